Context: an optimization exercise on an open-source flow, tuned for small area. The choices shown serve that exercise and are no tape-out recipe. At most, simulation tests tie the RTL to the original design; equivalence was not proved. The runs stand in the order in which they began. Some may have run side by side, so a run need not build on the results above it, and the first need not be the original design. The series may have gaps, and a smaller design here may also do less where the tests do not look. For runs 13 and 14, only the layout was checked, not whether the RTL still works. In runs 13 to 16 the design's own scripts or RTL, not TritonCTS, make the clock network. No driver is modelled on the clock port, so clock power and skew are understated where the tree is cut down; a real chip needs a root buffer or a tree. Power figures rest on the tool's default switching activity, not on a simulated workload.

[config.mk]
export PLATFORM = sky130hd
export DESIGN_NAME = project
export DESIGN_NICKNAME = project
export VERILOG_FILES = /design/flow/design.v
export SDC_FILE = /design/flow/constraint.sdc
export NUM_CORES = 4
export LEC_CHECK = 0
export CAP_MARGIN = 20
export CORE_MARGIN = 2
export CORE_UTILIZATION = 40
export SLEW_MARGIN = 20
[run.sh]
#!/bin/bash
# synth_recipe.tcl (not shown) runs the flow's synth.tcl, then flattens the netlist and writes it again
# the make line also repeats each setting of config.mk as NAME=value (left out here)
make -C /OpenROAD-flow-scripts/flow DESIGN_CONFIG=/design/flow/config.mk WORK_HOME=/design/flow/orfs CLKGATE_MAP_FILE= SYNTH_SCRIPT=/design/flow/synth_recipe.tcl finish
[design.v]
module project(clk,rst,echo,trigger,seg1,seg,seg2,seg3);
input clk,rst,echo;
output reg trigger;
output reg [6:0]seg;
output reg [6:0]seg1;
output reg [6:0]seg2;
output reg [6:0]seg3;
reg[31:0]distance;
reg [31:0]a;
reg [31:0]b;
reg [31:0]c;
reg [31:0]d;
reg [31:0]temp2;
reg [31:0]temp3;
reg [31:0]temp1;
reg [31:0]count8;
reg nclk;
reg [31:0]w1;
reg [31:0]w2;
reg [31:0]w3;
reg [31:0]w4;
reg [31:0]w5;
reg nclk_rise;
parameter oncount=500;
parameter offcount=30000;
parameter halfrefresh=500;
reg [31:0]count;
reg [31:0]timeofecho,finaltime,timeofecho2;
always@(posedge clk)
 begin
 if(rst)
   begin
	count<=0;
	trigger<=0;
	end
 else if(trigger==1)
   begin
	if(count+1==oncount)
	begin
	count<=0;
	trigger<=0;
	end
	else
	count<=count+1;
	end
 else
   begin
	if(count+1==offcount)
	begin
	count<=0;
	trigger<=1;
	end
	else
	count<=count+1;
	end
end
always@(*)
begin
 temp1=(timeofecho2)*(171);
 temp2=temp1/10;
 temp3=temp2/5;
 w5=temp3/10;
end
always@(posedge clk)
begin
 if(rst)
	distance<=0;
 else
	distance<=w5;
end
 always@(posedge clk)
 begin
    if(rst)
	 begin
	timeofecho<=0;
	finaltime<=0;
	timeofecho2<=0;
	 end
    else if(echo==1)
	 begin
	timeofecho<=timeofecho+1;
	finaltime<=timeofecho+1;
	 end
	 else
	 begin
	 timeofecho2<=finaltime+1;
	 timeofecho<=0;
	 end
end
always@(*)
begin
	nclk_rise=(count8+1==halfrefresh)&&(nclk==0);
end
always @(posedge clk) begin
	if(rst)
	begin
		count8<=0;
		nclk<=0;
	end
	else if(count8+1==halfrefresh)
	begin
		nclk<=~nclk;
		count8<=0;
	end
	else
		count8<=count8+1;
end
 always@(*)
	begin
	w1=distance/100;
   a=w1/10;
	w2=distance%100;
	w3=w2%10;
   w4=distance/100;
   b=w4%10;
	c=w2/10;
	d=(distance%10);
	end
	always @(posedge clk)
	begin
	if(nclk_rise)
	begin
		case(d)
		      0: seg<=7'b0000001;
			  	1: seg<=7'b1001111;
				2: seg<=7'b0010010;
				3: seg<=7'b0000110;
				4: seg<=7'b1001100;
				5: seg<=7'b0100100;
				6: seg<=7'b0100000;
				7: seg<=7'b0001111;
				8: seg<=7'b0000000;
				9: seg<=7'b0000100;
		endcase
		case(c)
		      0: seg1<=7'b0000001;
			  	1: seg1<=7'b1001111;
				2: seg1<=7'b0010010;
				3: seg1<=7'b0000110;
				4: seg1<=7'b1001100;
				5: seg1<=7'b0100100;
				6: seg1<=7'b0100000;
				7: seg1<=7'b0001111;
				8: seg1<=7'b0000000;
				9: seg1<=7'b0000100;
		endcase
		case(b)
		      0: seg2<=7'b0000001;
			  	1: seg2<=7'b1001111;
				2: seg2<=7'b0010010;
				3: seg2<=7'b0000110;
				4: seg2<=7'b1001100;
				5: seg2<=7'b0100100;
				6: seg2<=7'b0100000;
				7: seg2<=7'b0001111;
				8: seg2<=7'b0000000;
				9: seg2<=7'b0000100;
		endcase
		case(a)
		      0: seg3<=7'b0000001;
			  	1: seg3<=7'b1001111;
				2: seg3<=7'b0010010;
				3: seg3<=7'b0000110;
				4: seg3<=7'b1001100;
				5: seg3<=7'b0100100;
				6: seg3<=7'b0100000;
				7: seg3<=7'b0001111;
				8: seg3<=7'b0000000;
				9: seg3<=7'b0000100;
		endcase
	end
 end
endmodule
[constraint.sdc]
create_clock -name core_clock -period 20.0 [get_ports {clk}]
set_input_delay 4.0000 -clock core_clock [delete_from_list [all_inputs] [get_ports {clk}]]
set_output_delay 4.0000 -clock core_clock [all_outputs]
set_load 0.01 [all_outputs]
==> metrics.csv, run 1 <==
stage,metric,value,unit
global_route,M2 GR Usage,32.56,%
synthesis,Main synth FF type,dfxtp_1,
synthesis,Mean Syn Cell Area,7.127,um^2
critical_path,Worst path max stage delay,0.57,ns
clock_tree,CTS Sinks,214,
drt,drt pass-1 iters,9,
place,Port Buffers,31,
synthesis,Post-synth EDFFs,28,
final_layout,n_diodes,0,
critical_path,"Req. time, crit path",20.46,ns
sta,hold slack,0.4442,ns
critical_path,Worst setup EP type,flip-flop,
global_route,first-pass GRT wire length,158.3,mm
sta,Tmin final,18.87,ns
synthesis,sequential area share after synthesis,13.19,%
critical_path,Crit Reg-Reg Endpoint,distance[0],
global_route,largest net degree at the start of global routing,49,
critical_path,CP dominant cell by count,buf_4,
drt,DR WL/cell,15.80,um
floorplanning,Rows,107,
clock_tree,CTS buffer count,27,
critical_path,Crit path max-delay family,compound AO/OA/AOI/OAI gates,
final_layout,"commonest non-fill, non-tap cell in the layout",nor2_1,
global_route,Tot GR Track Use,19.80,%
synthesis,"Distinct cells, synth",144,
synthesis,syn_nets,5040,
sta,final setup violation count,0,
critical_path,Critical Path AT,19.33,ns
run_status,status,finished clean,
clock_tree,Longest Clk Path Bufs,3,
place,Final HPWL DP,67.69,mm
job,max-cap violations,0,
critical_path,slowest CP cell,or4_1,
drt,number of nets with antenna violations after detailed routing,0,
global_route,routing usage on met1,28.41,%
synthesis,"FFs w/ async S/R, synth",0,%
global_route,global route total overflow,0,
final_layout,Final Instance Area,0.03720,mm^2
sta,Rel. slew slack,30.40,%
drt,vias per cell,6.143,
floorplanning,Die X,298.2,um
sta,f_max,0.05299,GHz
drt,DRC Markers,0,
final_layout,most frequent cells in the layout,"nor2_1 (537), nand2_1 (411), a21oi_1 (321), o21ai_0 (251), nand3_1 (210)",
global_route,GRT busiest layer,met2,
critical_path,crit path max fanout,17,
synthesis,Syn Inst Count,4856,
clock_tree,CTS tree,yes,
critical_path,worst reg2reg setup slack,1.13,ns
sta,worst slew pin tran,1.037,ns
floorplanning,IO Pins,32,
synthesis,#FFs+latches synth,214,
global_route,M3 GR Usage,1.779,%
drt,1st-iter DRT viols,2897,
critical_path,WP depth,67,
min_path,hold path cells,1,
floorplanning,Die Ht,298.2,um
floorplanning,core area,0.08541,mm^2
global_route,antenna violations before repair,0,
sta,Tcrit/Tclk final,94.37,%
floorplanning,Initial Util,40.52,%
drt,total wire length,93.10,mm
clock_tree,Clock Pin Slew Worst Setup and Hold Paths,0.06,ns
final_layout,nets,4914,
global_route,vias in the first global route,32569,
final_layout,share of cells above drive strength 1,9.118,%
clock_tree,CTS Hold Buffers Added,0,
sta,Final Max Slew Viols,0,
synthesis,Syn Std Cell Area,0.03461,mm^2
place,Place WS,0.1318,ns
place,RD Place Congestion,0.8725,
clock_tree,CTS Root Cell,clkbuf_16,
floorplanning,total die area,0.08890,mm^2
critical_path,startpoint types,flip-flop,
critical_path,reg2reg path depth,67,
clock_tree,"Clk Latency, worst-skew pair",0.60,ns
sta,final hold viol count,0,
sta,"Worst Setup Slack, final",1.127,ns
min_path,Hold Crit Class,flip-flop to flip-flop,
sta,Worst Skew,0.05351,ns
critical_path,WP buf/inv,9,
drt,Vias,36200,
min_path,min-delay src,count[0],
critical_path,crit path kind,flip-flop to flip-flop,
synthesis,Yosys warning count,1,
final_layout,Area Overhead vs Synth,7.483,%
place,Area after DPL,0.03587,mm^2
min_path,Hold Path End,count[0],
critical_path,R2R Path Start,timeofecho2[6],
clock_tree,htree depth,1,
[state kept, by name, summed over array words and instances, names as in the netlist]
signal and cells:
timeofecho 32, seg 7, seg2 7, finaltime 32
distance 24, trigger 1, count 32, timeofecho2 32
count8 32, seg1 7, nclk 1, seg3 7
[logic make-up (layout without fill, tap and decap cells)]
group,after synthesis,in the layout,share of synthesized area (%)
adder cells (fa/ha/maj),207,207,8.922
AO/OA/AOI/OAI,1660,1660,35.18
multiplexers,86,86,2.686
XOR/XNOR,320,320,8.423
buffers and inverters,541,434,6.279
AND/OR/NAND/NOR,1828,1828,25.32
flip-flops,214,214,13.19
[worst max-delay path by stage]
stage	slack [ns]	to	start
after floorplan	3.33	distance[0]	timeofecho2[8]
after global placement	0.42	distance[0]	timeofecho2[12]
after detailed placement	0.13	distance[0]	timeofecho2[12]
after CTS	0.16	distance[0]	timeofecho2[12]
after global routing	-0.01	distance[0]	timeofecho2[5]
final	1.13	distance[0]	timeofecho2[6]
[layout make-up]
type	count	area (um^2)
Clock buffer	37	785.8
Clock inverter	11	118.9
Fill cell	8839	48210
Inverter	220	825.8
Multi-Input combinational cell	4101	28160
Sequential cell	214	4567
Tap cell	1144	1431
Timing Repair Buffer	166	1314
[through the flow]
| stage | util, % | setup TNS, ns | cells |
|---|---|---|---|
| 2_1_floorplan | - | 0 | 4856 |
| 3_3_place_gp | 42.00 | 0 | 5824 |
| 3_5_place_dp | 42.00 | 0 | 5824 |
| 4_1_cts | 43.06 | 0 | 5872 |
| 5_1_grt | 43.55 | -0.01197 | 5893 |
| 6_report | 43.55 | 0 | 5893 |
[repair_timing]
| item | CTS | global route |
|---|---|---|
| setup buffers | 0 | 21 |
| hold endpoints to repair | 0 | 0 |
| gates resized for setup | 0 | 50 |
| endpoints found under the setup margin | 0 | 24 |
[metal layers]
layer	routed length (um)	vias up	share of wire, %
li1	-	18003	-
met1	45360	17033	49
met2	42050	1054	45
met3	4514	110	4.8
met4	1180	0	1.3
met5	0	-	0
[cell usage after synthesis (51+ instances only)]
| cell | n | area, um^2 |
|---|---|---|
| o31ai_1 | 51 | 382.9 |
| nand2_1 | 414 | 1554 |
| buf_2 | 61 | 305.3 |
| fa_1 | 74 | 1481 |
| o21ai_1 | 57 | 285.3 |
| and2_1 | 60 | 375.4 |
| nor3_1 | 176 | 880.8 |
| ha_1 | 107 | 1339 |
| clkbuf_1 | 222 | 833.3 |
| a211oi_1 | 72 | 540.5 |
| xor2_1 | 102 | 893.4 |
| o21ai_0 | 253 | 1266 |
| a31oi_1 | 70 | 437.9 |
| dfxtp_1 | 186 | 3724 |
| nand4_1 | 73 | 456.7 |
| o211ai_1 | 71 | 533.0 |
| nor2_1 | 540 | 2027 |
| xnor2_1 | 207 | 1813 |
| and3_1 | 75 | 469.2 |
| nand3_1 | 211 | 1056 |
| a21o_1 | 89 | 668.1 |
| a21oi_1 | 323 | 1617 |
| inv_1 | 204 | 765.7 |
| mux2i_1 | 58 | 580.6 |
Power of run 1 is left out: the tool's default activity adds up to more than one toggle a clock period on the data nets, which glitch-free logic cannot reach.
==> inputs of run 2 (changes only) <==
==> design.v (replaced) <==
module project(clk,rst,echo,trigger,seg1,seg,seg2,seg3);
input clk,rst,echo;
output trigger;
output [6:0]seg;
output [6:0]seg1;
output [6:0]seg2;
output [6:0]seg3;
reg [8:0] c;
reg [6:0] h;
wire cwrap = (c == 9'd499);
wire hwrap = cwrap & (h == 7'd121);
always @(posedge clk) begin
  c <= (rst | cwrap) ? 9'd0 : c + 9'd1;
  h <= (rst | hwrap) ? 7'd0 : h + {6'd0, cwrap};
end
assign trigger = (h == 7'd60) | (h == 7'd121);
wire upd = cwrap & ~h[0];
reg inp;
reg [8:0] acc;
reg [15:0] r;
wire [9:0] sum = acc + 10'd171;
wire cy = (sum >= 10'd500) & echo & inp;
wire [8:0] accn = (sum >= 10'd500) ? (acc - 9'd329) : sum[8:0];
wire [3:0] r0 = r[3:0], r1 = r[7:4], r2 = r[11:8], r3 = r[15:12];
wire c0 = cy & (r0 == 4'd9);
wire c1 = c0 & (r1 == 4'd9);
wire c2 = c1 & (r2 == 4'd9);
wire clr = rst | (echo & ~inp);
always @(posedge clk) begin
  inp <= ~rst & echo;
  acc <= inp ? accn : 9'd342;
  if (clr) r <= 16'd0;
  else begin
    if (cy) r[3:0] <= c0 ? 4'd0 : r0 + 4'd1;
    if (c0) r[7:4] <= c1 ? 4'd0 : r1 + 4'd1;
    if (c1) r[11:8] <= c2 ? 4'd0 : r2 + 4'd1;
    if (c2) r[15:12] <= r3 + 4'd1;
  end
end
reg [15:0] l, s;
always @(posedge clk) begin
  if (~inp) l <= r;
  if (upd) s <= l;
end
function [6:0] dec(input [3:0] v);
  begin
    dec[0] = (v == 4'd0) | (v == 4'd1) | (v == 4'd7);
    dec[1] = (v == 4'd1) | (v == 4'd2) | (v == 4'd3) | (v == 4'd7);
    dec[2] = (v == 4'd1) | (v == 4'd3) | (v == 4'd4) | (v == 4'd5) | (v == 4'd7) | (v == 4'd9);
    dec[3] = (v == 4'd1) | (v == 4'd4) | (v == 4'd7);
    dec[4] = (v == 4'd2);
    dec[5] = (v == 4'd5) | (v == 4'd6);
    dec[6] = (v == 4'd1) | (v == 4'd4);
  end
endfunction
assign seg  = dec(s[3:0]);
assign seg1 = dec(s[7:4]);
assign seg2 = dec(s[11:8]);
assign seg3 = dec(s[15:12]);
endmodule
--- a/config.mk
+++ b/config.mk
@@ -6,6 +6,7 @@
 export NUM_CORES = 4
 export LEC_CHECK = 0
+export ABC_AREA = 1
 export CAP_MARGIN = 20
 export CORE_MARGIN = 2
-export CORE_UTILIZATION = 40
+export CORE_UTILIZATION = 60
 export SLEW_MARGIN = 20
==> metrics.csv, run 2 <==
stage,metric,value,unit
run_status,status,finished clean,
floorplanning,total die area,0.006565,mm^2
critical_path,Worst setup EP type,output port,
global_route,antenna violations before repair,0,
floorplanning,Rows,28,
global_route,first-pass GRT wire length,10.53,mm
synthesis,leading area contributor after synthesis,edfxtp_1,
global_route,global route total overflow,0,
clock_tree,postcts setup bufs,0,
synthesis,"FFs w/ async S/R, synth",0,%
clock_tree,htree depth,3,
global_route,M2 GR Usage,36.28,%
drt,total wire length,6.037,mm
place,Port Buffers,31,
global_route,largest net degree at the start of global routing,22,
global_route,M3 GR Usage,5.000,%
pwr,Worst VDD drop,0.09664,mV
global_route,Tot GR Track Use,20.85,%
drt,DR WL/cell,11.18,um
critical_path,"Req. time, crit path",16.00,ns
floorplanning,core area,0.005816,mm^2
final_layout,n_diodes,0,
floorplanning,IO Pins,32,
floorplanning,Die X,81.03,um
final_layout,"commonest non-fill, non-tap cell in the layout",nand2_1,
place,Final HPWL DP,4.356,mm
clock_tree,CTS tree,yes,
final_layout,biggest regs,"l x16, r x16, s x16",
clock_tree,CTS buffer count,9,
final_layout,share of cells above drive strength 1,7.312,%
sta,worst slew pin tran,0.8090,ns
pwr,total power,386.4,uW
sta,final setup violation count,0,
synthesis,most instantiated library cell after synthesis,nand2_1,
global_route,routing usage on met1,25.58,%
clock_tree,CTS Root Cell,clkbuf_8,
synthesis,Mean Syn Cell Area,8.455,um^2
clock_tree,Clock Pin Slew Worst Setup and Hold Paths,0.07,ns
sta,hold slack,0.4165,ns
synthesis,Syn Std Cell Area,0.003560,mm^2
drt,vias per cell,5.087,
clock_tree,CTS Hold Buffers Added,0,
critical_path,crit path kind,flip-flop to output port,
synthesis,top-area cell type share of the netlist area,26.99,%
sta,Rel. slew slack,46.01,%
drt,drt pass-1 iters,4,
synthesis,"Distinct cells, synth",36,
global_route,GRT busiest layer,met2,
pwr,P_leak,1.773,nW
critical_path,startpoint types,flip-flop,
sta,Setup TNS Final,0,ns
floorplanning,Die Ht,81.03,um
sta,Final Max Slew Viols,0,
final_layout,nets,475,
drt,DRC Markers,0,
synthesis,ranking of synthesized cells by area,"edfxtp_1 (27%), dfxtp_1 (24%), nand2_1 (8.1%), inv_1 (6.1%), nor2_1 (5.7%)",
clock_tree,"Clk Latency, worst-skew pair",0.33,ns
drt,Vias,2747,
clock_tree,CTS Sinks,74,
synthesis,#FFs+latches synth,74,
synthesis,syn_nets,436,
sta,f_max,0.1726,GHz
sta,Tcrit/Tclk final,28.97,%
critical_path,Critical Path AT,1.79,ns
synthesis,most frequent cells after synthesis,"nand2_1 (77), inv_1 (58), nor2_1 (54), dfxtp_1 (42), edfxtp_1 (32)",
final_layout,most frequent cells in the layout,"nand2_1 (77), inv_1 (58), nor2_1 (54), dfxtp_1 (42), edfxtp_1 (32)",
sta,RSZ-0062 raised after global routing,no,
clock_tree,PostCTS Resize Cnt,0,
min_path,Hold Crit Class,flip-flop to flip-flop,
synthesis,sequential area share after synthesis,50.62,%
floorplanning,Initial Util,61.21,%
sta,Worst Skew,0.008720,ns
drt,1st-iter DRT viols,190,
sta,final hold viol count,0,
clock_tree,Longest Clk Path Bufs,2,
synthesis,Post-synth EDFFs,32,
critical_path,crit path max fanout,3,
pwr,PwrDens,93.58,mW/mm^2
global_route,vias in the first global route,2490,
place,RD Place Congestion,0.7987,
synthesis,Main synth FF type,dfxtp_1,
drt,number of nets with antenna violations after detailed routing,0,
synthesis,Syn Inst Count,421,
synthesis,Yosys warning count,1,
sta,Tmin final,5.794,ns
final_layout,Area Overhead vs Synth,15.99,%
job,max-cap violations,0,
==> run 2: cell types whose count changed after synthesis, sizes merged, moves of 88 or more <==
cell,previous run,this run
a21o,89,1
buf,97,3
nor2,548,58
inv,213,63
ha,107,12
nor3,183,7
xnor2,213,3
clkbuf,224,0
nand2,415,84
a21oi,337,26
dfxtp,186,42
o21ai,315,26
xor2,104,11
nand3,213,33
==> run 2: final timing paths <==
path	startpoint	to	slack, ns	cells after the start
worst min-delay path	l[7]	s[7]	0.42	0
worst max register to register	acc[0]	r[9]	17.83	16
worst min register to register	l[7]	s[7]	0.42	0
worst max-delay path	h[4]	trigger	14.21	5
==> run 2: area by class of cell <==
cell class                 instances  area (um^2)
clock buffer                      10        127.6
clock inverter                     6        58.81
fill                             468         1687
inverter                          63        236.5
multi-input combinational        281         1500
sequential                        74         1802
tap                               75        93.84
timing repair buffer              31        310.3
==> run 2: report_power, final <==
| group | switching (mW) | internal (mW) |
|---|---|---|
| Clock | 0.0515 | 0.0568 |
| Sequential | 0.0113 | 0.167 |
| Combinational | 0.0668 | 0.0333 |
==> run 2: kinds of logic after synthesis <==
| family | share of synthesized area (%) |
|---|---|
| compound gates | 8.788 |
| simple gates | 25.69 |
| flops | 50.62 |
| xor+xnor | 3.445 |
| buf+inv | 7.241 |
| fa+ha+maj | 4.218 |
==> run 2: critical path: stages (launching register included) <==
cell	delay, ns
dfxtp_1	0.36
nand2_1	0.09
nor3b_1	0.27
nand3_1	0.14
nand2_1	0.09
clkdlybuf4s50_1	0.52
==> run 2: layer usage <==
layer  vias to the layer above  part of all wire, %
met3                         2                  3.2
li1                       1453                    -
met1                      1246                   46
met5                         -                    0
met2                        46                   50
met4                         0                 0.40
==> run 2: through the flow <==
| step | setup WS (ns) | util, % | instances | instance area, um^2 |
|---|---|---|---|---|
| after floorplan | 15.11 | - | 421 | 3560 |
| after global placement | 14.58 | 67.79 | 524 | 3943 |
| after detailed placement | 14.52 | 67.79 | 524 | 3943 |
| after CTS | 14.18 | 71.00 | 540 | 4129 |
| after global routing | 14.05 | 71.00 | 540 | 4129 |
| final | 14.21 | 71.00 | 540 | 4129 |
==> inputs of run 3 (changes only) <==
==> design.v (replaced) <==
module project(clk,rst,echo,trigger,seg1,seg,seg2,seg3);
input clk,rst,echo;
output trigger;
output [6:0]seg;
output [6:0]seg1;
output [6:0]seg2;
output [6:0]seg3;
reg [8:0] q;
wire cwrap = q[7] & q[6] & q[5] & q[3] & q[2] & q[1] & q[0];
wire qload = rst | cwrap;
always @(posedge clk)
  q <= qload ? 9'b111111011 : {q[7:0], ~(q[8] ^ q[3])};
reg [5:0] h;
reg p;
wire hlast = h[5] & h[4] & ~h[2] & ~h[1] & ~h[0];
always @(posedge clk) begin
  if (rst | (cwrap & hlast)) h <= 6'd0;
  else if (cwrap) h <= {h[4:0], ~(h[5] ^ h[0])};
  p <= ~rst & (p ^ cwrap);
end
assign trigger = hlast;
wire upd = cwrap & ~p;
reg inp;
reg [1:0] a;
reg [3:0] b;
reg [2:0] c;
reg e;
wire az = ~a[1] & ~a[0];
wire bz = (b == 4'd0);
wire cz = (c == 3'd0);
always @(posedge clk) begin
  inp <= ~rst & echo;
  if (~inp) begin
    a <= 2'b00; b <= 4'd12; c <= 3'd5; e <= 1'b0;
  end else begin
    a <= {az & ~bz, a[1] | (az & bz)};
    if (az) b <= bz ? {3'b110, cz} : b - 4'd1;
    if (az & bz) c <= cz ? {1'b1, ~e, e} : c - 3'd1;
    if (az & bz & cz) e <= ~e;
  end
end
reg [15:0] r;
wire clr = rst | (echo & ~inp);
wire t0 = az & echo & inp;
wire t1 = t0 & r[0] & r[3];
wire t2 = t1 & r[4] & r[7];
wire t3 = t2 & r[8] & r[11];
function [3:0] bcdinc(input [3:0] d, input t);
  begin
    bcdinc[0] = d[0] ^ t;
    bcdinc[1] = d[1] ^ (t & d[0] & ~d[3]);
    bcdinc[2] = d[2] ^ (t & d[0] & d[1]);
    bcdinc[3] = t & d[0] ? (d[1] & d[2]) : d[3];
  end
endfunction
always @(posedge clk)
  r <= clr ? 16'd0 : {bcdinc(r[15:12], t3), bcdinc(r[11:8], t2), bcdinc(r[7:4], t1), bcdinc(r[3:0], t0)};
reg [15:0] l, s;
always @(posedge clk) begin
  if (~inp) l <= r;
  if (upd) s <= l;
end
function [6:0] dec(input [3:0] v);
  begin
    dec[6] = ~v[1] & ((v[0] & ~v[2] & ~v[3]) | (v[2] & ~v[0]));
    dec[0] = (~v[1] & ~v[2] & ~v[3]) | (v[0] & v[1] & v[2]);
    dec[1] = (v[1] & ~v[2]) | (v[0] & v[1]) | (v[0] & ~v[2] & ~v[3]);
    dec[2] = v[0] | (v[2] & ~v[1]);
    dec[3] = dec[6] | (v[0] & v[1] & v[2]);
    dec[4] = v[1] & ~v[0] & ~v[2];
    dec[5] = v[2] & (v[0] ^ v[1]);
  end
endfunction
assign seg  = dec(s[3:0]);
assign seg1 = dec(s[7:4]);
assign seg2 = dec(s[11:8]);
assign seg3 = dec(s[15:12]);
endmodule
==> metrics.csv, run 3 <==
stage,metric,value,unit
synthesis,#FFs+latches synth,75,
sta,hold slack,0.4166,ns
critical_path,startpoint types,input pin,
sta,worst slew pin tran,0.7926,ns
floorplanning,Rows,26,
drt,DR WL/cell,11.63,um
pwr,P_leak,1.695,nW
global_route,Tot GR Track Use,19.93,%
floorplanning,Initial Util,62.42,%
drt,total wire length,5.246,mm
clock_tree,CTS tree,yes,
clock_tree,"Clk Latency, worst-skew pair",0.32,ns
floorplanning,IO Pins,32,
drt,met3 routed WL,113,um
place,RD Place Congestion,0.7898,
global_route,first-pass GRT wire length,9.384,mm
sta,Worst Skew,0.006048,ns
final_layout,nets,394,
final_layout,share of cells above drive strength 1,7.612,%
min_path,hold path cells,1,
place,Port Buffers,31,
sta,Tmin final,6.231,ns
synthesis,ranking of synthesized cells by area,"edfxtp_1 (30%), dfxtp_1 (27%), inv_1 (7.8%), ha_1 (5.9%), nand2_1 (5.8%)",
sta,Final Max Slew Viols,0,
clock_tree,postcts setup bufs,0,
synthesis,sequential area share after synthesis,57.14,%
final_layout,biggest regs,"l x16, r x16, s x16",
global_route,antenna violations before repair,0,
clock_tree,CTS buffer count,9,
floorplanning,Die Ht,76.90,um
sta,final setup violation count,0,
sta,final hold viol count,0,
synthesis,"Distinct cells, synth",30,
synthesis,Post-synth EDFFs,32,
clock_tree,CTS Hold Buffers Added,0,
synthesis,most instantiated library cell after synthesis,inv_1,
drt,1st-iter DRT viols,95,
floorplanning,total die area,0.005913,mm^2
synthesis,Mean Syn Cell Area,9.517,um^2
floorplanning,core area,0.005107,mm^2
sta,Tcrit/Tclk final,31.16,%
synthesis,leading area contributor after synthesis,edfxtp_1,
sta,Rel. slew slack,47.10,%
clock_tree,PostCTS Resize Cnt,0,
critical_path,Worst setup EP type,flip-flop,
critical_path,crit path max fanout,6,
final_layout,FILL cells,396,
synthesis,most frequent cells after synthesis,"inv_1 (66), nand2_1 (49), dfxtp_1 (43), edfxtp_1 (32), nor2_1 (32)",
global_route,vias in the first global route,2180,
synthesis,Syn Std Cell Area,0.003188,mm^2
clock_tree,CTS Sinks,75,
clock_tree,Longest Clk Path Bufs,2,
drt,Top Layer Used,met4,
run_status,status,finished clean,
pwr,PwrDens,96.48,mW/mm^2
synthesis,syn_nets,353,
critical_path,reg2reg path depth,16,
synthesis,top-area cell type share of the netlist area,30.14,%
drt,Vias,2219,
drt,met2 WL,2.608,mm
drt,number of nets with antenna violations after detailed routing,0,
global_route,global route total overflow,0,
final_layout,n_diodes,0,
clock_tree,Clock Pin Slew Worst Setup and Hold Paths,0.07,ns
clock_tree,htree depth,3,
final_layout,most frequent cells in the layout,"inv_1 (66), nand2_1 (49), dfxtp_1 (43), nor2_1 (32), edfxtp_1 (32)",
drt,DRC Markers,0,
synthesis,"FFs w/ async S/R, synth",0,%
final_layout,"commonest non-fill, non-tap cell in the layout",inv_1,
sta,Setup TNS Final,0,ns
critical_path,Critical Path AT,6.45,ns
synthesis,Main synth FF type,dfxtp_1,
pwr,Worst VDD drop,0.06470,mV
final_layout,Area Overhead vs Synth,19.78,%
synthesis,Syn Inst Count,335,
sta,f_max,0.1605,GHz
place,Final HPWL DP,3.686,mm
drt,vias per cell,4.920,
drt,WL met1,2.500,mm
drt,drt pass-1 iters,4,
global_route,largest net degree at the start of global routing,23,
job,max-cap violations,0,
floorplanning,Die X,76.90,um
sta,RSZ-0062 raised after global routing,no,
clock_tree,CTS Root Cell,clkbuf_8,
critical_path,crit path kind,input pin to flip-flop,
synthesis,Yosys warning count,1,
min_path,Hold Crit Class,flip-flop to flip-flop,
critical_path,"Req. time, crit path",20.22,ns
-- run 3: through the flow --
| step | instance area [um^2] | cells | total power, mW | worst slack [ns] | utilization, % |
|---|---|---|---|---|---|
| floorplan | 3188 | 335 | 0.2115 | 14.26 | - |
| global placement | 3578 | 435 | 0.2347 | 13.61 | 70.06 |
| detailed placement | 3578 | 435 | 0.2365 | 13.52 | 70.06 |
| CTS | 3819 | 451 | 0.3733 | 13.78 | 74.77 |
| global route | 3819 | 451 | 0.3855 | 13.45 | 74.77 |
| finish | 3819 | 451 | 0.3684 | 13.77 | 74.77 |
-- run 3: power breakdown --
part	internal (mW)	total, mW	switching, mW
registers	0.170	0.177	0.00662
clock network	0.0853	0.136	0.0502
logic	0.0256	0.0562	0.0306
-- run 3: kinds of logic after synthesis --
kind of cell / after synthesis / share of synthesized area (%)
flops: 75 / 57.14
compound gates: 41 / 7.653
buf+inv: 68 / 8.124
fa+ha+maj: 15 / 5.887
simple gates: 135 / 20.92
xor+xnor: 1 / 0.2748
-- run 3: final timing paths --
path | from | to | slack, ns
setup / recovery | echo | r[13] | 13.77
hold / removal | q[4] | q[5] | 0.42
setup reg to reg | inp | r[13] | 16.94
hold reg to reg | q[4] | q[5] | 0.42
-- run 3: area by class of cell --
cell class	count	area [um^2]	share of cell area, %
clock buffers	10	137.6	3.604
well taps	70	87.58	2.294
inverters	67	251.5	6.586
clock inverters	6	102.6	2.687
flip-flops and latches	75	1822	47.71
repair buffers	31	310.3	8.126
multi-input cells	192	1107	29.00
-- run 3: routing by layer --
layer / vias up / track usage [%]
met5: - / 0
met1: 1019 / 24.24
li1: 1176 / -
met3: 2 / 5.294
met4: 0 / 4.909
met2: 22 / 35.18
-- run 3: worst max-delay path, stage by stage --
cell	delay [ns]
clkdlybuf4s50_1	0.45
inv_1	0.06
nor3_1	0.19
ha_1	0.29
nand2_1	0.09
inv_1	0.06
ha_1	0.23
nand2_1	0.07
inv_1	0.05
ha_1	0.23
nand2_1	0.09
inv_1	0.06
ha_1	0.17
inv_1	0.07
nor2_1	0.10
nor2_1	0.05
nor3_1	0.19
==> inputs of run 4 (changes only) <==
--- a/design.v
+++ b/design.v
@@ -40,20 +40,42 @@
   end
 end
+function [6:0] dec(input [3:0] v);
+  begin
+    dec[0] = ((v[0] & ~v[3]));
+    dec[1] = ((~v[0] & ~v[2]) | (v[0] & v[1] & ~v[3]));
+    dec[2] = ((v[0] & v[1]) | (~v[0] & ~v[3]));
+    dec[3] = ((v[1] & ~v[3]));
+    dec[4] = ((~v[0] & v[3]));
+    dec[5] = ((v[0] & ~v[2] & v[3]));
+    dec[6] = ((v[1] & v[2]));
+  end
+endfunction
+function [3:0] inc(input [3:0] v, input t);
+  begin
+    inc[0] = v[0] ^ (t & ((v[2])));
+    inc[1] = v[1] ^ (t & ((~v[2])));
+    inc[2] = v[2] ^ (t & ((~v[3])));
+    inc[3] = v[3] ^ (t & ~((~v[1] & ~v[3]) | (v[0] & v[1] & v[3])));
+  end
+endfunction
+function [3:0] last(input [3:0] v, input t);
+  begin
+    last[0] = v[0] ^ (t & ((v[2])));
+    last[1] = v[1] ^ (t & ((~v[2])));
+    last[2] = v[2] ^ (t & ((~v[3])));
+    last[3] = v[3] ^ (t & ~((~v[1] & ~v[3]) | (v[0] & v[1] & v[3])));
+  end
+endfunction
+function nine(input [3:0] v);
+  nine = ((~v[0] & ~v[1] & v[2]));
+endfunction
 reg [15:0] r;
 wire clr = rst | (echo & ~inp);
 wire t0 = az & echo & inp;
-wire t1 = t0 & r[0] & r[3];
-wire t2 = t1 & r[4] & r[7];
-wire t3 = t2 & r[8] & r[11];
-function [3:0] bcdinc(input [3:0] d, input t);
-  begin
-    bcdinc[0] = d[0] ^ t;
-    bcdinc[1] = d[1] ^ (t & d[0] & ~d[3]);
-    bcdinc[2] = d[2] ^ (t & d[0] & d[1]);
-    bcdinc[3] = t & d[0] ? (d[1] & d[2]) : d[3];
-  end
-endfunction
+wire t1 = t0 & nine(r[3:0]);
+wire t2 = t1 & nine(r[7:4]);
+wire t3 = t2 & nine(r[11:8]);
 always @(posedge clk)
-  r <= clr ? 16'd0 : {bcdinc(r[15:12], t3), bcdinc(r[11:8], t2), bcdinc(r[7:4], t1), bcdinc(r[3:0], t0)};
+  r <= clr ? 16'h1111 : {last(r[15:12], t3), inc(r[11:8], t2), inc(r[7:4], t1), inc(r[3:0], t0)};
 reg [15:0] l, s;
 always @(posedge clk) begin
@@ -61,15 +83,4 @@
   if (upd) s <= l;
 end
-function [6:0] dec(input [3:0] v);
-  begin
-    dec[6] = ~v[1] & ((v[0] & ~v[2] & ~v[3]) | (v[2] & ~v[0]));
-    dec[0] = (~v[1] & ~v[2] & ~v[3]) | (v[0] & v[1] & v[2]);
-    dec[1] = (v[1] & ~v[2]) | (v[0] & v[1]) | (v[0] & ~v[2] & ~v[3]);
-    dec[2] = v[0] | (v[2] & ~v[1]);
-    dec[3] = dec[6] | (v[0] & v[1] & v[2]);
-    dec[4] = v[1] & ~v[0] & ~v[2];
-    dec[5] = v[2] & (v[0] ^ v[1]);
-  end
-endfunction
 assign seg  = dec(s[3:0]);
 assign seg1 = dec(s[7:4]);
==> flow/run.sh (new file) <==
#!/bin/bash
# Standard ORFS flow with two changes to how the layout is made:
#  - synthesis maps logic with an area-oriented ABC script (flow/abc_area.script)
#  - port buffers use the smallest buffer cell
set -euo pipefail
rm -rf scripts_mod
cp -r "$FLOW_HOME/scripts" scripts_mod
cp flow/abc_area.script scripts_mod/abc_area.script
bash standard.sh SCRIPTS_DIR="$PWD/scripts_mod" BUFFER_PORTS_ARGS="-buffer_cell sky130_fd_sc_hd__buf_1" finish > standard.log 2>&1
==> flow/abc_area.script (new file) <==
strash
dch
amap
topo
==> standard.sh (new file) <==
#!/bin/bash
# synth_recipe.tcl (not shown) runs the flow's synth.tcl, then flattens the netlist and writes it again
# the make line also repeats each setting of config.mk as NAME=value (left out here)
make -C /OpenROAD-flow-scripts/flow DESIGN_CONFIG=/design/flow/config.mk WORK_HOME=/design/flow/orfs CLKGATE_MAP_FILE= SYNTH_SCRIPT=/design/flow/synth_recipe.tcl "${@:-finish}"
removed: run.sh
==> metrics.csv, run 4 <==
stage,metric,value,unit
final_layout,Area Overhead vs Synth,14.11,%
min_path,Hold Crit Class,flip-flop to flip-flop,
final_layout,most frequent cells in the layout,"nor2_1 (52), dfxtp_1 (43), clkinv_1 (37), edfxtp_1 (32), buf_1 (31)",
place,RD Place Congestion,0.8400,
synthesis,sequential area share after synthesis,66.27,%
clock_tree,CTS Sinks,75,
place,Place WS,12.46,ns
final_layout,FILL cells,327,
final_layout,Multi-input gate area,792.0,um^2
critical_path,R2R Path Start,inp,
final_layout,register area,0.001822,mm^2
place,Port Buffers,31,
drt,drt pass-1 iters,4,
synthesis,syn_nets,264,
drt,number of nets with antenna violations after detailed routing,0,
floorplanning,Rows,24,
synthesis,Synth Area in Adders,1.365,%
drt,Vias,1889,
min_path,hold path cells,1,
critical_path,worst reg2reg setup slack,15.37,ns
floorplanning,core area,0.004384,mm^2
global_route,largest net degree at the start of global routing,26,
clock_tree,postcts setup bufs,0,
global_route,GRT busiest layer,met2,
synthesis,post-synthesis mux area share,0,%
synthesis,Syn Std Cell Area,0.002749,mm^2
pwr,Worst VDD drop,0.08698,mV
clock_tree,"Clk Latency, worst-skew pair",0.33,ns
synthesis,"FFs w/ async S/R, synth",0,%
synthesis,simple-gate share of the synthesized area,14.70,%
synthesis,top-area cell type share of the netlist area,34.96,%
clock_tree,CTS buffer count,9,
drt,DR WL/cell,11.32,um
clock_tree,CTS Hold Buffers Added,0,
critical_path,startpoint types,input pin,
critical_path,CP dominant cell by count,clkinv_1,
drt,DRC Markers,0,
floorplanning,Die Ht,71.69,um
drt,vias per cell,5.277,
sta,Setup TNS Final,0,ns
clock_tree,Clock Pin Slew Worst Setup and Hold Paths,0.07,ns
global_route,first-pass GRT wire length,6.755,mm
synthesis,most instantiated library cell after synthesis,nor2_1,
clock_tree,PostCTS Resize Cnt,0,
sta,Worst Skew,0.005142,ns
final_layout,"commonest non-fill, non-tap cell in the layout",nor2_1,
critical_path,Crit Reg-Reg Endpoint,r[14],
sta,worst slew pin tran,0.7935,ns
critical_path,slowest CP cell,nor4_1,
synthesis,#FFs+latches synth,75,
pwr,PwrDens,98.43,mW/mm^2
job,max-cap violations,0,
critical_path,Worst path max stage delay,0.54,ns
sta,Final Max Slew Viols,0,
final_layout,fin util,71.55,%
critical_path,crit path cell chain,"buf_1, clkinv_1, nor3_1, clkinv_1, nor4_1, clkinv_1, nor4_1, clkinv_1, nor4_1, clkinv_1, nor2_1, nor2_1, a211oi_1",
global_route,Tot GR Track Use,17.39,%
synthesis,Post-synth EDFFs,32,
sta,Tmin final,7.216,ns
floorplanning,IO Pins,32,
synthesis,largest family of logic cells by synthesized area,simple AND/OR/NAND/NOR gates,
synthesis,ranking of synthesized cells by area,"edfxtp_1 (35%), dfxtp_1 (31%), nor2_1 (7.1%), clkinv_1 (5.1%), a21oi_1 (2.5%)",
floorplanning,total die area,0.005139,mm^2
min_path,min-delay src,q[4],
critical_path,Critical Path AT,7.47,ns
synthesis,Syn Inst Count,258,
clock_tree,CTS Root Cell,clkbuf_8,
global_route,M2 GR Usage,26.75,%
final_layout,biggest regs,"l x16, r x16, s x16",
synthesis,leading area contributor after synthesis,edfxtp_1,
critical_path,crit path max fanout,4,
synthesis,Mean Syn Cell Area,10.65,um^2
clock_tree,Longest Clk Path Bufs,2,
sta,final setup violation count,0,
synthesis,Main synth FF type,dfxtp_1,
sta,"Worst Setup Slack, final",12.78,ns
critical_path,crit path kind,input pin to flip-flop,
floorplanning,Initial Util,62.70,%
sta,Rel. slew slack,46.77,%
critical_path,reg2reg path depth,12,
synthesis,Compound-Gate Fraction of Synth Area,12.29,%
critical_path,Worst setup EP type,flip-flop,
sta,f_max,0.1386,GHz
synthesis,xor/xnor share of the synthesized area,0.3186,%
sta,Tcrit/Tclk final,36.08,%
sta,RSZ-0062 raised after global routing,no,
final_layout,n_diodes,0,
clock_tree,CTS tree,yes,
global_route,vias in the first global route,1623,
synthesis,"Distinct cells, synth",29,
floorplanning,Die X,71.69,um
synthesis,most frequent cells after synthesis,"nor2_1 (52), dfxtp_1 (43), clkinv_1 (37), edfxtp_1 (32), a21oi_1 (14)",
run_status,status,finished clean,
global_route,M3 GR Usage,6.751,%
global_route,routing usage on met1,21.34,%
clock_tree,htree depth,3,
sta,final hold viol count,0,
min_path,Hold Path End,q[5],
final_layout,share of cells above drive strength 1,5.229,%
final_layout,nets,307,
place,Final HPWL DP,2.834,mm
drt,1st-iter DRT viols,97,
pwr,P_leak,1.080,nW
drt,total wire length,4.051,mm
synthesis,Yosys warning count,1,
critical_path,"Req. time, crit path",20.25,ns
global_route,antenna violations before repair,0,
global_route,global route total overflow,0,
[run 4: per-layer routing]
metal	vias to the layer above	part of all wire [%]
met3	6	5.9
met4	0	1.4
met5	-	0
met2	57	44
met1	831	49
li1	995	-
[run 4: power by group]
group,internal [mW],switching [mW],leakage (nW)
Sequential,0.168,0.00411,0.652
Clock,0.0609,0.0508,0.0926
Combinational,0.00844,0.0166,0.336
Total,0.237,0.0715,1.08
[run 4: kinds of logic (layout without fill, tap and decap cells)]
kind of cell,count (synthesis),after routing
fa+ha+maj,3,3
compound gates,51,51
xor+xnor,1,1
buf+inv,37,85
simple gates,91,91
flops,75,75
[run 4: cell type report]
cell class,count,share of cell area (%)
repair buffers,32,3.949
flip-flops and latches,75,58.08
clock inverters,4,1.596
multi-input cells,146,25.25
clock buffers,12,4.627
inverters,37,4.428
well taps,52,2.074
[run 4: worst max path at each step]
| stage | start | end |
|---|---|---|
| 3_5_place_dp | echo | r[14] |
| 6_report | echo | r[14] |
| 5_1_grt | echo | r[14] |
| 4_1_cts | echo | r[14] |
| 3_3_place_gp | echo | r[14] |
| 2_1_floorplan | echo | r[14] |
[run 4: worst max-delay path: cells and delay by family]
kind | cells | cell delay [ns]
AOI/OAI and AO/OA | 1 | 0.20
buffers and inverters | 6 | 1.17
and+or+nand+nor | 6 | 2.11
[run 4: through the flow]
stage               cell area [um^2]  cells  power (mW)  hold slack (ns)
floorplan                       2749    258      0.1921           0.3844
global route                    3137    358      0.3209           0.4328
global placement                2938    342      0.1997           0.3878
detailed placement              2938    342      0.2007           0.4003
finish                          3137    358      0.3088           0.4129
CTS                             3133    358      0.3118           0.4134
==> inputs of run 5 (changes only) <==
--- a/config.mk
+++ b/config.mk
@@ -10,3 +10,6 @@
 export CORE_MARGIN = 2
 export CORE_UTILIZATION = 60
+export CTS_BUF_LIST = sky130_fd_sc_hd__clkbuf_2 sky130_fd_sc_hd__clkbuf_4
+export CTS_CLUSTER_DIAMETER = 100
+export CTS_CLUSTER_SIZE = 25
 export SLEW_MARGIN = 20
==> metrics.csv, run 5 <==
stage,metric,value,unit
run_status,status,finished clean,
clock_tree,CTS Hold Buffers Added,0,
synthesis,Yosys warning count,1,
min_path,min-delay src,q[4],
place,Port Buffers,31,
sta,Tmin final,7.125,ns
synthesis,sequential area share after synthesis,66.27,%
synthesis,ranking of synthesized cells by area,"edfxtp_1 (35%), dfxtp_1 (31%), nor2_1 (7.1%), clkinv_1 (5.1%), a21oi_1 (2.5%)",
drt,1st-iter DRT viols,77,
synthesis,leading area contributor after synthesis,edfxtp_1,
synthesis,#FFs+latches synth,75,
final_layout,nets,307,
clock_tree,CTS buffer count,9,
min_path,hold path cells,1,
synthesis,most frequent cells after synthesis,"nor2_1 (52), dfxtp_1 (43), clkinv_1 (37), edfxtp_1 (32), a21oi_1 (14)",
critical_path,WP buf/inv,6,
drt,drt pass-1 iters,4,
synthesis,top-area cell type share of the netlist area,34.96,%
synthesis,"FFs w/ async S/R, synth",0,%
global_route,Tot GR Track Use,17.36,%
global_route,first-pass GRT wire length,6.768,mm
clock_tree,htree depth,3,
place,Final HPWL DP,2.834,mm
floorplanning,core area,0.004384,mm^2
critical_path,Critical Path AT,7.46,ns
drt,DR WL/cell,11.32,um
final_layout,most frequent cells in the layout,"nor2_1 (52), dfxtp_1 (43), clkinv_1 (38), edfxtp_1 (32), buf_1 (31)",
final_layout,"commonest non-fill, non-tap cell in the layout",nor2_1,
sta,Worst Skew,0.01131,ns
synthesis,Syn Inst Count,258,
pwr,Worst VDD drop,0.07978,mV
floorplanning,IO Pins,32,
clock_tree,CTS tree,yes,
floorplanning,Initial Util,62.70,%
clock_tree,Clock Pin Slew Worst Setup and Hold Paths,0.11,ns
sta,RSZ-0062 raised after global routing,no,
pwr,P_leak,1.058,nW
final_layout,Area Overhead vs Synth,11.97,%
drt,number of nets with antenna violations after detailed routing,0,
final_layout,n_diodes,0,
sta,Setup TNS Final,0,ns
global_route,global route total overflow,0,
drt,total wire length,4.054,mm
critical_path,CP dominant cell by count,clkinv_1,
critical_path,crit path max fanout,4,
pwr,PwrDens,93.01,mW/mm^2
sta,final setup violation count,0,
floorplanning,Rows,24,
sta,hold slack,0.4211,ns
critical_path,startpoint types,input pin,
drt,vias per cell,5.263,
drt,DRC Markers,0,
floorplanning,Die X,71.69,um
final_layout,Final Non-Filler Cells,358,
sta,Rel. slew slack,47.26,%
critical_path,WP depth,13,
floorplanning,total die area,0.005139,mm^2
synthesis,most instantiated library cell after synthesis,nor2_1,
clock_tree,"Clk Latency, worst-skew pair",0.41,ns
clock_tree,Longest Clk Path Bufs,2,
final_layout,biggest regs,"l x16, r x16, s x16",
drt,Vias,1884,
critical_path,R2R Path Start,inp,
clock_tree,postcts setup bufs,0,
sta,final hold viol count,0,
critical_path,crit path kind,input pin to flip-flop,
place,Place WS,12.46,ns
global_route,vias in the first global route,1603,
synthesis,Syn Std Cell Area,0.002749,mm^2
sta,Final Max Slew Viols,0,
floorplanning,Die Ht,71.69,um
critical_path,reg2reg path depth,12,
sta,f_max,0.1404,GHz
synthesis,Main synth FF type,dfxtp_1,
final_layout,FILL cells,335,
sta,"Worst Setup Slack, final",12.88,ns
critical_path,worst reg2reg setup slack,15.38,ns
sta,Tcrit/Tclk final,35.62,%
job,max-cap violations,0,
critical_path,slowest CP cell,nor4_1,
critical_path,Worst path max stage delay,0.53,ns
final_layout,fin util,70.21,%
critical_path,Crit path max-delay family,simple AND/OR/NAND/NOR gates,
clock_tree,PostCTS Resize Cnt,0,
critical_path,Worst setup EP type,flip-flop,
synthesis,syn_nets,264,
min_path,Hold Crit Class,flip-flop to flip-flop,
synthesis,Post-synth EDFFs,32,
critical_path,Crit Reg-Reg Endpoint,r[14],
sta,worst slew pin tran,0.7862,ns
clock_tree,CTS Sinks,75,
global_route,antenna violations before repair,0,
final_layout,share of cells above drive strength 1,5.556,%
place,RD Place Congestion,0.8400,
synthesis,"Distinct cells, synth",29,
critical_path,"Req. time, crit path",20.33,ns
clock_tree,CTS Root Cell,clkbuf_4,
min_path,Hold Path End,q[5],
critical_path,crit path cell chain,"buf_1, clkinv_1, nor3_1, clkinv_1, nor4_1, clkinv_1, nor4_1, clkinv_1, nor4_1, clkinv_1, nor2_1, nor2_1, a211oi_1",
global_route,largest net degree at the start of global routing,26,
synthesis,Mean Syn Cell Area,10.65,um^2
place,placed cell count,342,
[run 5: changes by cell type in the layout (fill, tap and decap cells not counted), sizes merged]
cell and change:
clkbuf -1, clkinv +1
[run 5: cell type report]
| class | count | area (um^2) | share of cell area (%) |
|---|---|---|---|
| Clock buffer | 11 | 82.58 | 2.683 |
| Clock inverter | 5 | 53.80 | 1.748 |
| Inverter | 37 | 138.9 | 4.512 |
| Multi-Input combinational cell | 146 | 792.0 | 25.73 |
| Sequential cell | 75 | 1822 | 59.19 |
| Tap cell | 52 | 65.06 | 2.114 |
| Timing Repair Buffer | 32 | 123.9 | 4.024 |
[run 5: where the power goes]
part	internal [mW]	leakage (nW)	switching, mW	total, mW
logic	0.00844	0.336	0.0165	0.0249
registers	0.168	0.652	0.00407	0.172
clock network	0.0403	0.0705	0.0491	0.0894
[run 5: how the worst max path moves through the flow]
stage / start / endpoint / slack, ns
after global placement: echo / r[14] / 12.66
after detailed placement: echo / r[14] / 12.46
after global routing: echo / r[14] / 12.29
final: echo / r[14] / 12.88
after floorplan: echo / r[14] / 13.13
after CTS: echo / r[14] / 12.89
[run 5: worst register-to-register path: stages (launching register included)]
cell	delay, ns
dfxtp_1	0.42
clkinv_1	0.66
nor3_1	0.59
clkinv_1	0.23
nor4_1	0.49
clkinv_1	0.25
nor4_1	0.46
clkinv_1	0.24
nor4_1	0.53
clkinv_1	0.26
nor2_1	0.17
nor2_1	0.06
a211oi_1	0.20
[run 5: routing by layer]
metal / up-vias / routed length (um) / global-route usage [%]
li1: 1000 / - / -
met1: 825 / 2023 / 21.81
met2: 50 / 1746 / 26.44
met3: 9 / 202 / 6.329
met4: 0 / 81 / 9.015
met5: - / 0 / 0
[run 5: cell families after synthesis]
family | count (synthesis) | synth area share (%)
compound gates | 51 | 12.29
flops | 75 | 66.27
xor+xnor | 1 | 0.3187
fa+ha+maj | 3 | 1.366
simple gates | 91 | 14.70
buf+inv | 37 | 5.052
[run 5: metrics by stage]
stage               total power, mW  cell area (um^2)
detailed placement           0.2007              2938
finish                       0.2863              3078
global placement             0.1997              2938
floorplan                    0.1921              2749
CTS                          0.2885              3074
global route                 0.2978              3078
==> inputs of run 6 (changes only) <==
--- a/config.mk
+++ b/config.mk
@@ -10,6 +10,6 @@
 export CORE_MARGIN = 2
 export CORE_UTILIZATION = 60
-export CTS_BUF_LIST = sky130_fd_sc_hd__clkbuf_2 sky130_fd_sc_hd__clkbuf_4
-export CTS_CLUSTER_DIAMETER = 100
-export CTS_CLUSTER_SIZE = 25
+export CTS_BUF_LIST = sky130_fd_sc_hd__clkbuf_4 sky130_fd_sc_hd__clkbuf_8
+export CTS_CLUSTER_DIAMETER = 200
+export CTS_CLUSTER_SIZE = 40
 export SLEW_MARGIN = 20
==> metrics.csv, run 6 <==
stage,metric,value,unit
floorplanning,core area,0.004384,mm^2
sta,worst slew pin tran,0.8086,ns
floorplanning,Rows,24,
drt,vias per cell,5.263,
critical_path,startpoint types,input pin,
synthesis,Syn Std Cell Area,0.002749,mm^2
clock_tree,postcts setup bufs,0,
clock_tree,htree depth,3,
job,max-cap violations,0,
sta,Setup TNS Final,0,ns
place,RD Place Congestion,0.8400,
critical_path,Worst setup EP type,flip-flop,
clock_tree,CTS Sinks,75,
drt,number of nets with antenna violations after detailed routing,0,
synthesis,#FFs+latches synth,75,
critical_path,crit path max fanout,4,
floorplanning,IO Pins,32,
clock_tree,Clock Pin Slew Worst Setup and Hold Paths,0.07,ns
synthesis,ranking of synthesized cells by area,"edfxtp_1 (35%), dfxtp_1 (31%), nor2_1 (7.1%), clkinv_1 (5.1%), a21oi_1 (2.5%)",
sta,Tmin final,7.294,ns
drt,drt pass-1 iters,4,
synthesis,top-area cell type share of the netlist area,34.96,%
synthesis,"FFs w/ async S/R, synth",0,%
synthesis,syn_nets,264,
sta,f_max,0.1371,GHz
floorplanning,Die Ht,71.69,um
place,Port Buffers,31,
global_route,antenna violations before repair,0,
pwr,PwrDens,99.38,mW/mm^2
synthesis,sequential area share after synthesis,66.27,%
synthesis,Post-synth EDFFs,32,
clock_tree,CTS buffer count,9,
sta,"Worst Setup Slack, final",12.71,ns
global_route,global route total overflow,0,
global_route,Tot GR Track Use,17.51,%
clock_tree,"Clk Latency, worst-skew pair",0.34,ns
clock_tree,CTS tree,yes,
synthesis,"Distinct cells, synth",29,
place,Place WS,12.46,ns
critical_path,worst reg2reg setup slack,15.27,ns
final_layout,most frequent cells in the layout,"nor2_1 (52), dfxtp_1 (43), clkinv_1 (37), edfxtp_1 (32), buf_1 (31)",
synthesis,most frequent cells after synthesis,"nor2_1 (52), dfxtp_1 (43), clkinv_1 (37), edfxtp_1 (32), a21oi_1 (14)",
sta,Rel. slew slack,45.76,%
synthesis,Yosys warning count,1,
synthesis,most instantiated library cell after synthesis,nor2_1,
sta,final setup violation count,0,
place,Final HPWL DP,2.834,mm
sta,Final Max Slew Viols,0,
synthesis,leading area contributor after synthesis,edfxtp_1,
pwr,Worst VDD drop,0.08586,mV
synthesis,Syn Inst Count,258,
final_layout,n_diodes,0,
sta,Worst Skew,0.005397,ns
drt,DR WL/cell,11.53,um
final_layout,nets,307,
floorplanning,Die X,71.69,um
final_layout,Final Instance Area,0.003144,mm^2
critical_path,crit path kind,input pin to flip-flop,
min_path,Hold Crit Class,flip-flop to flip-flop,
drt,total wire length,4.129,mm
drt,Vias,1884,
clock_tree,CTS Root Cell,clkbuf_8,
place,Area after DPL,0.002938,mm^2
final_layout,share of cells above drive strength 1,5.882,%
floorplanning,total die area,0.005139,mm^2
clock_tree,CTS Hold Buffers Added,0,
floorplanning,Initial Util,62.70,%
drt,DRC Markers,0,
global_route,largest net degree at the start of global routing,26,
sta,final hold viol count,0,
global_route,first-pass GRT wire length,6.796,mm
sta,RSZ-0062 raised after global routing,no,
critical_path,Critical Path AT,7.55,ns
clock_tree,PostCTS Resize Cnt,0,
synthesis,Mean Syn Cell Area,10.65,um^2
pwr,total power,312.5,uW
critical_path,"Req. time, crit path",20.25,ns
synthesis,Main synth FF type,dfxtp_1,
final_layout,Area Overhead vs Synth,14.38,%
pwr,P_leak,1.087,nW
clock_tree,Longest Clk Path Bufs,2,
final_layout,"commonest non-fill, non-tap cell in the layout",nor2_1,
drt,1st-iter DRT viols,92,
run_status,status,finished clean,
sta,Tcrit/Tclk final,36.47,%
global_route,vias in the first global route,1630,
final_layout,biggest regs,"l x16, r x16, s x16",
## run 6: cell counts after synthesis
Identical to the previous run, type by type.
## run 6: critical path: stages
cell and delay (ns):
buf_1 0.08, clkinv_1 0.11, nor3_1 0.39, clkinv_1 0.23, nor4_1 0.53, clkinv_1 0.27
nor4_1 0.47, clkinv_1 0.24, nor4_1 0.54, clkinv_1 0.26, nor2_1 0.17, nor2_1 0.06
a211oi_1 0.20
## run 6: layer usage
layer | GRT usage (%) | up-vias | routed length (um) | part of all wire [%]
met5 | 0 | - | 0 | 0
met4 | 9.015 | 0 | 80 | 1.9
met3 | 6.751 | 8 | 234 | 5.7
met2 | 26.95 | 59 | 1773 | 43
met1 | 21.51 | 823 | 2040 | 49
li1 | - | 994 | - | -
## run 6: logic make-up (layout without fill, tap and decap cells)
logic type               count (synthesis)  after routing  synth area share [%]
AO/OA/AOI/OAI                           51             51                 12.29
XOR/XNOR                                 1              1                0.3187
adder cells (fa/ha/maj)                  3              3                 1.366
buffers and inverters                   37             85                 5.052
flip-flops                              75             75                 66.27
AND/OR/NAND/NOR                         91             91                 14.70
## run 6: area by class of cell
cell class | instances | area (um^2)
clock buffer | 12 | 152.6
tap | 52 | 65.06
inverter | 37 | 138.9
clock inverter | 4 | 50.05
sequential | 75 | 1822
fill | 324 | 1240
multi-input combinational | 146 | 792.0
timing repair buffer | 32 | 123.9
## run 6: path summary, 6_finish.rpt
kind | from | end | cells past startpoint
setup / recovery | echo | r[14] | 13
hold / removal | q[4] | q[5] | 1
setup reg to reg | inp | r[14] | 12
hold reg to reg | q[4] | q[5] | 1
## run 6: where the power goes
part	internal (mW)	switching, mW	leakage [nW]	total, mW
Combinational	0.00844	0.0166	0.336	0.0250
Clock	0.0636	0.0518	0.0994	0.115
Sequential	0.168	0.00412	0.652	0.172
Total	0.240	0.0725	1.09	0.312
## run 6: stage by stage
step | util (%) | hold WS [ns] | std cells
finish | 71.72 | 0.4129 | 358
detailed placement | 67.01 | 0.4003 | 342
global route | 71.72 | 0.4328 | 358
floorplan | - | 0.3844 | 258
global placement | 67.01 | 0.3878 | 342
CTS | 71.63 | 0.4134 | 358
==> inputs of run 7 (changes only) <==
--- a/flow/run.sh
+++ b/flow/run.sh
@@ -7,3 +7,3 @@
 cp -r "$FLOW_HOME/scripts" scripts_mod
 cp flow/abc_area.script scripts_mod/abc_area.script
-bash standard.sh SCRIPTS_DIR="$PWD/scripts_mod" BUFFER_PORTS_ARGS="-buffer_cell sky130_fd_sc_hd__buf_1" finish > standard.log 2>&1
+bash standard.sh SCRIPTS_DIR="$PWD/scripts_mod" BUFFER_PORTS_ARGS="-buffer_cell sky130_fd_sc_hd__buf_1" CTS_ARGS="-repair_clock_nets -dont_use_dummy_load -buf_list sky130_fd_sc_hd__clkbuf_16" finish > standard.log 2>&1
--- a/config.mk
+++ b/config.mk
@@ -10,6 +10,3 @@
 export CORE_MARGIN = 2
 export CORE_UTILIZATION = 60
-export CTS_BUF_LIST = sky130_fd_sc_hd__clkbuf_4 sky130_fd_sc_hd__clkbuf_8
-export CTS_CLUSTER_DIAMETER = 200
-export CTS_CLUSTER_SIZE = 40
 export SLEW_MARGIN = 20
==> metrics.csv, run 7 <==
stage,metric,value,unit
drt,Top Layer Used,met4,
synthesis,most instantiated library cell after synthesis,nor2_1,
global_route,vias in the first global route,1631,
final_layout,nets,307,
floorplanning,core area,0.004384,mm^2
critical_path,crit path max fanout,4,
min_path,Hold Crit Class,flip-flop to flip-flop,
clock_tree,CTS Hold Buffers Added,0,
sta,Worst Skew,0.01180,ns
synthesis,Syn Inst Count,258,
floorplanning,Initial Util,62.70,%
global_route,antenna violations before repair,0,
synthesis,Main synth FF type,dfxtp_1,
sta,Rel. slew slack,47.93,%
synthesis,sequential area share after synthesis,66.27,%
critical_path,Worst setup EP type,flip-flop,
clock_tree,PostCTS Resize Cnt,0,
drt,DRC Markers,0,
critical_path,Crit path max-delay family,simple AND/OR/NAND/NOR gates,
critical_path,slowest CP cell,nor4_1,
synthesis,"FFs w/ async S/R, synth",0,%
sta,hold slack,0.4055,ns
synthesis,syn_nets,264,
clock_tree,Longest Clk Path Bufs,2,
synthesis,Yosys warning count,1,
global_route,first-pass GRT wire length,6.844,mm
sta,Tcrit/Tclk final,36.63,%
floorplanning,Rows,24,
drt,met2 WL,1.826,mm
synthesis,Syn Std Cell Area,0.002749,mm^2
floorplanning,total die area,0.005139,mm^2
synthesis,Post-synth EDFFs,32,
clock_tree,CTS Root Cell,clkbuf_16,
sta,RSZ-0062 raised after global routing,no,
drt,DR WL/cell,11.75,um
drt,vias per cell,5.330,
pwr,P_leak,1.099,nW
pwr,PwrDens,102.8,mW/mm^2
synthesis,most frequent cells after synthesis,"nor2_1 (52), dfxtp_1 (43), clkinv_1 (37), edfxtp_1 (32), a21oi_1 (14)",
pwr,Worst VDD drop,0.06196,mV
critical_path,CP dominant cell by count,clkinv_1,
critical_path,Critical Path AT,7.56,ns
run_status,status,finished clean,
critical_path,R2R Path Start,inp,
synthesis,ranking of synthesized cells by area,"edfxtp_1 (35%), dfxtp_1 (31%), nor2_1 (7.1%), clkinv_1 (5.1%), a21oi_1 (2.5%)",
floorplanning,Die X,71.69,um
sta,Final Max Slew Viols,0,
place,RD Place Congestion,0.8400,
drt,1st-iter DRT viols,92,
final_layout,Area Overhead vs Synth,15.20,%
global_route,largest net degree at the start of global routing,26,
drt,total wire length,4.123,mm
job,max-cap violations,0,
final_layout,share of cells above drive strength 1,3.679,%
synthesis,"Distinct cells, synth",29,
critical_path,reg2reg path depth,12,
drt,WL met1,2.029,mm
global_route,global route total overflow,0,
sta,final setup violation count,0,
sta,f_max,0.1365,GHz
clock_tree,htree depth,3,
critical_path,WP buf/inv,6,
critical_path,Worst path max stage delay,0.55,ns
drt,drt pass-1 iters,4,
clock_tree,"Clk Latency, worst-skew pair",0.32,ns
clock_tree,CTS Sinks,75,
floorplanning,IO Pins,32,
critical_path,startpoint types,input pin,
final_layout,FILL cells,326,
place,Port Buffers,31,
sta,Setup TNS Final,0,ns
drt,met3 routed WL,195,um
final_layout,biggest regs,"l x16, r x16, s x16",
critical_path,Crit Reg-Reg Endpoint,r[14],
min_path,min-delay src,q[4],
drt,Vias,1871,
critical_path,crit path cell chain,"buf_1, clkinv_1, nor3_1, clkinv_1, nor4_1, clkinv_1, nor4_1, clkinv_1, nor4_1, clkinv_1, nor2_1, nor2_1, a211oi_1",
clock_tree,CTS tree,yes,
drt,number of nets with antenna violations after detailed routing,0,
critical_path,"Req. time, crit path",20.24,ns
final_layout,n_diodes,0,
clock_tree,Clock Pin Slew Worst Setup and Hold Paths,0.05,ns
global_route,Tot GR Track Use,17.38,%
synthesis,#FFs+latches synth,75,
synthesis,Mean Syn Cell Area,10.65,um^2
synthesis,leading area contributor after synthesis,edfxtp_1,
min_path,hold path cells,1,
sta,final hold viol count,0,
critical_path,crit path kind,input pin to flip-flop,
sta,Tmin final,7.326,ns
sta,worst slew pin tran,0.7762,ns
final_layout,"commonest non-fill, non-tap cell in the layout",nor2_1,
final_layout,most frequent cells in the layout,"nor2_1 (52), dfxtp_1 (43), clkinv_1 (37), edfxtp_1 (32), buf_1 (31)",
place,Final HPWL DP,2.834,mm
synthesis,top-area cell type share of the netlist area,34.96,%
min_path,Hold Path End,q[5],
floorplanning,Die Ht,71.69,um
critical_path,worst reg2reg setup slack,15.31,ns
clock_tree,CTS buffer count,9,
clock_tree,postcts setup bufs,0,
==> run 7: area by class of cell <==
class	count	area (um^2)	area share, %
tap	52	65.06	2.055
multi-input combinational	146	792.0	25.01
inverter	37	138.9	4.386
clock buffer	9	225.2	7.112
timing repair buffer	32	123.9	3.912
sequential	75	1822	57.53
==> run 7: metrics by stage <==
stage               area [um^2]  total power, mW  setup WS (ns)  util [%]  std cells
global placement           2938           0.1997          12.66     67.01        342
finish                     3167           0.3257          12.67     72.23        351
global route               3167           0.3365          12.09     72.23        351
CTS                        3163           0.3283          12.75     72.15        351
detailed placement         2938           0.2007          12.46     67.01        342
floorplan                  2749           0.1921          13.13         -        258
==> run 7: kinds of logic after synthesis <==
logic type	after synthesis	synth area share (%)
buf+inv	37	5.052
compound gates	51	12.29
fa+ha+maj	3	1.366
flops	75	66.27
xor+xnor	1	0.3187
simple gates	91	14.70
==> run 7: power by group <==
part	total [mW]	internal [mW]	switching, mW
clock network	0.128	0.0786	0.0496
logic	0.0250	0.00844	0.0165
registers	0.173	0.168	0.00412
total	0.326	0.255	0.0702
==> run 7: worst max-delay path by stage <==
stage,start,cells after the start,to
floorplan,echo,12,r[14]
global placement,echo,13,r[14]
detailed placement,echo,13,r[14]
CTS,echo,13,r[14]
global route,echo,13,r[14]
finish,echo,13,r[14]
==> run 7: layer usage <==
metal / up-vias / global-route usage, %
met1: 828 / 21.98
met2: 49 / 27.57
met4: 0 / 10.27
met5: - / 0
li1: 987 / -
met3: 7 / 3.797
==> inputs of run 8 (changes only) <==
==> flow/run.sh (replaced) <==
#!/bin/bash
# Standard ORFS flow with two changes to how the layout is made:
#  - synthesis maps logic with an area-oriented ABC script (flow/abc_area.script)
#  - port buffers use the smallest buffer cell
set -euo pipefail
rm -rf scripts_mod
cp -r "$FLOW_HOME/scripts" scripts_mod
cp flow/abc_area.script scripts_mod/abc_area.script
bash standard.sh SCRIPTS_DIR="$PWD/scripts_mod" BUFFER_PORTS_ARGS="-buffer_cell sky130_fd_sc_hd__buf_1" CTS_ARGS="-sink_clustering_enable -repair_clock_nets -dont_use_dummy_load -buf_list sky130_fd_sc_hd__clkbuf_8 -sink_clustering_size 40 -sink_clustering_max_diameter 300" finish > standard.log 2>&1
==> metrics.csv, run 8 <==
stage,metric,value,unit
run_status,status,finished clean,
clock_tree,postcts setup bufs,0,
synthesis,Main synth FF type,dfxtp_1,
drt,drt pass-1 iters,5,
critical_path,startpoint types,input pin,
critical_path,WP buf/inv,6,
place,Final HPWL DP,2.834,mm
drt,vias per cell,5.308,
floorplanning,Rows,24,
global_route,largest net degree at the start of global routing,26,
synthesis,#FFs+latches synth,75,
synthesis,ranking of synthesized cells by area,"edfxtp_1 (35%), dfxtp_1 (31%), nor2_1 (7.1%), clkinv_1 (5.1%), a21oi_1 (2.5%)",
sta,Worst Skew,0.01739,ns
min_path,Hold Crit Class,flip-flop to flip-flop,
synthesis,most instantiated library cell after synthesis,nor2_1,
final_layout,biggest regs,"l x16, r x16, s x16",
critical_path,crit path cell chain,"buf_1, clkinv_1, nor3_1, clkinv_1, nor4_1, clkinv_1, nor4_1, clkinv_1, nor4_1, clkinv_1, nor2_1, nor2_1, a211oi_1",
pwr,Worst VDD drop,0.05995,mV
clock_tree,CTS Hold Buffers Added,0,
sta,Rel. slew slack,47.27,%
global_route,global route total overflow,0,
synthesis,leading area contributor after synthesis,edfxtp_1,
synthesis,"FFs w/ async S/R, synth",0,%
pwr,PwrDens,91.83,mW/mm^2
drt,total wire length,4.017,mm
critical_path,Worst path max stage delay,0.54,ns
clock_tree,Longest Clk Path Bufs,2,
synthesis,Syn Std Cell Area,0.002749,mm^2
sta,f_max,0.1378,GHz
final_layout,"commonest non-fill, non-tap cell in the layout",nor2_1,
drt,Vias,1863,
sta,worst slew pin tran,0.7861,ns
final_layout,Area Overhead vs Synth,11.52,%
place,placed cell count,342,
job,max-cap violations,0,
clock_tree,CTS Sinks,75,
critical_path,crit path kind,input pin to flip-flop,
floorplanning,Initial Util,62.70,%
clock_tree,CTS Root Cell,clkbuf_8,
sta,RSZ-0062 raised after global routing,no,
drt,1st-iter DRT viols,99,
clock_tree,Clock Pin Slew Worst Setup and Hold Paths,0.07,ns
final_layout,nets,307,
critical_path,Critical Path AT,7.51,ns
critical_path,Worst setup EP type,flip-flop,
final_layout,most frequent cells in the layout,"nor2_1 (52), dfxtp_1 (43), clkinv_1 (37), edfxtp_1 (32), buf_1 (31)",
floorplanning,core area,0.004384,mm^2
critical_path,CP dominant cell by count,clkinv_1,
synthesis,Yosys warning count,1,
critical_path,"Req. time, crit path",20.25,ns
final_layout,Final Non-Filler Cells,351,
synthesis,Syn Inst Count,258,
synthesis,syn_nets,264,
clock_tree,CTS buffer count,9,
global_route,vias in the first global route,1607,
floorplanning,Die X,71.69,um
final_layout,share of cells above drive strength 1,3.679,%
synthesis,"Distinct cells, synth",29,
sta,Tcrit/Tclk final,36.28,%
final_layout,n_diodes,0,
sta,Setup TNS Final,0,ns
sta,final setup violation count,0,
pwr,P_leak,1.052,nW
floorplanning,IO Pins,32,
sta,Tmin final,7.255,ns
synthesis,Post-synth EDFFs,32,
clock_tree,CTS tree,yes,
floorplanning,total die area,0.005139,mm^2
sta,Final Max Slew Viols,0,
clock_tree,"Clk Latency, worst-skew pair",0.33,ns
critical_path,Crit path max-delay family,simple AND/OR/NAND/NOR gates,
clock_tree,PostCTS Resize Cnt,0,
place,RD Place Congestion,0.8400,
drt,DRC Markers,0,
synthesis,top-area cell type share of the netlist area,34.96,%
critical_path,slowest CP cell,nor4_1,
global_route,first-pass GRT wire length,6.748,mm
clock_tree,htree depth,3,
critical_path,crit path max fanout,4,
place,Port Buffers,31,
synthesis,Mean Syn Cell Area,10.65,um^2
drt,number of nets with antenna violations after detailed routing,0,
sta,final hold viol count,0,
synthesis,sequential area share after synthesis,66.27,%
synthesis,most frequent cells after synthesis,"nor2_1 (52), dfxtp_1 (43), clkinv_1 (37), edfxtp_1 (32), a21oi_1 (14)",
sta,hold slack,0.4089,ns
global_route,antenna violations before repair,0,
floorplanning,Die Ht,71.69,um
drt,DR WL/cell,11.44,um
global_route,Tot GR Track Use,17.39,%
-- run 8: changes by cell type in the layout (fill, tap and decap cells not counted) --
cell       previous run  this run
clkbuf_16             9         0
clkbuf_8              0         9
-- run 8: worst reg2reg max path, cell delays in order, from the launching register on --
cell and delay (ns):
dfxtp_1 0.40, clkinv_1 0.66, nor3_1 0.59, clkinv_1 0.23
nor4_1 0.51, clkinv_1 0.26, nor4_1 0.47, clkinv_1 0.24
nor4_1 0.54, clkinv_1 0.26, nor2_1 0.17, nor2_1 0.06
a211oi_1 0.20
-- run 8: power by group --
part / switching [mW] / leakage [nW] / internal (mW) / total, mW
Sequential: 0.00407 / 0.652 / 0.168 / 0.172
Clock: 0.0444 / 0.0647 / 0.0401 / 0.0845
Combinational: 0.0164 / 0.336 / 0.00844 / 0.0249
Total: 0.0649 / 1.05 / 0.217 / 0.281
-- run 8: cells by family after synthesis --
logic type | count (synthesis) | synth area share [%]
buffers and inverters | 37 | 5.052
flip-flops | 75 | 66.27
AO/OA/AOI/OAI | 51 | 12.29
XOR/XNOR | 1 | 0.3187
AND/OR/NAND/NOR | 91 | 14.70
adder cells (fa/ha/maj) | 3 | 1.366
-- run 8: final cells by class --
cell class,count,area [um^2]
repair buffers,32,123.9
fillers,335,1319
flip-flops and latches,75,1822
multi-input cells,146,792.0
inverters,37,138.9
well taps,52,65.06
clock buffers,9,123.9
-- run 8: routing by layer --
layer | GRT usage [%] | up-vias | part of all wire, %
met5 | 0 | - | 0
met4 | 9.015 | 0 | 0
met3 | 6.751 | 0 | 5.2
met2 | 26.75 | 54 | 47
met1 | 21.34 | 823 | 48
li1 | - | 986 | -
-- run 8: path summary, 6_finish.rpt --
kind | start | to | slack (ns) | depth (start not counted)
worst max-delay path | echo | r[14] | 12.74 | 13
worst min-delay path | q[4] | q[5] | 0.41 | 1
worst max register to register | inp | r[14] | 15.35 | 12
worst min register to register | q[4] | q[5] | 0.41 | 1
-- run 8: stage by stage --
stage | setup slack (ns) | utilization (%) | cell area (um^2) | total power [mW]
final | 12.74 | 69.92 | 3065 | 0.2815
after floorplan | 13.13 | - | 2749 | 0.1921
after global placement | 12.66 | 67.01 | 2938 | 0.1997
after detailed placement | 12.46 | 67.01 | 2938 | 0.2007
after CTS | 12.80 | 69.83 | 3062 | 0.2842
after global routing | 12.20 | 69.92 | 3065 | 0.2936
==> inputs of run 9 (changes only) <==
==> flow/run.sh (replaced) <==
#!/bin/bash
# Standard ORFS flow with two changes to how the layout is made:
#  - synthesis maps logic with an area-oriented ABC script (flow/abc_area.script)
#  - port buffers use the smallest buffer cell
set -euo pipefail
rm -rf scripts_mod
cp -r "$FLOW_HOME/scripts" scripts_mod
cp flow/abc_area.script scripts_mod/abc_area.script
bash standard.sh SCRIPTS_DIR="$PWD/scripts_mod" BUFFER_PORTS_ARGS="-buffer_cell sky130_fd_sc_hd__buf_1" CTS_ARGS="-sink_clustering_enable -repair_clock_nets -dont_use_dummy_load -buf_list sky130_fd_sc_hd__clkbuf_4 -sink_clustering_size 30 -sink_clustering_max_diameter 300 -sink_clustering_levels 1" finish > standard.log 2>&1
==> metrics.csv, run 9 <==
stage,metric,value,unit
synthesis,leading area contributor after synthesis,edfxtp_1,
sta,final setup violation count,0,
sta,Final Max Slew Viols,0,
pwr,Clock power frac,24.3,%
critical_path,WP buf/inv,6,
synthesis,"Distinct cells, synth",29,
floorplanning,IO Pins,32,
drt,total wire length,4.039,mm
global_route,antenna violations before repair,0,
critical_path,startpoint types,input pin,
floorplanning,Die Ht,71.69,um
sta,Tmin final,7.137,ns
sta,Rel. slew slack,48.44,%
final_layout,"commonest non-fill, non-tap cell in the layout",nor2_1,
critical_path,Critical Path AT,7.47,ns
drt,DR WL/cell,11.51,um
clock_tree,htree depth,3,
drt,drt pass-1 iters,4,
critical_path,"Req. time, crit path",20.33,ns
pwr,Net Sw Power,62.67,uW
pwr,PwrDens,86.36,mW/mm^2
synthesis,Post-synth EDFFs,32,
pwr,P_leak,1.029,nW
synthesis,Yosys warning count,1,
sta,worst slew pin tran,0.7687,ns
pwr,Worst VDD drop,0.04404,mV
job,max-cap violations,0,
floorplanning,Rows,24,
drt,Vias,1866,
sta,RSZ-0062 raised after global routing,no,
sta,final hold viol count,0,
floorplanning,total die area,0.005139,mm^2
min_path,hold path cells,1,
floorplanning,Die X,71.69,um
floorplanning,Initial Util,62.70,%
critical_path,crit path kind,input pin to flip-flop,
final_layout,n_diodes,0,
synthesis,sequential area share after synthesis,66.27,%
final_layout,biggest regs,"l x16, r x16, s x16",
critical_path,WP depth,13,
place,Port Buffers,31,
global_route,Tot GR Track Use,17.42,%
drt,1st-iter DRT viols,87,
clock_tree,CTS Sinks,75,
drt,DRC Markers,0,
synthesis,most frequent cells after synthesis,"nor2_1 (52), dfxtp_1 (43), clkinv_1 (37), edfxtp_1 (32), a21oi_1 (14)",
place,placed cell count,342,
clock_tree,postcts setup bufs,0,
pwr,Sw Ratio,24.11,%
clock_tree,Clock Pin Slew Worst Setup and Hold Paths,0.11,ns
drt,vias per cell,5.316,
global_route,largest net degree at the start of global routing,26,
clock_tree,Longest Clk Path Bufs,2,
synthesis,Syn Std Cell Area,0.002749,mm^2
drt,number of nets with antenna violations after detailed routing,0,
clock_tree,CTS Root Cell,clkbuf_4,
synthesis,ranking of synthesized cells by area,"edfxtp_1 (35%), dfxtp_1 (31%), nor2_1 (7.1%), clkinv_1 (5.1%), a21oi_1 (2.5%)",
clock_tree,PostCTS Resize Cnt,0,
floorplanning,core area,0.004384,mm^2
critical_path,CP dominant cell by count,clkinv_1,
synthesis,Mean Syn Cell Area,10.65,um^2
clock_tree,CTS tree,yes,
synthesis,Main synth FF type,dfxtp_1,
critical_path,Crit path max-delay family,simple AND/OR/NAND/NOR gates,
sta,Worst Skew,0.02779,ns
pwr,Seq pwr share,66.1,%
place,RD Place Congestion,0.8400,
critical_path,crit path max fanout,4,
final_layout,Final Non-Filler Cells,351,
clock_tree,CTS buffer count,9,
min_path,Hold Crit Class,flip-flop to flip-flop,
final_layout,share of cells above drive strength 1,3.679,%
synthesis,syn_nets,264,
critical_path,Worst path max stage delay,0.53,ns
final_layout,Area Overhead vs Synth,9.468,%
final_layout,nets,307,
synthesis,Syn Inst Count,258,
critical_path,slowest CP cell,nor4_1,
critical_path,crit path cell chain,"buf_1, clkinv_1, nor3_1, clkinv_1, nor4_1, clkinv_1, nor4_1, clkinv_1, nor4_1, clkinv_1, nor2_1, nor2_1, a211oi_1",
synthesis,most instantiated library cell after synthesis,nor2_1,
sta,Setup TNS Final,0,ns
run_status,status,finished clean,
synthesis,top-area cell type share of the netlist area,34.96,%
clock_tree,"Clk Latency, worst-skew pair",0.41,ns
global_route,global route total overflow,0,
global_route,first-pass GRT wire length,6.768,mm
clock_tree,CTS Hold Buffers Added,0,
critical_path,Worst setup EP type,flip-flop,
place,Final HPWL DP,2.834,mm
final_layout,most frequent cells in the layout,"nor2_1 (52), dfxtp_1 (43), clkinv_1 (37), edfxtp_1 (32), buf_1 (31)",
synthesis,#FFs+latches synth,75,
sta,f_max,0.1401,GHz
sta,Tcrit/Tclk final,35.69,%
critical_path,reg2reg path depth,12,
pwr,total power,259.9,uW
synthesis,"FFs w/ async S/R, synth",0,%
pwr,combinational share of power,9.6,%
pwr,P_int,197.2,uW
global_route,vias in the first global route,1603,
==> run 9: power by group through the flow <==
stage	sequential, mW	combinational (mW)	clock [mW]
3_5_place_dp	0.175	0.0252	0
2_1_floorplan	0.174	0.0178	0
6_report	0.172	0.0249	0.0631
3_3_place_gp	0.175	0.0246	0
5_1_grt	0.173	0.0283	0.0701
4_1_cts	0.172	0.0253	0.0650
==> run 9: cell type report <==
cell class | instances | area, um^2
Multi-Input combinational cell | 146 | 792.0
Inverter | 37 | 138.9
Fill cell | 343 | 1375
Sequential cell | 75 | 1822
Timing Repair Buffer | 32 | 123.9
Tap cell | 52 | 65.06
Clock buffer | 9 | 67.56
==> run 9: final timing paths <==
path | startpoint | end | slack (ns)
hold / removal | q[4] | q[5] | 0.42
setup / recovery | echo | r[14] | 12.86
hold reg to reg | q[4] | q[5] | 0.42
setup reg to reg | inp | r[14] | 15.42
==> run 9: cells by family after synthesis <==
logic type / Yosys count / share of synthesized area (%)
xor gates and xnor gates: 1 / 0.3187
adders and majority gates: 3 / 1.366
AOI/OAI and AO/OA: 51 / 12.29
buffers and inverters: 37 / 5.052
and+or+nand+nor: 91 / 14.70
DFF: 75 / 66.27
==> run 9: stage by stage <==
step	area [um^2]	hold WS, ns	utilization, %	worst slack [ns]
floorplan	2749	0.3844	-	13.13
global placement	2938	0.3878	67.01	12.66
detailed placement	2938	0.4003	67.01	12.46
CTS	3005	0.4180	68.55	12.89
global route	3009	0.4385	68.64	12.29
finish	3009	0.4172	68.64	12.86
==> run 9: metal layers <==
metal	wire [um]	GRT usage (%)	vias to the layer above
li1	-	-	995
met1	1978	21.34	818
met2	1769	26.85	45
met3	214	6.329	8
met4	77	9.644	0
met5	0	0	-
==> inputs of run 10 (changes only) <==
==> flow/run.sh (replaced) <==
#!/bin/bash
# Standard ORFS flow with two changes to how the layout is made:
#  - synthesis maps logic with an area-oriented ABC script (flow/abc_area.script)
#  - port buffers use the smallest buffer cell
set -euo pipefail
rm -rf scripts_mod
cp -r "$FLOW_HOME/scripts" scripts_mod
cp flow/abc_area.script scripts_mod/abc_area.script
bash standard.sh SCRIPTS_DIR="$PWD/scripts_mod" BUFFER_PORTS_ARGS="-buffer_cell sky130_fd_sc_hd__buf_1" CTS_ARGS="-sink_clustering_enable -repair_clock_nets -dont_use_dummy_load -buf_list sky130_fd_sc_hd__clkbuf_4 -sink_clustering_size 25 -sink_clustering_max_diameter 100" finish > standard.log 2>&1
==> metrics.csv, run 10 <==
stage,metric,value,unit
clock_tree,htree depth,3,
synthesis,most frequent cells after synthesis,"nor2_1 (52), dfxtp_1 (43), clkinv_1 (37), edfxtp_1 (32), a21oi_1 (14)",
global_route,Tot GR Track Use,17.42,%
floorplanning,Rows,24,
sta,Final Max Slew Viols,0,
drt,DR WL/cell,11.51,um
sta,Tmin final,7.137,ns
synthesis,top-area cell type share of the netlist area,34.96,%
global_route,global route total overflow,0,
sta,Tcrit/Tclk final,35.69,%
drt,drt pass-1 iters,4,
final_layout,most frequent cells in the layout,"nor2_1 (52), dfxtp_1 (43), clkinv_1 (37), edfxtp_1 (32), buf_1 (31)",
synthesis,leading area contributor after synthesis,edfxtp_1,
sta,f_max,0.1401,GHz
pwr,P_leak,1.029,nW
sta,final setup violation count,0,
global_route,vias in the first global route,1603,
synthesis,most instantiated library cell after synthesis,nor2_1,
synthesis,"FFs w/ async S/R, synth",0,%
synthesis,syn_nets,264,
synthesis,Main synth FF type,dfxtp_1,
critical_path,Worst setup EP type,flip-flop,
place,Final HPWL DP,2.834,mm
clock_tree,PostCTS Resize Cnt,0,
floorplanning,total die area,0.005139,mm^2
drt,DRC Markers,0,
synthesis,Syn Inst Count,258,
drt,vias per cell,5.316,
final_layout,Area Overhead vs Synth,9.468,%
run_status,status,finished clean,
sta,Setup TNS Final,0,ns
global_route,antenna violations before repair,0,
final_layout,nets,307,
clock_tree,CTS Hold Buffers Added,0,
clock_tree,Longest Clk Path Bufs,2,
critical_path,crit path kind,input pin to flip-flop,
pwr,PwrDens,86.36,mW/mm^2
synthesis,sequential area share after synthesis,66.27,%
floorplanning,IO Pins,32,
clock_tree,CTS tree,yes,
critical_path,Crit Reg-Reg Endpoint,r[14],
final_layout,"commonest non-fill, non-tap cell in the layout",nor2_1,
global_route,largest net degree at the start of global routing,26,
critical_path,startpoint types,input pin,
drt,total wire length,4.039,mm
clock_tree,CTS buffer count,9,
critical_path,Critical Path AT,7.47,ns
critical_path,"Req. time, crit path",20.33,ns
sta,RSZ-0062 raised after global routing,no,
synthesis,#FFs+latches synth,75,
critical_path,worst reg2reg setup slack,15.42,ns
clock_tree,postcts setup bufs,0,
critical_path,CP endpoint,r[14],
drt,number of nets with antenna violations after detailed routing,0,
synthesis,ranking of synthesized cells by area,"edfxtp_1 (35%), dfxtp_1 (31%), nor2_1 (7.1%), clkinv_1 (5.1%), a21oi_1 (2.5%)",
place,RD Place Congestion,0.8400,
synthesis,Syn Std Cell Area,0.002749,mm^2
clock_tree,CTS Root Cell,clkbuf_4,
place,Port Buffers,31,
clock_tree,"Clk Latency, worst-skew pair",0.41,ns
critical_path,crit path launch,echo,
floorplanning,Die Ht,71.69,um
sta,final hold viol count,0,
synthesis,Mean Syn Cell Area,10.65,um^2
final_layout,share of cells above drive strength 1,3.679,%
place,Area after DPL,0.002938,mm^2
final_layout,FILL cells,343,
final_layout,biggest regs,"l x16, r x16, s x16",
critical_path,reg2reg path depth,12,
final_layout,n_diodes,0,
critical_path,crit path max fanout,4,
drt,1st-iter DRT viols,87,
job,max-cap violations,0,
critical_path,R2R Path Start,inp,
floorplanning,Die X,71.69,um
floorplanning,core area,0.004384,mm^2
global_route,first-pass GRT wire length,6.768,mm
floorplanning,Initial Util,62.70,%
sta,worst slew pin tran,0.7687,ns
drt,Vias,1866,
pwr,Worst VDD drop,0.04404,mV
final_layout,Final Instance Area,0.003009,mm^2
synthesis,"Distinct cells, synth",29,
clock_tree,CTS Sinks,75,
sta,Worst Skew,0.02779,ns
sta,Rel. slew slack,48.44,%
min_path,Hold Crit Class,flip-flop to flip-flop,
synthesis,Yosys warning count,1,
clock_tree,Clock Pin Slew Worst Setup and Hold Paths,0.11,ns
synthesis,Post-synth EDFFs,32,
==> run 10: cell counts after synthesis <==
No cell type changed its count.
==> run 10: how the worst min path moves through the flow <==
stage,to,cells after the start,slack (ns),from
5_1_grt,q[5],1,0.44,q[4]
6_report,q[5],1,0.42,q[4]
3_3_place_gp,q[5],1,0.39,q[4]
2_1_floorplan,q[5],1,0.38,q[4]
4_1_cts,q[5],1,0.42,q[4]
3_5_place_dp,q[5],1,0.40,q[4]
==> run 10: critical path, stage by stage <==
cell and delay, ns:
buf_1 0.08, clkinv_1 0.11, nor3_1 0.38, clkinv_1 0.22, nor4_1 0.49, clkinv_1 0.26, nor4_1 0.47, clkinv_1 0.24
nor4_1 0.53, clkinv_1 0.26, nor2_1 0.17, nor2_1 0.06, a211oi_1 0.20
==> run 10: kinds of logic after synthesis <==
group	Yosys count	synth area share, %
AND/OR/NAND/NOR	91	14.70
flip-flops	75	66.27
AO/OA/AOI/OAI	51	12.29
buffers and inverters	37	5.052
adder cells (fa/ha/maj)	3	1.366
XOR/XNOR	1	0.3187
==> run 10: area by class of cell <==
type / instances / area (um^2) / share of cell area (%)
clock buffer: 9 / 67.56 / 2.245
inverter: 37 / 138.9 / 4.615
multi-input combinational: 146 / 792.0 / 26.32
sequential: 75 / 1822 / 60.54
tap: 52 / 65.06 / 2.162
timing repair buffer: 32 / 123.9 / 4.116
==> run 10: through the flow <==
step	cells	setup slack (ns)	util (%)	total power, mW	hold WS (ns)
2_1_floorplan	258	13.13	-	0.1921	0.3844
3_3_place_gp	342	12.66	67.01	0.1997	0.3878
3_5_place_dp	342	12.46	67.01	0.2007	0.4003
4_1_cts	351	12.89	68.55	0.2622	0.4180
5_1_grt	351	12.29	68.64	0.2714	0.4385
6_report	351	12.86	68.64	0.2599	0.4172
==> run 10: power by group <==
group          total, mW  switching (mW)  internal (mW)
registers          0.172         0.00406          0.168
logic             0.0249          0.0165        0.00844
clock network     0.0631          0.0421         0.0209
total              0.260          0.0627          0.197
==> run 10: routing by layer <==
layer  wire, um  GRT usage [%]  vias up
li1           -              -      995
met1       1978          21.34      818
met2       1769          26.85       45
met3        214          6.329        8
met4         77          9.644        0
met5          0              0        -
==> inputs of run 11 (changes only) <==
==> flow/run.sh (replaced) <==
#!/bin/bash
# Standard ORFS flow with two changes to how the layout is made:
#  - synthesis maps logic with an area-oriented ABC script (flow/abc_area.script)
#  - port buffers use the smallest buffer cell
set -euo pipefail
rm -rf scripts_mod
cp -r "$FLOW_HOME/scripts" scripts_mod
cp flow/abc_area.script scripts_mod/abc_area.script
bash standard.sh SCRIPTS_DIR="$PWD/scripts_mod" BUFFER_PORTS_ARGS="-buffer_cell sky130_fd_sc_hd__buf_1" CTS_ARGS="-sink_clustering_enable -repair_clock_nets -dont_use_dummy_load -buf_list sky130_fd_sc_hd__clkbuf_16 -sink_clustering_size 80 -sink_clustering_max_diameter 1000" finish > standard.log 2>&1
==> metrics.csv, run 11 <==
stage,metric,value,unit
clock_tree,Clock Pin Slew Worst Setup and Hold Paths,0.05,ns
min_path,min-delay src,q[4],
pwr,Worst VDD drop,0.06196,mV
clock_tree,CTS Hold Buffers Added,0,
critical_path,Crit Reg-Reg Endpoint,r[14],
sta,worst slew pin tran,0.7762,ns
synthesis,ranking of synthesized cells by area,"edfxtp_1 (35%), dfxtp_1 (31%), nor2_1 (7.1%), clkinv_1 (5.1%), a21oi_1 (2.5%)",
synthesis,Main synth FF type,dfxtp_1,
final_layout,"commonest non-fill, non-tap cell in the layout",nor2_1,
final_layout,Final Non-Filler Cells,351,
sta,f_max,0.1365,GHz
critical_path,crit path launch,echo,
drt,vias per cell,5.330,
synthesis,most instantiated library cell after synthesis,nor2_1,
floorplanning,Rows,24,
drt,Vias,1871,
global_route,antenna violations before repair,0,
drt,DRC Markers,0,
floorplanning,IO Pins,32,
critical_path,WP buf/inv,6,
critical_path,Worst path max stage delay,0.55,ns
clock_tree,CTS Sinks,75,
sta,final setup violation count,0,
floorplanning,Initial Util,62.70,%
critical_path,CP dominant cell by count,clkinv_1,
min_path,hold path cells,1,
critical_path,R2R Path Start,inp,
final_layout,n_diodes,0,
floorplanning,core area,0.004384,mm^2
pwr,PwrDens,102.8,mW/mm^2
critical_path,crit path kind,input pin to flip-flop,
synthesis,most frequent cells after synthesis,"nor2_1 (52), dfxtp_1 (43), clkinv_1 (37), edfxtp_1 (32), a21oi_1 (14)",
sta,Tmin final,7.326,ns
final_layout,fin util,72.23,%
synthesis,Syn Inst Count,258,
final_layout,share of cells above drive strength 1,3.679,%
floorplanning,Die X,71.69,um
synthesis,Yosys warning count,1,
drt,1st-iter DRT viols,92,
synthesis,sequential area share after synthesis,66.27,%
critical_path,slowest CP cell,nor4_1,
floorplanning,total die area,0.005139,mm^2
synthesis,"FFs w/ async S/R, synth",0,%
floorplanning,Die Ht,71.69,um
sta,Setup TNS Final,0,ns
global_route,Tot GR Track Use,17.38,%
critical_path,Critical Path AT,7.56,ns
min_path,Hold Path End,q[5],
job,max-cap violations,0,
global_route,vias in the first global route,1631,
final_layout,biggest regs,"l x16, r x16, s x16",
synthesis,Post-synth EDFFs,32,
clock_tree,htree depth,3,
place,Final HPWL DP,2.834,mm
drt,DR WL/cell,11.75,um
synthesis,Syn Std Cell Area,0.002749,mm^2
global_route,first-pass GRT wire length,6.844,mm
critical_path,Crit path max-delay family,simple AND/OR/NAND/NOR gates,
synthesis,"Distinct cells, synth",29,
clock_tree,CTS Root Cell,clkbuf_16,
place,RD Place Congestion,0.8400,
final_layout,most frequent cells in the layout,"nor2_1 (52), dfxtp_1 (43), clkinv_1 (37), edfxtp_1 (32), buf_1 (31)",
final_layout,nets,307,
clock_tree,PostCTS Resize Cnt,0,
clock_tree,CTS tree,yes,
drt,total wire length,4.123,mm
sta,RSZ-0062 raised after global routing,no,
sta,Rel. slew slack,47.93,%
critical_path,crit path max fanout,4,
synthesis,#FFs+latches synth,75,
sta,Worst Skew,0.01180,ns
clock_tree,CTS buffer count,9,
synthesis,Mean Syn Cell Area,10.65,um^2
pwr,P_leak,1.099,nW
final_layout,Area Overhead vs Synth,15.20,%
synthesis,top-area cell type share of the netlist area,34.96,%
sta,Final Max Slew Viols,0,
drt,drt pass-1 iters,4,
critical_path,startpoint types,input pin,
critical_path,"Req. time, crit path",20.24,ns
min_path,Hold Crit Class,flip-flop to flip-flop,
place,placed cell count,342,
clock_tree,postcts setup bufs,0,
synthesis,syn_nets,264,
critical_path,Worst setup EP type,flip-flop,
sta,final hold viol count,0,
clock_tree,"Clk Latency, worst-skew pair",0.32,ns
drt,number of nets with antenna violations after detailed routing,0,
clock_tree,Longest Clk Path Bufs,2,
critical_path,reg2reg path depth,12,
synthesis,leading area contributor after synthesis,edfxtp_1,
sta,Tcrit/Tclk final,36.63,%
run_status,status,finished clean,
critical_path,crit path cell chain,"buf_1, clkinv_1, nor3_1, clkinv_1, nor4_1, clkinv_1, nor4_1, clkinv_1, nor4_1, clkinv_1, nor2_1, nor2_1, a211oi_1",
global_route,global route total overflow,0,
critical_path,worst reg2reg setup slack,15.31,ns
global_route,largest net degree at the start of global routing,26,
place,Port Buffers,31,
## run 11: cell count changes in the layout (fill, tap and decap cells not counted)
cell       change
clkbuf_16      +9
clkbuf_4       -9
## run 11: power breakdown
part	switching, mW	internal (mW)	total [mW]
registers	0.00412	0.168	0.173
logic	0.0165	0.00844	0.0250
clock network	0.0496	0.0786	0.128
total	0.0702	0.255	0.326
## run 11: layout make-up
class	instances	area [um^2]
Sequential cell	75	1822
Fill cell	326	1217
Multi-Input combinational cell	146	792.0
Clock buffer	9	225.2
Inverter	37	138.9
Timing Repair Buffer	32	123.9
Tap cell	52	65.06
## run 11: how the worst max path moves through the flow
stage,to,cells after the start
2_1_floorplan,r[14],12
3_3_place_gp,r[14],13
3_5_place_dp,r[14],13
4_1_cts,r[14],13
5_1_grt,r[14],13
6_report,r[14],13
## run 11: cells by family (layout without fill, tap and decap cells)
logic type	after synthesis	in the layout	share of synthesized area (%)
AND/OR/NAND/NOR	91	91	14.70
flip-flops	75	75	66.27
AO/OA/AOI/OAI	51	51	12.29
buffers and inverters	37	78	5.052
adder cells (fa/ha/maj)	3	3	1.366
XOR/XNOR	1	1	0.3187
## run 11: metrics by stage
step | total power [mW] | cell area, um^2 | worst slack [ns] | hold WS [ns]
6_report | 0.3257 | 3167 | 12.67 | 0.4055
5_1_grt | 0.3365 | 3167 | 12.09 | 0.4271
4_1_cts | 0.3283 | 3163 | 12.75 | 0.4074
3_5_place_dp | 0.2007 | 2938 | 12.46 | 0.4003
3_3_place_gp | 0.1997 | 2938 | 12.66 | 0.3878
2_1_floorplan | 0.1921 | 2749 | 13.13 | 0.3844
## run 11: metal layers
layer	wire length, um	track usage [%]	up-vias	part of all wire (%)
met2	1826	27.57	49	44
met1	2029	21.98	828	49
li1	-	-	987	-
met5	0	0	-	0
met4	72	10.27	0	1.7
met3	195	3.797	7	4.7
==> inputs of run 12 (changes only) <==
--- a/design.v
+++ b/design.v
@@ -42,11 +42,11 @@
 function [6:0] dec(input [3:0] v);
   begin
-    dec[0] = ((v[0] & ~v[3]));
-    dec[1] = ((~v[0] & ~v[2]) | (v[0] & v[1] & ~v[3]));
-    dec[2] = ((v[0] & v[1]) | (~v[0] & ~v[3]));
-    dec[3] = ((v[1] & ~v[3]));
-    dec[4] = ((~v[0] & v[3]));
-    dec[5] = ((v[0] & ~v[2] & v[3]));
-    dec[6] = ((v[1] & v[2]));
+    dec[0] = ~((v[0] & ~v[1]) | (~v[2]));
+    dec[1] = ((~v[0] & v[2]) | (~v[2] & ~v[3]));
+    dec[2] = ~((v[0] & v[1]) | (~v[0] & ~v[1] & ~v[2]));
+    dec[3] = ((~v[1] & v[2]));
+    dec[4] = ((v[1] & ~v[3]));
+    dec[5] = ((~v[0] & ~v[2]));
+    dec[6] = ((v[2] & ~v[3]));
   end
 endfunction
@@ -54,7 +54,7 @@
   begin
     inc[0] = v[0] ^ (t & ((v[2])));
-    inc[1] = v[1] ^ (t & ((~v[2])));
-    inc[2] = v[2] ^ (t & ((~v[3])));
-    inc[3] = v[3] ^ (t & ~((~v[1] & ~v[3]) | (v[0] & v[1] & v[3])));
+    inc[1] = v[1] ^ (t & ((v[1]) | (v[2]) | (v[0] & v[3])));
+    inc[2] = v[2] ^ (t & ((~v[1])));
+    inc[3] = v[3] ^ (t & ((v[0] & v[2])));
   end
 endfunction
@@ -62,11 +62,11 @@
   begin
     last[0] = v[0] ^ (t & ((v[2])));
-    last[1] = v[1] ^ (t & ((~v[2])));
-    last[2] = v[2] ^ (t & ((~v[3])));
-    last[3] = v[3] ^ (t & ~((~v[1] & ~v[3]) | (v[0] & v[1] & v[3])));
+    last[1] = v[1] ^ (t & ((v[1]) | (v[2])));
+    last[2] = v[2] ^ (t & ((~v[1])));
+    last[3] = v[3] ^ (t & ((v[0] & v[2])));
   end
 endfunction
 function nine(input [3:0] v);
-  nine = ((~v[0] & ~v[1] & v[2]));
+  nine = ((v[0] & ~v[1] & v[3]));
 endfunction
 reg [15:0] r;
@@ -77,5 +77,5 @@
 wire t3 = t2 & nine(r[11:8]);
 always @(posedge clk)
-  r <= clr ? 16'h1111 : {last(r[15:12], t3), inc(r[11:8], t2), inc(r[7:4], t1), inc(r[3:0], t0)};
+  r <= clr ? 16'hffff : {last(r[15:12], t3), inc(r[11:8], t2), inc(r[7:4], t1), inc(r[3:0], t0)};
 reg [15:0] l, s;
 always @(posedge clk) begin
==> flow/run.sh (replaced) <==
#!/bin/bash
# Standard ORFS flow with two changes to how the layout is made:
#  - synthesis maps logic with an area-oriented ABC script (flow/abc_area.script)
#  - port buffers use the smallest buffer cell
set -euo pipefail
rm -rf scripts_mod
cp -r "$FLOW_HOME/scripts" scripts_mod
cp flow/abc_area.script scripts_mod/abc_area.script
bash standard.sh SCRIPTS_DIR="$PWD/scripts_mod" BUFFER_PORTS_ARGS="-buffer_cell sky130_fd_sc_hd__buf_1" CTS_ARGS="-sink_clustering_enable -repair_clock_nets -dont_use_dummy_load -buf_list sky130_fd_sc_hd__clkbuf_4 -sink_clustering_size 25 -sink_clustering_max_diameter 100" finish > standard.log 2>&1
==> flow/abc_area.script (replaced) <==
strash
&get -n
&deepsyn -T 30
&put
dch
amap
topo
==> metrics.csv, run 12 <==
stage,metric,value,unit
critical_path,Crit path max-delay family,simple AND/OR/NAND/NOR gates,
synthesis,Syn Std Cell Area,0.002655,mm^2
clock_tree,CTS Root Cell,clkbuf_4,
job,max-cap violations,0,
clock_tree,htree depth,3,
critical_path,reg2reg path depth,4,
critical_path,WP depth,12,
sta,Tcrit/Tclk final,28.30,%
place,Place WS,13.95,ns
clock_tree,CTS buffer count,9,
sta,Final Max Slew Viols,0,
place,Final HPWL DP,2.731,mm
critical_path,crit path max fanout,5,
sta,"Worst Setup Slack, final",14.34,ns
final_layout,Final Instance Area,0.002904,mm^2
synthesis,Main synth FF type,dfxtp_1,
global_route,global route total overflow,0,
global_route,first-pass GRT wire length,6.996,mm
clock_tree,Clock Pin Slew Worst Setup and Hold Paths,0.09,ns
final_layout,n_diodes,0,
final_layout,Area Overhead vs Synth,9.378,%
synthesis,ranking of synthesized cells by area,"edfxtp_1 (36%), dfxtp_1 (32%), nor2_1 (6.6%), clkinv_1 (5.2%), o22ai_1 (3.1%)",
drt,Vias,1760,
clock_tree,postcts setup bufs,0,
final_layout,nets,297,
synthesis,Post-synth EDFFs,32,
sta,final setup violation count,0,
floorplanning,Die Ht,70.52,um
synthesis,leading area contributor after synthesis,edfxtp_1,
pwr,Worst VDD drop,0.05509,mV
place,Area after DPL,0.002836,mm^2
critical_path,crit path cell chain,"buf_1, clkinv_1, nor3_1, nand3_1, nor2_1, nand3_1, nor2_1, nand3_1, nor2_1, nand2_1, a21oi_1, o21ai_0",
drt,total wire length,3.905,mm
drt,drt pass-1 iters,4,
drt,1st-iter DRT viols,70,
synthesis,top-area cell type share of the netlist area,36.19,%
critical_path,startpoint types,input pin,
synthesis,#FFs+latches synth,75,
synthesis,"FFs w/ async S/R, synth",0,%
min_path,hold path cells,0,
clock_tree,PostCTS Resize Cnt,0,
sta,Setup TNS Final,0,ns
floorplanning,Initial Util,61.83,%
run_status,status,finished clean,
global_route,largest net degree at the start of global routing,24,
synthesis,Yosys warning count,1,
clock_tree,CTS Sinks,75,
synthesis,Mean Syn Cell Area,10.66,um^2
drt,vias per cell,5.161,
critical_path,Critical Path AT,5.93,ns
drt,DR WL/cell,11.45,um
final_layout,most frequent cells in the layout,"nor2_1 (47), dfxtp_1 (43), clkinv_1 (37), edfxtp_1 (32), buf_1 (31)",
sta,hold slack,0.4244,ns
drt,number of nets with antenna violations after detailed routing,0,
min_path,Hold Crit Class,flip-flop to flip-flop,
critical_path,"Req. time, crit path",20.27,ns
synthesis,"Distinct cells, synth",22,
final_layout,biggest regs,"l x16, r x16, s x16",
sta,f_max,0.1767,GHz
pwr,total power,249.3,uW
sta,worst slew pin tran,0.8056,ns
floorplanning,Die X,70.52,um
synthesis,most frequent cells after synthesis,"nor2_1 (47), dfxtp_1 (43), clkinv_1 (37), edfxtp_1 (32), o21ai_0 (16)",
final_layout,Final Non-Filler Cells,341,
synthesis,sequential area share after synthesis,68.61,%
critical_path,worst reg2reg setup slack,17.37,ns
floorplanning,Rows,24,
sta,RSZ-0062 raised after global routing,no,
critical_path,Worst path max stage delay,0.32,ns
global_route,antenna violations before repair,0,
pwr,P_leak,0.9614,nW
clock_tree,Longest Clk Path Bufs,2,
final_layout,FILL cells,327,
floorplanning,total die area,0.004973,mm^2
sta,Rel. slew slack,46.29,%
synthesis,syn_nets,255,
clock_tree,"Clk Latency, worst-skew pair",0.39,ns
floorplanning,core area,0.004294,mm^2
final_layout,"commonest non-fill, non-tap cell in the layout",nor2_1,
pwr,PwrDens,85.84,mW/mm^2
critical_path,crit path kind,input pin to flip-flop,
critical_path,slowest CP cell,nor3_1,
critical_path,WP buf/inv,2,
synthesis,most instantiated library cell after synthesis,nor2_1,
sta,Worst Skew,0.02970,ns
final_layout,share of cells above drive strength 1,3.114,%
global_route,Tot GR Track Use,18.27,%
place,RD Place Congestion,0.7975,
place,Port Buffers,31,
drt,DRC Markers,0,
final_layout,fin util,67.63,%
critical_path,Worst setup EP type,flip-flop,
clock_tree,CTS tree,yes,
place,placed cell count,332,
global_route,vias in the first global route,1535,
sta,final hold viol count,0,
clock_tree,CTS Hold Buffers Added,0,
sta,Tmin final,5.660,ns
floorplanning,IO Pins,32,
synthesis,Syn Inst Count,249,
==> run 12: changes by cell type after synthesis, sizes merged, moves of 8 or more <==
| cell | change |
|---|---|
| or3 | -9 |
| or2 | +8 |
| o21ai | +8 |
| o22ai | +10 |
==> run 12: cells by family (layout without fill, tap and decap cells) <==
group                    Yosys count  after routing  synth area share (%)
flip-flops                        75             75                 68.61
AO/OA/AOI/OAI                     50             50                 10.89
AND/OR/NAND/NOR                   84             84                 13.85
buffers and inverters             37             77                 5.231
adder cells (fa/ha/maj)            3              3                 1.414
==> run 12: final cells by class <==
cell class | count | area, um^2 | area share [%]
sequential | 75 | 1822 | 62.73
multi-input combinational | 137 | 694.4 | 23.91
inverter | 37 | 138.9 | 4.782
timing repair buffer | 31 | 116.4 | 4.007
clock buffer | 9 | 67.56 | 2.327
tap | 52 | 65.06 | 2.240
==> run 12: worst paths after layout <==
| kind | startpoint | to |
|---|---|---|
| max | echo | r[15] |
| min reg2reg | l[2] | s[2] |
| min | l[2] | s[2] |
| max reg2reg | inp | r[13] |
==> run 12: power by group <==
group / internal (mW) / switching (mW)
Sequential: 0.166 / 0.00300
Clock: 0.0210 / 0.0410
Combinational: 0.00573 / 0.0125
Total: 0.193 / 0.0565
==> run 12: routing by layer <==
layer / vias to the layer above / GRT usage, % / share of wire [%]
li1: 940 / - / -
met1: 771 / 25.02 / 50
met2: 41 / 26.62 / 44
met3: 8 / 4.329 / 4.4
met4: 0 / 10.90 / 1.2
met5: - / 0 / 0
==> run 12: worst reg2reg max path, stage by stage (launching register included) <==
cell and delay, ns:
dfxtp_1 0.32, clkinv_1 0.59, a21oi_1 0.90, clkinv_1 0.38, a211o_1 0.34
==> inputs of run 13 (changes only) <==
--- a/design.v
+++ b/design.v
@@ -21,18 +21,19 @@
 assign trigger = hlast;
 wire upd = cwrap & ~p;
-reg inp;
 reg [1:0] a;
 reg [3:0] b;
 reg [2:0] c;
 reg e;
+wire idle = a[1] & a[0];
 wire az = ~a[1] & ~a[0];
 wire bz = (b == 4'd0);
 wire cz = (c == 3'd0);
 always @(posedge clk) begin
-  inp <= ~rst & echo;
-  if (~inp) begin
-    a <= 2'b00; b <= 4'd12; c <= 3'd5; e <= 1'b0;
+  if (rst | ~echo) a <= 2'b11;
+  else if (idle) a <= 2'b00;
+  else a <= {az & ~bz, a[1] | (az & bz)};
+  if (idle) begin
+    b <= 4'd12; c <= 3'd5; e <= 1'b0;
   end else begin
-    a <= {az & ~bz, a[1] | (az & bz)};
     if (az) b <= bz ? {3'b110, cz} : b - 4'd1;
     if (az & bz) c <= cz ? {1'b1, ~e, e} : c - 3'd1;
@@ -71,6 +72,6 @@
 endfunction
 reg [15:0] r;
-wire clr = rst | (echo & ~inp);
-wire t0 = az & echo & inp;
+wire clr = rst | (echo & idle);
+wire t0 = az & echo;
 wire t1 = t0 & nine(r[3:0]);
 wire t2 = t1 & nine(r[7:4]);
@@ -80,5 +81,5 @@
 reg [15:0] l, s;
 always @(posedge clk) begin
-  if (~inp) l <= r;
+  if (idle) l <= r;
   if (upd) s <= l;
 end
==> flow/run.sh (replaced) <==
#!/bin/bash
# Standard ORFS flow with these changes to how the layout is made:
#  - synthesis maps logic with an area-oriented ABC script (flow/abc_area.script)
#  - port buffers use the smallest buffer cell
#  - clock buffering by flow/cts_manual.tcl: the clock port drives 4 clock
#    buffers, each driving one quadrant's registers (in place of TritonCTS)
set -euo pipefail
rm -rf scripts_mod
cp -r "$FLOW_HOME/scripts" scripts_mod
cp flow/abc_area.script scripts_mod/abc_area.script
cp flow/cts_manual.tcl scripts_mod/cts_manual.tcl
python3 - <<'PY'
p = 'scripts_mod/cts.tcl'
s = open(p).read()
old = 'log_cmd clock_tree_synthesis {*}$cts_args'
assert old in s
open(p, 'w').write(s.replace(old, 'source $::env(SCRIPTS_DIR)/cts_manual.tcl'))
PY
export MANUAL_CTS_CELL=${MANUAL_CTS_CELL:-sky130_fd_sc_hd__clkbuf_8}
export MANUAL_CTS_COLS=${MANUAL_CTS_COLS:-2}
export MANUAL_CTS_ROWS=${MANUAL_CTS_ROWS:-2}
bash standard.sh SCRIPTS_DIR="$PWD/scripts_mod" BUFFER_PORTS_ARGS="-buffer_cell sky130_fd_sc_hd__buf_1" finish > standard.log 2>&1
==> flow/cts_manual.tcl (new file) <==
# Clock buffering in place of TritonCTS: the clock port drives a few clock
# buffers, each of which drives the clock pins of one group of nearby registers.
set block [ord::get_db_block]
set db [ord::get_db]
set master [$db findMaster $::env(MANUAL_CTS_CELL)]
set clknet [$block findNet clk]
set ffs {}
foreach it [$clknet getITerms] {
  lappend ffs [list [$it getInst] [lindex [[$it getInst] getLocation] 0] [lindex [[$it getInst] getLocation] 1]]
}
proc split_by {items idx parts} {
  set s [lsort -real -index $idx $items]
  set n [llength $s]
  set out {}
  for {set k 0} {$k < $parts} {incr k} {
    lappend out [lrange $s [expr {$k * $n / $parts}] [expr {($k + 1) * $n / $parts - 1}]]
  }
  return $out
}
set groups {}
foreach col [split_by $ffs 1 $::env(MANUAL_CTS_COLS)] {
  foreach g [split_by $col 2 $::env(MANUAL_CTS_ROWS)] { lappend groups $g }
}
set k 0
foreach g $groups {
  set sx 0; set sy 0
  foreach f $g { set sx [expr {$sx + [lindex $f 1]}]; set sy [expr {$sy + [lindex $f 2]}] }
  set n [llength $g]
  set buf [odb::dbInst_create $block $master "clkbuf_leaf_$k"]
  set net [odb::dbNet_create $block "clknet_leaf_$k"]
  $net setSigType CLOCK
  [$buf findITerm A] connect $clknet
  [$buf findITerm X] connect $net
  foreach f $g {
    set it [[lindex $f 0] findITerm CLK]
    $it disconnect
    $it connect $net
  }
  $buf setLocation [expr {int($sx / $n)}] [expr {int($sy / $n)}]
  $buf setPlacementStatus PLACED
  incr k
}
puts "manual clock buffering: [llength $groups] buffers of $::env(MANUAL_CTS_CELL) for [llength $ffs] registers"
set_propagated_clock [all_clocks]
==> metrics.csv, run 13 <==
stage,metric,value,unit
run_status,status,finished clean,
clock_tree,postcts setup bufs,0,
pwr,Seq pwr share,71.8,%
critical_path,CP dominant cell by count,nor2_1,
synthesis,sequential area share after synthesis,68.44,%
sta,final setup violation count,0,
global_route,Tot GR Track Use,15.16,%
synthesis,leading area contributor after synthesis,edfxtp_1,
critical_path,Crit Reg-Reg Endpoint,r[1],
drt,Vias,1702,
critical_path,Crit path max-delay family,simple AND/OR/NAND/NOR gates,
drt,number of nets with antenna violations after detailed routing,0,
final_layout,Area Overhead vs Synth,8.983,%
critical_path,slowest CP cell,nand3_1,
synthesis,Post-synth EDFFs,32,
synthesis,Main synth FF type,dfxtp_1,
drt,1st-iter DRT viols,87,
sta,Tcrit/Tclk final,29.21,%
min_path,Hold Crit Class,flip-flop to flip-flop,
sta,final hold viol count,0,
synthesis,Syn Inst Count,247,
sta,Tmin final,5.841,ns
critical_path,Critical Path AT,5.90,ns
synthesis,#FFs+latches synth,74,
critical_path,worst reg2reg setup slack,17.37,ns
sta,Final Max Slew Viols,0,
global_route,first-pass GRT wire length,6.341,mm
synthesis,Yosys warning count,1,
global_route,antenna violations before repair,0,
critical_path,WP depth,14,
sta,f_max,0.1712,GHz
min_path,hold path cells,0,
critical_path,CP endpoint,r[15],
sta,Rel. slew slack,50.22,%
clock_tree,CTS Hold Buffers Added,0,
floorplanning,total die area,0.004934,mm^2
pwr,Net Sw Power,44.12,uW
drt,drt pass-1 iters,4,
critical_path,reg2reg path depth,6,
place,RD Place Congestion,0.7943,
critical_path,Worst path max stage delay,0.19,ns
final_layout,share of cells above drive strength 1,1.418,%
drt,DRC Markers,0,
floorplanning,IO Pins,32,
synthesis,most frequent cells after synthesis,"nor2_1 (43), dfxtp_1 (42), clkinv_1 (36), edfxtp_1 (32), o21ai_0 (17)",
pwr,PwrDens,79.39,mW/mm^2
floorplanning,core area,0.004294,mm^2
floorplanning,Die X,70.24,um
global_route,largest net degree at the start of global routing,20,
critical_path,"Req. time, crit path",20.06,ns
final_layout,nets,290,
critical_path,crit path max fanout,5,
clock_tree,PostCTS Resize Cnt,0,
final_layout,biggest regs,"l x16, r x16, s x16",
floorplanning,Initial Util,61.31,%
pwr,Clock power frac,22.9,%
sta,RSZ-0062 raised after global routing,no,
sta,Setup TNS Final,0,ns
floorplanning,Rows,24,
final_layout,n_diodes,0,
global_route,global route total overflow,0,
synthesis,"FFs w/ async S/R, synth",0,%
global_route,vias in the first global route,1452,
sta,Worst Skew,0.005026,ns
job,max-cap violations,0,
synthesis,top-area cell type share of the netlist area,36.50,%
synthesis,"Distinct cells, synth",23,
critical_path,R2R Path Start,a[0],
critical_path,startpoint types,input pin,
clock_tree,"Clk Latency, worst-skew pair",0.16,ns
synthesis,ranking of synthesized cells by area,"edfxtp_1 (37%), dfxtp_1 (32%), nor2_1 (6.1%), clkinv_1 (5.1%), o22ai_1 (3.3%)",
floorplanning,Die Ht,70.24,um
synthesis,Syn Std Cell Area,0.002633,mm^2
critical_path,crit path kind,input pin to flip-flop,
pwr,Worst VDD drop,0.05633,mV
synthesis,syn_nets,253,
critical_path,Worst setup EP type,flip-flop,
final_layout,"commonest non-fill, non-tap cell in the layout",nor2_1,
synthesis,most instantiated library cell after synthesis,nor2_1,
pwr,Sw Ratio,19.37,%
place,Final HPWL DP,2.748,mm
pwr,P_int,183.7,uW
sta,worst slew pin tran,0.7467,ns
place,Area after DPL,0.002814,mm^2
final_layout,fin util,66.81,%
final_layout,most frequent cells in the layout,"nor2_1 (43), dfxtp_1 (42), clkinv_1 (36), edfxtp_1 (32), buf_1 (31)",
critical_path,crit path launch,echo,
drt,total wire length,3.631,mm
clock_tree,Clock Pin Slew Worst Setup and Hold Paths,0.10,ns
pwr,P_leak,0.9154,nW
critical_path,crit path cell chain,"buf_1, clkinv_1, nor2_1, clkinv_1, nor2_1, nand3_1, nor2_1, nand3_1, nor2_1, nand3_1, nor2_1, nand2_1, a21oi_1, o21ai_0",
drt,DR WL/cell,10.87,um
final_layout,Final Instance Area,0.002869,mm^2
drt,vias per cell,5.096,
pwr,combinational share of power,5.4,%
synthesis,Mean Syn Cell Area,10.66,um^2
sta,hold slack,0.4289,ns
place,Port Buffers,31,
critical_path,WP buf/inv,3,
-- run 13: changes by cell type in the layout (fill, tap and decap cells not counted), moves of 2 or more --
| cell | previous run | this run |
|---|---|---|
| clkbuf_8 | 0 | 4 |
| nor2_1 | 47 | 43 |
| clkbuf_4 | 9 | 0 |
| nand3_1 | 5 | 7 |
-- run 13: layer usage --
metal	track usage, %	share of wire (%)	wire (um)	vias to the layer above
met5	0	0	0	-
met4	2.564	2.0	72	0
met3	1.010	2.6	96	9
met2	26.00	46	1682	27
met1	21.76	49	1779	750
li1	-	-	-	916
-- run 13: power groups by stage --
stage	sequential (mW)	combinational [mW]	clock (mW)
after floorplan	0.166	0.00924	0
after global placement	0.167	0.0122	0
after detailed placement	0.167	0.0124	0
after CTS	0.164	0.0124	0.0539
after global routing	0.164	0.0141	0.0594
final	0.163	0.0122	0.0521
-- run 13: kinds of logic after synthesis --
group | after synthesis | share of synthesized area, %
AOI/OAI and AO/OA | 52 | 11.26
buffers and inverters | 36 | 5.133
and+or+nand+nor | 82 | 13.74
DFF | 74 | 68.44
adders and majority gates | 3 | 1.426
-- run 13: worst min path at each step --
stage                       end  start  slack (ns)
after detailed placement   q[5]   q[4]        0.40
final                     s[13]  l[13]        0.43
after global routing       s[0]   l[0]        0.44
after floorplan            q[5]   q[4]        0.39
after CTS                  s[7]   l[7]        0.43
after global placement     q[5]   q[4]        0.40
-- run 13: metrics by stage --
step / power (mW) / std cells / setup slack [ns]
finish: 0.2278 / 334 / 14.16
global route: 0.2375 / 334 / 13.81
CTS: 0.2299 / 334 / 14.15
detailed placement: 0.1794 / 330 / 13.97
global placement: 0.1791 / 330 / 14.03
floorplan: 0.1757 / 247 / 14.34
-- run 13: worst reg2reg max path, cell delays in order, from the launching register on --
cell and delay, ns:
dfxtp_1 0.33, nand2_1 0.09, clkinv_1 0.53, a21oi_1 0.83
clkinv_1 0.39, a211oi_1 0.29, nand2_1 0.07
-- run 13: area by class of cell --
type                            instances  area (um^2)
Sequential cell                        74         1802
Fill cell                             343         1425
Multi-Input combinational cell        137        695.7
Inverter                               36        135.1
Timing Repair Buffer                   31        116.4
Tap cell                               52        65.06
Buffer                                  4        55.05
==> inputs of run 14 (changes only) <==
--- a/flow/run.sh
+++ b/flow/run.sh
@@ -17,5 +17,5 @@
 open(p, 'w').write(s.replace(old, 'source $::env(SCRIPTS_DIR)/cts_manual.tcl'))
 PY
-export MANUAL_CTS_CELL=${MANUAL_CTS_CELL:-sky130_fd_sc_hd__clkbuf_8}
+export MANUAL_CTS_CELL=${MANUAL_CTS_CELL:-sky130_fd_sc_hd__buf_6}
 export MANUAL_CTS_COLS=${MANUAL_CTS_COLS:-2}
 export MANUAL_CTS_ROWS=${MANUAL_CTS_ROWS:-2}
==> metrics.csv, run 14 <==
stage,metric,value,unit
run_status,status,finished clean,
critical_path,reg2reg path depth,6,
final_layout,register area,0.001802,mm^2
synthesis,Yosys warning count,1,
floorplanning,IO Pins,32,
sta,hold slack,0.4314,ns
drt,vias per cell,5.087,
final_layout,"commonest non-fill, non-tap cell in the layout",nor2_1,
final_layout,Area Overhead vs Synth,8.603,%
pwr,Seq pwr share,72.5,%
drt,number of nets with antenna violations after detailed routing,0,
final_layout,n_diodes,0,
synthesis,syn_nets,253,
min_path,hold path cells,0,
pwr,total power,225.5,uW
critical_path,"Req. time, crit path",20.04,ns
critical_path,Worst path max stage delay,0.19,ns
global_route,Tot GR Track Use,15.19,%
drt,1st-iter DRT viols,87,
floorplanning,Rows,24,
drt,DRC Markers,0,
synthesis,Syn Std Cell Area,0.002633,mm^2
place,Port Buffers,31,
final_layout,biggest regs,"l x16, r x16, s x16",
clock_tree,CTS Hold Buffers Added,0,
sta,final setup violation count,0,
sta,"Worst Setup Slack, final",14.14,ns
critical_path,Critical Path AT,5.90,ns
global_route,largest net degree at the start of global routing,20,
synthesis,Syn Inst Count,247,
global_route,vias in the first global route,1458,
sta,Final Max Slew Viols,0,
sta,RSZ-0062 raised after global routing,no,
min_path,Hold Path End,s[13],
synthesis,top-area cell type share of the netlist area,36.50,%
critical_path,slowest CP cell,nand3_1,
clock_tree,Clock Pin Slew Worst Setup and Hold Paths,0.11,ns
global_route,global route total overflow,0,
critical_path,crit path max fanout,5,
synthesis,Mean Syn Cell Area,10.66,um^2
synthesis,sequential area share after synthesis,68.44,%
final_layout,Multi-input gate area,695.7,um^2
synthesis,leading area contributor after synthesis,edfxtp_1,
synthesis,ranking of synthesized cells by area,"edfxtp_1 (37%), dfxtp_1 (32%), nor2_1 (6.1%), clkinv_1 (5.1%), o22ai_1 (3.3%)",
sta,Rel. slew slack,50.23,%
synthesis,"Distinct cells, synth",23,
floorplanning,Die Ht,70.24,um
sta,Worst Skew,0.006896,ns
floorplanning,Initial Util,61.31,%
clock_tree,PostCTS Resize Cnt,0,
drt,DR WL/cell,10.91,um
final_layout,most frequent cells in the layout,"nor2_1 (43), dfxtp_1 (42), clkinv_1 (36), edfxtp_1 (32), buf_1 (31)",
drt,Top Layer Used,met4,
drt,WL met1,1.791,mm
pwr,Sw Ratio,19.63,%
floorplanning,total die area,0.004934,mm^2
final_layout,FILL cells,346,
critical_path,worst reg2reg setup slack,17.37,ns
place,Place WS,13.97,ns
synthesis,"FFs w/ async S/R, synth",0,%
critical_path,R2R Path Start,a[0],
pwr,P_int,181.3,uW
sta,Setup TNS Final,0,ns
final_layout,share of cells above drive strength 1,1.418,%
synthesis,Post-synth EDFFs,32,
pwr,Worst VDD drop,0.05440,mV
sta,final hold viol count,0,
sta,Tmin final,5.860,ns
pwr,PwrDens,78.88,mW/mm^2
synthesis,most frequent cells after synthesis,"nor2_1 (43), dfxtp_1 (42), clkinv_1 (36), edfxtp_1 (32), o21ai_0 (17)",
place,Final HPWL DP,2.748,mm
job,max-cap violations,0,
critical_path,startpoint types,input pin,
drt,total wire length,3.645,mm
global_route,antenna violations before repair,0,
critical_path,Worst setup EP type,flip-flop,
critical_path,crit path kind,input pin to flip-flop,
synthesis,#FFs+latches synth,74,
pwr,combinational share of power,5.4,%
sta,f_max,0.1707,GHz
pwr,Clock power frac,22.1,%
final_layout,nets,290,
critical_path,crit path cell chain,"buf_1, clkinv_1, nor2_1, clkinv_1, nor2_1, nand3_1, nor2_1, nand3_1, nor2_1, nand3_1, nor2_1, nand2_1, a21oi_1, o21ai_0",
place,RD Place Congestion,0.7943,
drt,met2 WL,1.702,mm
clock_tree,"Clk Latency, worst-skew pair",0.14,ns
pwr,P_leak,0.9109,nW
sta,worst slew pin tran,0.7466,ns
synthesis,most instantiated library cell after synthesis,nor2_1,
drt,Vias,1699,
critical_path,CP dominant cell by count,nor2_1,
clock_tree,postcts setup bufs,0,
synthesis,Main synth FF type,dfxtp_1,
drt,met3 routed WL,121,um
sta,Tcrit/Tclk final,29.30,%
floorplanning,core area,0.004294,mm^2
pwr,Net Sw Power,44.27,uW
drt,drt pass-1 iters,4,
global_route,first-pass GRT wire length,6.354,mm
min_path,Hold Crit Class,flip-flop to flip-flop,
min_path,min-delay src,l[13],
floorplanning,Die X,70.24,um
critical_path,Crit Reg-Reg Endpoint,r[1],
-- run 14: cell counts after synthesis --
Identical to the previous run, type by type.
-- run 14: final cells by class --
| type | count | area share (%) |
|---|---|---|
| flip-flops and latches | 74 | 63.02 |
| inverters | 36 | 4.726 |
| well taps | 52 | 2.276 |
| repair buffers | 31 | 4.070 |
| plain buffers | 4 | 1.575 |
| multi-input cells | 137 | 24.33 |
-- run 14: per-layer routing --
layer	global-route usage (%)	vias up
met5	0	-
met4	1.923	0
met3	1.587	5
met2	26.00	27
met1	21.76	751
li1	-	916
-- run 14: critical path: cells and delay by family --
kind	cells	cell delay [ns]
compound gates	2	0.22
buf+inv	3	0.30
simple gates	9	1.40
-- run 14: through the flow --
step           utilization, %  cell area (um^2)  std cells
2_1_floorplan               -              2633        247
3_3_place_gp            65.53              2814        330
3_5_place_dp            65.53              2814        330
4_1_cts                 66.58              2859        334
5_1_grt                 66.58              2859        334
6_report                66.58              2859        334
-- run 14: how the worst max path moves through the flow --
stage,endpoint,start,slack [ns]
finish,r[15],echo,14.14
global route,r[15],echo,13.79
CTS,r[15],echo,14.13
detailed placement,r[15],echo,13.97
global placement,r[15],echo,14.03
floorplan,r[15],echo,14.34
-- run 14: cells by family (layout without fill, tap and decap cells) --
logic type      Yosys count  after routing  share of synthesized area, %
fa+ha+maj                 3              3                         1.426
simple gates             82             82                         13.74
buf+inv                  36             71                         5.133
compound gates           52             52                         11.26
flops                    74             74                         68.44
-- run 14: power by group through the flow --
stage | sequential [mW] | combinational (mW) | clock, mW
3_5_place_dp | 0.167 | 0.0124 | 0
5_1_grt | 0.164 | 0.0141 | 0.0570
3_3_place_gp | 0.167 | 0.0122 | 0
6_report | 0.163 | 0.0122 | 0.0498
4_1_cts | 0.163 | 0.0124 | 0.0515
2_1_floorplan | 0.166 | 0.00924 | 0
==> inputs of run 15 (changes only) <==
--- a/design.v
+++ b/design.v
@@ -27,6 +27,6 @@
 wire idle = a[1] & a[0];
 wire az = ~a[1] & ~a[0];
-wire bz = (b == 4'd0);
-wire cz = (c == 3'd0);
+wire bz = (b == 4'd13);
+wire cz = (c == 3'd6);
 always @(posedge clk) begin
   if (rst | ~echo) a <= 2'b11;
@@ -34,8 +34,8 @@
   else a <= {az & ~bz, a[1] | (az & bz)};
   if (idle) begin
-    b <= 4'd12; c <= 3'd5; e <= 1'b0;
+    b <= 4'd1; c <= 3'd1; e <= 1'b0;
   end else begin
-    if (az) b <= bz ? {3'b110, cz} : b - 4'd1;
-    if (az & bz) c <= cz ? {1'b1, ~e, e} : c - 3'd1;
+    if (az) b <= bz ? {3'b000, ~cz} : {b[3] ^ (b[2] & b[1] & b[0]), b[2] ^ (b[1] & b[0]), b[1] ^ b[0], ~b[0]};
+    if (az & bz) c <= cz ? {2'b00, e} : {c[2] ^ (c[1] & c[0]), c[1] ^ c[0], ~c[0]};
     if (az & bz & cz) e <= ~e;
   end
--- a/flow/run.sh
+++ b/flow/run.sh
@@ -3,6 +3,6 @@
 #  - synthesis maps logic with an area-oriented ABC script (flow/abc_area.script)
 #  - port buffers use the smallest buffer cell
-#  - clock buffering by flow/cts_manual.tcl: the clock port drives 4 clock
-#    buffers, each driving one quadrant's registers (in place of TritonCTS)
+#  - clock buffering by flow/cts_manual.tcl: the clock port drives 4
+#    buffers (buf_6), each driving one quadrant's registers (in place of TritonCTS)
 set -euo pipefail
 rm -rf scripts_mod
==> metrics.csv, run 15 <==
stage,metric,value,unit
place,RD Place Congestion,0.7586,
drt,DRC Markers,0,
synthesis,Mean Syn Cell Area,10.59,um^2
floorplanning,Die Ht,69.89,um
drt,DR WL/cell,11.65,um
floorplanning,Die X,69.89,um
drt,drt pass-1 iters,4,
sta,final setup violation count,0,
global_route,largest net degree at the start of global routing,21,
clock_tree,"Clk Latency, worst-skew pair",0.14,ns
final_layout,n_diodes,0,
final_layout,fin util,69.41,%
floorplanning,Rows,23,
critical_path,WP depth,14,
global_route,vias in the first global route,1550,
sta,Rel. slew slack,51.18,%
final_layout,Area Overhead vs Synth,8.886,%
synthesis,"Distinct cells, synth",23,
final_layout,nets,288,
final_layout,most frequent cells in the layout,"nor2_1 (50), dfxtp_1 (42), clkinv_1 (35), edfxtp_1 (32), buf_1 (31)",
floorplanning,Initial Util,63.75,%
sta,f_max,0.1699,GHz
synthesis,most instantiated library cell after synthesis,nor2_1,
drt,total wire length,3.867,mm
critical_path,Worst setup EP type,flip-flop,
synthesis,ranking of synthesized cells by area,"edfxtp_1 (37%), dfxtp_1 (32%), nor2_1 (7.2%), clkinv_1 (5.0%), o22ai_1 (3.1%)",
clock_tree,Clock Pin Slew Worst Setup and Hold Paths,0.11,ns
job,max-cap violations,0,
critical_path,Critical Path AT,5.92,ns
drt,1st-iter DRT viols,98,
critical_path,CP dominant cell by count,nor2_1,
synthesis,Syn Inst Count,246,
synthesis,Syn Std Cell Area,0.002605,mm^2
clock_tree,CTS Hold Buffers Added,0,
drt,Vias,1717,
synthesis,sequential area share after synthesis,69.16,%
place,Final HPWL DP,2.763,mm
global_route,first-pass GRT wire length,6.796,mm
min_path,hold path cells,0,
synthesis,"FFs w/ async S/R, synth",0,%
critical_path,Crit path max-delay family,simple AND/OR/NAND/NOR gates,
synthesis,most frequent cells after synthesis,"nor2_1 (50), dfxtp_1 (42), clkinv_1 (35), edfxtp_1 (32)",
sta,Tcrit/Tclk final,29.43,%
pwr,P_leak,0.9075,nW
run_status,status,finished clean,
place,Place WS,13.93,ns
global_route,Tot GR Track Use,16.35,%
pwr,total power,226.2,uW
global_route,antenna violations before repair,0,
critical_path,WP buf/inv,3,
synthesis,Main synth FF type,dfxtp_1,
critical_path,crit path kind,input pin to flip-flop,
synthesis,syn_nets,250,
sta,Worst Skew,0.004372,ns
sta,"Worst Setup Slack, final",14.11,ns
synthesis,Post-synth EDFFs,32,
sta,final hold viol count,0,
min_path,Hold Crit Class,flip-flop to flip-flop,
final_layout,Multi-input gate area,671.9,um^2
pwr,Worst VDD drop,0.06172,mV
final_layout,FILL cells,322,
pwr,PwrDens,79.74,mW/mm^2
sta,Setup TNS Final,0,ns
critical_path,reg2reg path depth,14,
synthesis,leading area contributor after synthesis,edfxtp_1,
sta,Final Max Slew Viols,0,
critical_path,"Req. time, crit path",20.03,ns
global_route,global route total overflow,0,
clock_tree,PostCTS Resize Cnt,0,
critical_path,crit path max fanout,5,
drt,vias per cell,5.172,
critical_path,startpoint types,input pin,
final_layout,share of cells above drive strength 1,1.773,%
sta,Tmin final,5.885,ns
critical_path,crit path cell chain,"buf_1, clkinv_1, nor2_1, clkinv_1, nor2_1, nand3_1, nor2_1, nand3_1, nor2_1, nand3_1, nor2_1, nand2_1, a21oi_1, o21ai_0",
floorplanning,total die area,0.004885,mm^2
synthesis,#FFs+latches synth,74,
synthesis,Yosys warning count,1,
floorplanning,core area,0.004086,mm^2
final_layout,biggest regs,"l x16, r x16, s x16",
critical_path,Worst path max stage delay,0.18,ns
sta,worst slew pin tran,0.7322,ns
sta,RSZ-0062 raised after global routing,no,
clock_tree,postcts setup bufs,0,
critical_path,slowest CP cell,nand3_1,
place,Port Buffers,31,
drt,number of nets with antenna violations after detailed routing,0,
floorplanning,IO Pins,32,
synthesis,top-area cell type share of the netlist area,36.89,%
final_layout,register area,0.001802,mm^2
final_layout,"commonest non-fill, non-tap cell in the layout",nor2_1,
run 15: cells by family after synthesis:
family | Yosys count | synth area share, %
compound gates | 52 | 11.67
buf+inv | 35 | 5.043
simple gates | 84 | 13.64
flops | 74 | 69.16
fa+ha+maj | 1 | 0.4802
run 15: worst register-to-register path: cells and delay by family (launching register included):
family,cells,cell delay (ns)
compound gates,2,0.24
buf+inv,2,0.20
flops,1,0.35
simple gates,10,1.57
run 15: per-stage QoR:
stage | hold slack [ns] | area [um^2] | std cells
global route | 0.4398 | 2836 | 332
floorplan | 0.3940 | 2605 | 246
finish | 0.4317 | 2836 | 332
detailed placement | 0.4065 | 2791 | 328
global placement | 0.4004 | 2791 | 328
CTS | 0.4340 | 2836 | 332
run 15: path summary, 6_finish.rpt:
check,startpoint,end,slack (ns)
worst min register to register,l[7],s[7],0.43
worst max-delay path,echo,r[15],14.11
worst max register to register,a[0],r[15],17.54
worst min-delay path,l[7],s[7],0.43
run 15: layer usage:
| metal | share of wire [%] | wire, um | track usage [%] |
|---|---|---|---|
| met1 | 52 | 2016 | 25.05 |
| met5 | 0 | 0 | 0 |
| met4 | 0.98 | 38 | 1.709 |
| met2 | 44 | 1684 | 26.88 |
| met3 | 3.3 | 127 | 1.154 |
run 15: power breakdown:
group          switching [mW]  internal [mW]
Sequential            0.00199          0.162
Combinational         0.00924        0.00346
Clock                  0.0337         0.0162
Total                  0.0449          0.181
run 15: area by class of cell:
class	instances	area share [%]
Sequential cell	74	63.52
Multi-Input combinational cell	137	23.69
Inverter	35	4.632
Timing Repair Buffer	32	4.367
Tap cell	50	2.206
Buffer	4	1.588
==> inputs of run 16 (changes only) <==
==> flow/abc_area.script (replaced) <==
strash
&get -n
&deepsyn -T 30
&put
dc2
dch
amap
topo
==> metrics.csv, run 16 <==
stage,metric,value,unit
run_status,status,finished clean,
global_route,Tot GR Track Use,15.23,%
pwr,PwrDens,79.41,mW/mm^2
clock_tree,Clock Pin Slew Worst Setup and Hold Paths,0.11,ns
min_path,min-delay src,q[4],
synthesis,Syn Std Cell Area,0.002610,mm^2
min_path,Hold Path End,q[5],
final_layout,share of cells above drive strength 1,1.767,%
synthesis,Yosys warning count,1,
final_layout,register area,0.001802,mm^2
floorplanning,total die area,0.004894,mm^2
floorplanning,IO Pins,32,
critical_path,crit path kind,input pin to flip-flop,
critical_path,Worst setup EP type,flip-flop,
synthesis,ranking of synthesized cells by area,"edfxtp_1 (37%), dfxtp_1 (32%), nor2_1 (7.2%), clkinv_1 (4.7%), o21ai_0 (2.9%)",
critical_path,Crit Reg-Reg Endpoint,r[15],
global_route,global route total overflow,0,
final_layout,FILL cells,317,
critical_path,"Req. time, crit path",20.03,ns
critical_path,CP dominant cell by count,nor2_1,
synthesis,top-area cell type share of the netlist area,36.82,%
synthesis,Mean Syn Cell Area,10.57,um^2
global_route,antenna violations before repair,0,
synthesis,sequential area share after synthesis,69.03,%
final_layout,most frequent cells in the layout,"nor2_1 (50), dfxtp_1 (42), clkinv_1 (33), edfxtp_1 (32), buf_1 (31)",
drt,DRC Markers,0,
final_layout,"commonest non-fill, non-tap cell in the layout",nor2_1,
synthesis,Post-synth EDFFs,32,
place,placed cell count,329,
final_layout,fin util,69.53,%
sta,Tmin final,5.687,ns
critical_path,slowest CP cell,nand3_1,
final_layout,n_diodes,0,
clock_tree,"Clk Latency, worst-skew pair",0.14,ns
synthesis,Main synth FF type,dfxtp_1,
critical_path,crit path max fanout,5,
critical_path,WP buf/inv,1,
drt,DR WL/cell,10.65,um
drt,Vias,1721,
sta,"Worst Setup Slack, final",14.31,ns
drt,total wire length,3.546,mm
critical_path,reg2reg path depth,12,
critical_path,R2R Path Start,a[0],
synthesis,most frequent cells after synthesis,"nor2_1 (50), dfxtp_1 (42), clkinv_1 (33), edfxtp_1 (32)",
final_layout,nets,289,
synthesis,most instantiated library cell after synthesis,nor2_1,
critical_path,worst reg2reg setup slack,17.69,ns
synthesis,"Distinct cells, synth",21,
job,max-cap violations,0,
floorplanning,Die Ht,69.96,um
final_layout,Final Non-Filler Cells,333,
floorplanning,Die X,69.96,um
floorplanning,Rows,23,
clock_tree,PostCTS Resize Cnt,0,
sta,Setup TNS Final,0,ns
synthesis,"FFs w/ async S/R, synth",0,%
global_route,vias in the first global route,1526,
place,Final HPWL DP,2.627,mm
critical_path,Crit path max-delay family,simple AND/OR/NAND/NOR gates,
drt,drt pass-1 iters,4,
critical_path,Worst path max stage delay,0.19,ns
pwr,P_leak,0.9044,nW
min_path,Hold Crit Class,flip-flop to flip-flop,
pwr,total power,225.6,uW
final_layout,Multi-input gate area,684.4,um^2
sta,final setup violation count,0,
sta,Tcrit/Tclk final,28.44,%
clock_tree,postcts setup bufs,0,
clock_tree,CTS Hold Buffers Added,0,
synthesis,#FFs+latches synth,74,
synthesis,Syn Inst Count,247,
final_layout,biggest regs,"l x16, r x16, s x16",
min_path,hold path cells,1,
sta,RSZ-0062 raised after global routing,no,
synthesis,leading area contributor after synthesis,edfxtp_1,
drt,1st-iter DRT viols,107,
place,Port Buffers,31,
sta,worst slew pin tran,0.7057,ns
drt,vias per cell,5.168,
place,Place WS,14.17,ns
pwr,Worst VDD drop,0.06161,mV
place,RD Place Congestion,0.7958,
sta,final hold viol count,0,
sta,Final Max Slew Viols,0,
sta,f_max,0.1758,GHz
final_layout,Area Overhead vs Synth,8.869,%
critical_path,Critical Path AT,5.72,ns
critical_path,crit path cell chain,"buf_1, nand2_1, nor2_1, nand3_1, nor2_1, nand3_1, nor2_1, nand3_1, nor2_1, nand2_1, a21oi_1, o21ai_0",
global_route,largest net degree at the start of global routing,20,
critical_path,startpoint types,input pin,
floorplanning,Initial Util,63.87,%
global_route,first-pass GRT wire length,6.458,mm
sta,Rel. slew slack,52.95,%
floorplanning,core area,0.004086,mm^2
sta,Worst Skew,0.005669,ns
synthesis,syn_nets,251,
drt,number of nets with antenna violations after detailed routing,0,
[run 16: worst max-delay path by stage]
stage,end,start,slack (ns),depth (start not counted)
after floorplan,r[15],echo,14.56,11
after global placement,r[15],echo,14.24,12
after detailed placement,r[15],echo,14.17,12
after CTS,r[15],echo,14.33,12
after global routing,r[15],echo,14.05,12
final,r[15],echo,14.31,12
[run 16: report_power, final]
group	switching, mW	internal, mW
clock network	0.0333	0.0162
logic	0.00921	0.00356
registers	0.00182	0.162
total	0.0443	0.181
[run 16: worst reg2reg max path: stages, from the launching register on]
cell	delay (ns)
dfxtp_1	0.34
nor2_1	0.26
nand2_1	0.12
nor2_1	0.14
nand3_1	0.17
nor2_1	0.16
nand3_1	0.17
nor2_1	0.16
nand3_1	0.19
nor2_1	0.17
nand2_1	0.10
a21oi_1	0.13
o21ai_0	0.09
[run 16: layout make-up]
cell class | instances | share of cell area [%]
multi-input combinational | 140 | 24.09
sequential | 74 | 63.41
tap | 50 | 2.202
inverter | 33 | 4.359
timing repair buffer | 32 | 4.359
buffer | 4 | 1.585
[run 16: metal layers]
metal | wire [um] | vias up | track usage (%)
li1 | - | 927 | -
met1 | 1730 | 763 | 21.55
met2 | 1628 | 26 | 26.77
met3 | 123 | 5 | 0.8658
met4 | 63 | 0 | 2.137
met5 | 0 | - | 0
[run 16: kinds of logic (layout without fill, tap and decap cells)]
| family | after synthesis | count (layout) | synth area share (%) |
|---|---|---|---|
| DFF | 74 | 74 | 69.03 |
| adders and majority gates | 1 | 1 | 0.4793 |
| AOI/OAI and AO/OA | 49 | 49 | 11.03 |
| buffers and inverters | 33 | 69 | 4.746 |
| and+or+nand+nor | 90 | 90 | 14.72 |
[run 16: per-stage QoR]
step           hold slack, ns  area [um^2]
6_report               0.4293         2841
5_1_grt                0.4411         2841
4_1_cts                0.4330         2841
3_5_place_dp           0.4054         2796
3_3_place_gp           0.3957         2796
2_1_floorplan          0.3940         2610

re-timing with driven ports:
The results above use ideal ports. As a check the final layouts listed here were re-extracted and re-timed, cells and wires unchanged. Step 1, drivers: a clkbuf_16 drives clk and a buf_2 each remaining input, both assumed. Step 2, shift: input delay + t, output delay - t, t = (earliest + latest rising clock arrival at the registers) / 2. This alone moves slack from input paths to output paths. a / b / c = ideal / step 1 / step 2; a / b = the first two.
run	t, ns	setup WS [ns]	hold slack, ns	slew at the worst register clock pin (ns)	worst data-port slew with drivers (ns)
run 1	0.641	1.127 / 1.127 / 1.127	0.444 / 0.444 / 0.444	0.06 / 0.06	0.03
run 2	0.352	14.206 / 14.177 / 14.520	0.417 / 0.417 / 0.417	0.08 / 0.08	0.03
run 3	0.347	13.769 / 13.776 / 13.428	0.417 / 0.417 / 0.417	0.07 / 0.07	0.03
run 4	0.357	12.784 / 12.787 / 12.429	0.413 / 0.413 / 0.413	0.07 / 0.07	0.03
run 5	0.429	12.875 / 12.877 / 12.448	0.421 / 0.421 / 0.421	0.12 / 0.12	0.03
run 6	0.359	12.706 / 12.709 / 12.350	0.413 / 0.413 / 0.413	0.07 / 0.07	0.03
run 7	0.345	12.674 / 12.682 / 12.337	0.405 / 0.405 / 0.405	0.05 / 0.05	0.03
run 8	0.349	12.745 / 12.746 / 12.397	0.409 / 0.409 / 0.409	0.07 / 0.07	0.03
run 9	0.417	12.863 / 12.864 / 12.447	0.417 / 0.417 / 0.417	0.11 / 0.11	0.03
run 10	0.417	12.863 / 12.864 / 12.447	0.417 / 0.417 / 0.417	0.11 / 0.11	0.03
run 11	0.345	12.674 / 12.682 / 12.337	0.405 / 0.405 / 0.405	0.05 / 0.05	0.03
run 12	0.400	14.340 / 14.341 / 13.941	0.424 / 0.424 / 0.424	0.11 / 0.11	0.03
run 13	0.208	14.159 / 14.188 / 13.980	0.429 / 0.429 / 0.429	0.10 / 0.10	0.03
run 14	0.190	14.140 / 14.171 / 13.982	0.431 / 0.431 / 0.431	0.11 / 0.11	0.03
run 15	0.190	14.115 / 14.147 / 13.957	0.432 / 0.432 / 0.432	0.11 / 0.11	0.03
run 16	0.191	14.313 / 14.346 / 14.155	0.429 / 0.429 / 0.429	0.11 / 0.11	0.03
After both steps setup and hold are still met in every run listed. The setup slack of run 5, which loses most, moves by +0.002 ns with the drivers and by -0.427 ns with both steps.
